Context: an optimization exercise on an open-source flow, tuned for small area. The choices shown serve that exercise and are no tape-out recipe.
Function was checked by simulation only, so behaviour that the tests miss may differ from the original.
Runs are listed by start time; runs that overlapped did not see each other's results, and the first one shown may already differ from the original design.
Some runs may be left out. An edit can pass the tests and still lose a function that they never use.
No activity file was given, so power comes from the tool's default toggle rates.

## design/flow/run.sh

```bash
#!/bin/bash
# synth_recipe.tcl (not shown) runs the flow's synth.tcl, then flattens the netlist and writes it again
# the make line also repeats each setting of config.mk as NAME=value (left out here)
make -C /OpenROAD-flow-scripts/flow DESIGN_CONFIG=/design/flow/config.mk WORK_HOME=/design/flow/orfs CLKGATE_MAP_FILE= SYNTH_SCRIPT=/design/flow/synth_recipe.tcl finish
```

## design/flow/config.mk

```make
export PLATFORM = sky130hd
export DESIGN_NAME = top_mailbox
export DESIGN_NICKNAME = top_mailbox
export VERILOG_FILES = /design/flow/design.v
export SDC_FILE = /design/flow/constraint.sdc
export NUM_CORES = 4
export LEC_CHECK = 0
export CAP_MARGIN = 20
export CORE_MARGIN = 2
export CORE_UTILIZATION = 40
export SLEW_MARGIN = 20
```

## design/flow/constraint.sdc

```tcl
create_clock -name core_clock -period 10.0 [get_ports {pclk_i}]
set_input_delay 2.0000 -clock core_clock [delete_from_list [all_inputs] [get_ports {pclk_i}]]
set_output_delay 2.0000 -clock core_clock [all_outputs]
set_load 0.01 [all_outputs]
```

## design/flow/design.v

```verilog
module apb_controller 
#(
    parameter   [31:0]  W_WIDTH_SYS     =   32  ,
    parameter   [31:0]  WIDTH_ADDR      =   32  
)
(
    input                        pclk_i     ,
    input                        psel_i     ,
    input                        penable_i  ,
    input                        presetn_i  ,
    input                        ack_w_i    ,
    input                        ack_r_i    ,
    input                        pwrite_i   ,
    input      [WIDTH_ADDR-1:0]  paddr_i    ,
    input      [W_WIDTH_SYS-1:0] pwdata_i   ,
    input                        err_w_i    ,
    input                        err_r_i    ,
    input      [W_WIDTH_SYS-1:0] rdata_i    ,
    input                        irq        ,
    output reg [W_WIDTH_SYS-1:0] prdata_o   ,
    output reg                   pslverr_o  ,
    output reg                   req_w_o    ,
    output reg                   req_r_o    ,
    output reg                   pready_o   ,
    output reg [WIDTH_ADDR-1:0]  addr_o     ,
    output reg [W_WIDTH_SYS-1:0] data_o     ,
    output reg                   write_o    
);
    reg                     r_err_i     ;
  enum logic [3:0] {
    CHECK_PSEL_PEN  ,
    CHECK_PWEN      ,
    REQ_WRITE       ,
    ACK_WRITE       ,
    WRITE_RDY       ,
    WRITE_ERR       ,
    REQ_READ        ,
    ACK_READ        ,
    READ_RDY        
  } state;
  always @(posedge pclk_i)
    if (!presetn_i) 
      begin
        state     <= CHECK_PSEL_PEN     ;
        req_w_o   <= 1'b0               ;
        req_r_o   <= 1'b0               ;
        pready_o  <= 1'b1               ;
        addr_o    <= {WIDTH_ADDR {1'b0}};
        data_o    <= {W_WIDTH_SYS{1'b0}};
        prdata_o  <= {W_WIDTH_SYS{1'b0}};
        write_o   <= 1'b0               ;
        pslverr_o <= 1'b1               ;
        r_err_i   <= '0                 ;  
      end 
    else
      case (state)
        CHECK_PSEL_PEN:
            begin
                pslverr_o   <=  1'b0    ;
                if(psel_i && penable_i)
                    begin
                        addr_o      <=  paddr_i         ;
                        data_o      <=  pwdata_i        ;
                        write_o     <=  pwrite_i        ;
                        state       <=  CHECK_PWEN      ;
                        pready_o    <=  1'b0            ;
                    end
                else
                    begin
                        state       <=  CHECK_PSEL_PEN  ;
                        pready_o    <=  1'b1            ;
                    end
            end
        CHECK_PWEN    :
            begin
                if(irq && write_o)
                    state   <=  WRITE_ERR   ;
                else    if(write_o)
                            state   <=  REQ_WRITE   ;
                        else
                            state   <=  REQ_READ    ;
            end
        REQ_WRITE     :
            begin
                if(req_w_o && ack_w_i)
                    begin
                        r_err_i <=  err_w_i     ;
                        req_w_o <=  1'b0        ;
                        state   <=  ACK_WRITE   ;
                    end
                else
                    req_w_o <=  1'b1    ;
            end
        ACK_WRITE     :
            begin
                if(!ack_w_i)
                    state   <=  WRITE_RDY   ;
            end
        WRITE_RDY     :
            begin
                addr_o      <=  '0              ;
                data_o      <=  '0              ;
                write_o     <=  '0              ;
                pready_o    <=  1'b1            ;
                pslverr_o   <=  r_err_i         ;
                state       <=  CHECK_PSEL_PEN  ;
            end
        WRITE_ERR     :
            begin
                addr_o      <=  '0              ;
                data_o      <=  '0              ;
                write_o     <=  '0              ;
                pready_o    <=  1'b1            ;
                pslverr_o   <=  1'b1            ;
                state       <=  CHECK_PSEL_PEN  ;
            end
        REQ_READ      :
            begin
                if(req_r_o && ack_r_i)
                    begin
                        prdata_o    <=  rdata_i     ;
                        r_err_i     <=  err_r_i     ;
                        req_r_o     <=  1'b0        ;
                        state       <=  ACK_READ    ;
                    end
                else
                    req_r_o <=  1'b1    ;
            end
        ACK_READ      :
            begin
                if(!ack_r_i)
                    state   <=  READ_RDY    ;
            end
        READ_RDY      :
            begin
                addr_o      <=  '0              ;
                data_o      <=  '0              ;
                write_o     <=  '0              ;
                pready_o    <=  1'b1            ;
                pslverr_o   <=  r_err_i         ;
                state       <=  CHECK_PSEL_PEN  ;
            end
        default: state <= CHECK_PSEL_PEN;
      endcase
endmodule
module fifo_ctrl #(
    parameter   [31:0]  W_WIDTH_SYS     =   32  ,
    parameter   [31:0]  WIDTH_ADDR      =   32  ,
    parameter           FIFO_DATA       =   0   ,
    parameter   [31:0]  N_NUMB_CPU      =   4   
    )
    (
        input                                           clk             ,
        input                                           rstn            ,
        output  reg                                     err_fifo_full_o ,
        input                                           req_i           ,
        input       [WIDTH_ADDR-1:0]                    addr_i          ,
        input       [W_WIDTH_SYS-1:0]                   data_i          ,
        input                                           wren_i          ,
        input       [31:0]                              numb_cpu_i      ,
        output  reg [W_WIDTH_SYS-1:0]                   rdata_o         ,
        output  reg [N_NUMB_CPU-1 : 0]                  ack_o           ,
        output  reg [FIFO_DATA-1:0]                     s_tdata_o       ,
        output  reg                                     s_tvalid_o      ,
        input                                           s_tready_i          
    );
    reg [1:0]   c_delay ;
    enum logic [3:0] {
        REQ ,
        WR  ,
        ERR ,
        FIN ,
        DEL 
    } state ;
    always @(posedge clk)
        if (!rstn)
            begin
                err_fifo_full_o <=  '0  ;         
                rdata_o         <=  '0  ;
                ack_o           <=  '0  ;
                s_tdata_o       <=  '0  ;    
                s_tvalid_o      <=  '0  ;
                c_delay         <=  '0  ;
                state           <=  REQ ;    
            end
        else
            begin
                case(state)
                REQ :
                    begin
                        if(req_i && s_tready_i && wren_i)
                            state   <=  WR  ;
                        else
                            if(req_i && !s_tready_i)
                                state   <=  ERR ;
                    end
                WR  :
                    begin
                        s_tdata_o   <=  {numb_cpu_i,addr_i,data_i}  ;
                        s_tvalid_o  <=  1'b1                        ;
                        state       <=  FIN                         ;
                    end
                ERR :
                    begin
                        err_fifo_full_o <=  1'b1        ;
                        ack_o [numb_cpu_i]  <=  1'b1    ;
                        state   <=  DEL                 ;
                    end
                FIN :
                    begin
                        s_tvalid_o          <=  1'b0    ;
                        ack_o [numb_cpu_i]  <=  1'b1    ;
                        state               <=  DEL     ;
                    end
                DEL :
                    begin
                        if(c_delay != 2'b11)
                            c_delay <=  c_delay +   1'b1    ;
                        else
                            begin
                                ack_o [numb_cpu_i]  <=  1'b0    ;
                                if(!req_i)
                                state               <=  REQ     ;
                                c_delay             <=  '0      ;
                                err_fifo_full_o     <=  1'b0    ;
                            end
                    end
                default :   state   <=  REQ ;
                endcase
            end
endmodule
module mux #(
        parameter   [31:0]  W_WIDTH_SYS     =   32  ,
        parameter   [31:0]  N_NUMB_CPU      =   3   
    ) 
    (
        input                                                   clk             ,
        input                                                   rstn            ,
        input           [N_NUMB_CPU-1 : 0]  [0:0]               req_i           ,
        input           [N_NUMB_CPU-1 : 0]  [W_WIDTH_SYS-1:0]   addr_i          ,
        input           [N_NUMB_CPU-1 : 0]  [W_WIDTH_SYS-1:0]   data_i          ,
        input           [N_NUMB_CPU-1 : 0]  [0:0]               write_i         ,
        output  reg     [N_NUMB_CPU-1: 0]                       mux_err_o       ,
        output  reg     [N_NUMB_CPU-1: 0]                       mux_req_o       ,
        output  reg     [W_WIDTH_SYS-1: 0]                      mux_addr_o      ,
        output  reg     [W_WIDTH_SYS-1: 0]                      mux_data_o      ,
        output  reg                                             mux_write_o     ,
        output  reg     [31:0]                                  mux_numb_cpu_o  ,
        input           [W_WIDTH_SYS-1: 0]                      rdata_i         ,
        output  reg     [N_NUMB_CPU-1 : 0]  [W_WIDTH_SYS-1: 0]  mux_rdata_o     ,
        input                                                   mux_err_i       ,
        input           [N_NUMB_CPU-1 : 0]                      ack_i           ,
        output  reg     [N_NUMB_CPU-1 : 0]                      mux_ack_o   
    );
	enum logic [N_NUMB_CPU-1:0] {
		CHECK_REQ_0,
		CHECK_REQ_1,
		CHECK_REQ_2,
		CHECK_REQ_3
		} state ;
	always @(posedge clk)
		if(!rstn)
			begin
				state		<=	CHECK_REQ_0	;
				mux_err_o	<=	'0	;
				mux_req_o	<=	'0	;
				mux_addr_o	<=	'0	;
				mux_data_o	<=	'0	;
				mux_write_o	<=	'0	;
				mux_rdata_o	<=	'0	;
				mux_ack_o	<=	'0	;
				mux_numb_cpu_o	<=	'0	;
			end
		else
			begin
				case(state)
					CHECK_REQ_0 :
						begin
						if(req_i[0])
							begin
							mux_err_o	[0]	<=	mux_err_i	;
							mux_req_o	[0]	<=	req_i	[0]	;
							mux_addr_o		<=	addr_i	[0]	;
							mux_data_o		<=	data_i	[0]	;
							mux_write_o		<=	write_i	[0]	;
							mux_rdata_o	[0]	<=	rdata_i		;
							mux_ack_o	[0]	<=	ack_i	[0]	;
							mux_numb_cpu_o	<=	32'd0		;
							end
						else if(!ack_i[0])
							begin
								mux_ack_o	[0]	<=	ack_i	[0]	;
								mux_req_o	[0]	<=	1'b0		;
								state	<=	CHECK_REQ_1		;
							end
						else
							mux_req_o	[0]	<=	1'b0		;
						end
					CHECK_REQ_1 :
						begin
						if(req_i[1])
							begin
							mux_err_o	[1]	<=	mux_err_i	;
							mux_req_o	[1]	<=	req_i	[1]	;
							mux_addr_o		<=	addr_i	[1]	;
							mux_data_o		<=	data_i	[1]	;
							mux_write_o		<=	write_i	[1]	;
							mux_rdata_o	[1]	<=	rdata_i		;
							mux_ack_o	[1]	<=	ack_i	[1]	;
							mux_numb_cpu_o	<=	32'd1		;
							end
						else if(!ack_i[1])
							begin
								mux_ack_o	[1]	<=	ack_i	[1]	;
								mux_req_o	[1]	<=	1'b0		;
								state	<=	CHECK_REQ_2		;
							end
						else
							mux_req_o	[1]	<=	1'b0		;
						end
					CHECK_REQ_2 :
						begin
						if(req_i[2])
							begin
							mux_err_o	[2]	<=	mux_err_i	;
							mux_req_o	[2]	<=	req_i	[2]	;
							mux_addr_o		<=	addr_i	[2]	;
							mux_data_o		<=	data_i	[2]	;
							mux_write_o		<=	write_i	[2]	;
							mux_rdata_o	[2]	<=	rdata_i		;
							mux_ack_o	[2]	<=	ack_i	[2]	;
							mux_numb_cpu_o	<=	32'd2		;
							end
						else if(!ack_i[2])
							begin
								mux_ack_o	[2]	<=	ack_i	[2]	;
								mux_req_o	[2]	<=	1'b0		;
								state	<=	CHECK_REQ_3		;
							end
						else
							mux_req_o	[2]	<=	1'b0		;
						end
					CHECK_REQ_3 :
						begin
						if(req_i[3])
							begin
							mux_err_o	[3]	<=	mux_err_i	;
							mux_req_o	[3]	<=	req_i	[3]	;
							mux_addr_o		<=	addr_i	[3]	;
							mux_data_o		<=	data_i	[3]	;
							mux_write_o		<=	write_i	[3]	;
							mux_rdata_o	[3]	<=	rdata_i		;
							mux_ack_o	[3]	<=	ack_i	[3]	;
							mux_numb_cpu_o	<=	32'd3		;
							end
						else if(!ack_i[3])
							begin
								mux_ack_o	[3]	<=	ack_i	[3]	;
								mux_req_o	[3]	<=	1'b0		;
								state	<=	CHECK_REQ_0		;
							end
						else
							mux_req_o	[3]	<=	1'b0		;
						end
					default:	state	<=	CHECK_REQ_0	;
				endcase
			end
endmodule
module reg_model #(
    parameter   FIFO_DATA   =   0,
    parameter   WIDTH_ADDR  =   0,
    parameter   W_WIDTH_SYS =   0,
    parameter   N_NUMB_CPU  =   4
    )
    (
        input                               clk         ,
        input                               rstn        ,
        input           [FIFO_DATA-1:0]     m_tdata_i   ,
        input                               m_tvalid_i  ,
        output  reg                         m_tready_o  ,
        input                               req_i       ,
        input           [WIDTH_ADDR-1:0]    addr_r_i    ,
        input           [W_WIDTH_SYS-1:0]   data_r_i    ,
        input                               write_r_i   ,
        input           [31:0]              numb_r_cpu_i,
        output  reg     [W_WIDTH_SYS-1:0]   rdata_r_o   ,
        output  reg                         err_r_o     ,
        output  reg     [N_NUMB_CPU-1:0]    ack_r_o     ,
        output  reg     [N_NUMB_CPU-1:0]    irq_o       
    );
    reg [(N_NUMB_CPU*N_NUMB_CPU)-1:0]   r_irq   ;
    genvar j;
    genvar i;
    generate
        assign  irq_o[0] =  |r_irq[(N_NUMB_CPU-1):0] ;
        for(j = 1; j < N_NUMB_CPU; j = j + 1)
        begin
            assign  irq_o[j] =  |r_irq[(j*N_NUMB_CPU)+N_NUMB_CPU-1:j*N_NUMB_CPU] ;
        end
    endgenerate
    reg [(N_NUMB_CPU*N_NUMB_CPU+N_NUMB_CPU + N_NUMB_CPU)-1:0] [W_WIDTH_SYS - 1: 0]  mem         ;
    reg                                                                             f_wr        ;
    reg [(N_NUMB_CPU*N_NUMB_CPU)-1:0]                                               f_busy      ;
    reg [1:0]                                                                       c_delay     ;
    reg [1:0]                                                                       c_delay_w   ;
    wire    [WIDTH_ADDR-1:0]    addr    ;
    wire    [W_WIDTH_SYS-1:0]   data    ;
    wire    [31:0]              numb    ;
    reg    [WIDTH_ADDR-1:0]     r_addr  ;
    reg    [W_WIDTH_SYS-1:0]    r_data  ;
    reg    [31:0]               r_numb  ;
    generate
    for(i = 0; i < WIDTH_ADDR; i++)
        begin
            assign addr[i] =  m_tdata_i[i+W_WIDTH_SYS] ;
        end
    for(i = 0; i < W_WIDTH_SYS; i++)
        begin
            assign data[i] =  m_tdata_i[i] ;
        end
    for(i = 0; i < 32; i++)
        begin
            assign numb[i] =  m_tdata_i[i+W_WIDTH_SYS+WIDTH_ADDR] ;
        end
    endgenerate
    enum logic [3:0] {
        RDY ,
        WR  ,
        WAIT,
        WAIT_RD 
    } state_wr  ;
    enum logic [3:0] {
        REQ         ,
        ERR_ADDR    ,
        READ        ,
        WAIT_R
    } state_r   ;
    always @(posedge clk) 
        if(!rstn)
            begin
                mem         <=  '0  ;
                m_tready_o  <=  '1  ;
                rdata_r_o   <=  '0  ;
                err_r_o     <=  '0  ;
                ack_r_o     <=  '0  ;
                f_wr        <=  '0  ;
                state_wr    <=  RDY ;
                r_addr      <=  '0  ;
                r_data      <=  '0  ;
                r_numb      <=  '0  ;
                f_busy      <=  '0  ;
                state_r     <=  REQ ;
                c_delay     <=  '0  ;
                c_delay_w   <=  '0  ;
                r_irq       <=  '0  ;
            end
        else
            begin
                case(state_wr)
                    RDY     :
                        begin
                            if(m_tvalid_i)
                                begin
                                    m_tready_o  <=  1       ;
                                    state_wr    <=  WR      ;
                                    r_addr      <=  addr    ;
                                    r_data      <=  data    ;
                                    r_numb      <=  numb    ;
                                end
                        end
                    WR      :
                        begin
                            m_tready_o  <=  0       ;
                            f_wr        <=  1       ;
                            if(((r_addr % N_NUMB_CPU) == 0) && r_numb == 0)
                                begin
                                    if((r_addr < (N_NUMB_CPU*N_NUMB_CPU)) && f_busy[r_addr])
                                        begin
                                            state_wr    <=  WAIT_RD ;
                                        end
                                    else
                                        begin
                                            if(r_addr < (N_NUMB_CPU*N_NUMB_CPU+N_NUMB_CPU+N_NUMB_CPU))
                                                mem[r_addr]   <=  r_data    ; 
                                            if(r_addr < (N_NUMB_CPU*N_NUMB_CPU+N_NUMB_CPU))
                                                mem[N_NUMB_CPU*N_NUMB_CPU+ (r_addr / N_NUMB_CPU)][r_numb] <= 1'b1  ;
                                            if(r_addr < (N_NUMB_CPU*N_NUMB_CPU))
                                                r_irq[r_addr] <=  1'b1    ;
                                            state_wr    <=  WAIT    ;
                                            if(r_addr < (N_NUMB_CPU*N_NUMB_CPU))
                                                f_busy[r_addr] <=   1'b1    ;
                                        end
                                end
                            else if (r_numb == (r_addr % N_NUMB_CPU))
                                begin
                                    if((r_addr < (N_NUMB_CPU*N_NUMB_CPU)) && f_busy[r_addr])
                                        begin
                                            state_wr    <=  WAIT_RD ;
                                        end
                                    else
                                        begin
                                            if(r_addr < (N_NUMB_CPU*N_NUMB_CPU+N_NUMB_CPU+N_NUMB_CPU))
                                                mem[r_addr]   <=  r_data    ; 
                                            if(r_addr < (N_NUMB_CPU*N_NUMB_CPU+N_NUMB_CPU))
                                                mem[N_NUMB_CPU*N_NUMB_CPU+ (r_addr / N_NUMB_CPU)][r_numb] <= 1'b1  ;
                                            if(r_addr < (N_NUMB_CPU*N_NUMB_CPU))
                                                r_irq[r_addr] <=  1'b1    ;
                                            state_wr    <=  WAIT    ;
                                            if(r_addr < (N_NUMB_CPU*N_NUMB_CPU))
                                                f_busy[r_addr] <=   1'b1    ;
                                        end
                                end
                                    else
                                        begin
                                           mem[N_NUMB_CPU*N_NUMB_CPU+N_NUMB_CPU+r_numb] <= mem[N_NUMB_CPU*N_NUMB_CPU+N_NUMB_CPU+r_numb] + 1 ;
                                           state_wr    <=  WAIT    ;
                                        end
                        end
                    WAIT    :
                        begin
                            f_wr        <=  1'b0    ;
                            if(c_delay_w    != 2'b11)
                                c_delay_w   <=  c_delay_w   +   1'b1    ;
                            else
                                begin
                                    c_delay_w   <=  '0      ;
                                    state_wr    <=  RDY     ;
                                end
                        end
                    WAIT_RD :
                        begin
                            f_wr        <=  1'b0    ;
                            if(!((r_addr < (N_NUMB_CPU*N_NUMB_CPU)) && f_busy[r_addr]))
                                state_wr    <= WR       ;
                        end
                    default : state_wr <=  RDY;
                endcase
                case(state_r)
                    REQ :
                        begin
                            if(req_i)
                                state_r   <=  ERR_ADDR    ;
                        end
                    ERR_ADDR :
                        begin
                            if(addr_r_i > ((N_NUMB_CPU*N_NUMB_CPU+N_NUMB_CPU + N_NUMB_CPU)-1))
                                begin
                                    ack_r_o[numb_r_cpu_i]   <=  1'b1    ;
                                    err_r_o                 <=  1'b1    ;
                                    state_r                 <=  WAIT_R  ;
                                end
                            else if(!f_wr)
                                state_r <=  READ    ;
                        end
                    READ:
                        begin
                            if ((addr_r_i >= (N_NUMB_CPU*numb_r_cpu_i)) && (addr_r_i <= ((N_NUMB_CPU*numb_r_cpu_i) + N_NUMB_CPU - 1)))
                                begin
                                    rdata_r_o               <=  (addr_r_i < (N_NUMB_CPU*N_NUMB_CPU+N_NUMB_CPU+N_NUMB_CPU)) ? mem[addr_r_i] : {W_WIDTH_SYS{1'b0}};
                                    r_irq[addr_r_i]         <=  1'b0    ;
                                    state_r                 <=  WAIT_R  ;
                                    f_busy[addr_r_i]        <=  1'b0    ;
                                    ack_r_o[numb_r_cpu_i]   <=  1'b1    ;
                                    mem[N_NUMB_CPU*N_NUMB_CPU+(numb_r_cpu_i)][addr_r_i % N_NUMB_CPU] <= 1'b0  ; 
                                end
                            else
                                begin
                                    rdata_r_o               <=  (addr_r_i < (N_NUMB_CPU*N_NUMB_CPU+N_NUMB_CPU+N_NUMB_CPU)) ? mem[addr_r_i] : {W_WIDTH_SYS{1'b0}};
                                    state_r                 <=  WAIT_R          ;
                                    ack_r_o[numb_r_cpu_i]   <=  1'b1            ; 
                                end
                        end
                    WAIT_R:
                        begin
                            if (c_delay != 2'b11)
                                c_delay <=  c_delay + 1;
                            else
                                begin
                                    c_delay                 <=  '0      ;
                                    ack_r_o[numb_r_cpu_i]   <=  1'b0    ;
                                    err_r_o                 <=  1'b0    ;
                                    if(!req_i)
                                    state_r                 <=  REQ     ;
                                end
                        end
                    default : state_r                 <=  REQ     ;
                endcase
            end
endmodule
`resetall
`timescale 1ns / 1ps
`default_nettype none
module axis_fifo #
(
    parameter DEPTH = 4096,
    parameter DATA_WIDTH = 8,
    parameter KEEP_ENABLE = 1'b1 ,
    parameter KEEP_WIDTH = ((DATA_WIDTH+7)/8),
    parameter LAST_ENABLE = 0,
    parameter ID_ENABLE = 0,
    parameter ID_WIDTH = 8,
    parameter DEST_ENABLE = 0,
    parameter DEST_WIDTH = 8,
    parameter USER_ENABLE = 0,
    parameter USER_WIDTH = 1,
    parameter RAM_PIPELINE = 32,
    parameter OUTPUT_FIFO_ENABLE = 0,
    parameter FRAME_FIFO = 0,
    parameter USER_BAD_FRAME_VALUE = 1'b1,
    parameter USER_BAD_FRAME_MASK = 1'b1,
    parameter DROP_OVERSIZE_FRAME = FRAME_FIFO,
    parameter DROP_BAD_FRAME = 0,
    parameter DROP_WHEN_FULL = 0
)
(
    input  wire                   clk,
    input  wire                   rst,
    input  wire [DATA_WIDTH-1:0]  s_axis_tdata,
    input  wire [KEEP_WIDTH-1:0]  s_axis_tkeep,
    input  wire                   s_axis_tvalid,
    output wire                   s_axis_tready,
    input  wire                   s_axis_tlast,
    input  wire [ID_WIDTH-1:0]    s_axis_tid,
    input  wire [DEST_WIDTH-1:0]  s_axis_tdest,
    input  wire [USER_WIDTH-1:0]  s_axis_tuser,
    output wire [DATA_WIDTH-1:0]  m_axis_tdata,
    output wire [KEEP_WIDTH-1:0]  m_axis_tkeep,
    output wire                   m_axis_tvalid,
    input  wire                   m_axis_tready,
    output wire                   m_axis_tlast,
    output wire [ID_WIDTH-1:0]    m_axis_tid,
    output wire [DEST_WIDTH-1:0]  m_axis_tdest,
    output wire [USER_WIDTH-1:0]  m_axis_tuser,
    output wire                   status_overflow,
    output wire                   status_bad_frame,
    output wire                   status_good_frame
);
parameter ADDR_WIDTH = (KEEP_ENABLE && KEEP_WIDTH > 1) ? $clog2(DEPTH/KEEP_WIDTH) : $clog2(DEPTH);
parameter OUTPUT_FIFO_ADDR_WIDTH = RAM_PIPELINE < 2 ? 3 : $clog2(RAM_PIPELINE*2+7);
initial begin
    if (FRAME_FIFO && !LAST_ENABLE) begin
        $error("Error: FRAME_FIFO set requires LAST_ENABLE set (instance %m)");
        $finish;
    end
    if (DROP_OVERSIZE_FRAME && !FRAME_FIFO) begin
        $error("Error: DROP_OVERSIZE_FRAME set requires FRAME_FIFO set (instance %m)");
        $finish;
    end
    if (DROP_BAD_FRAME && !(FRAME_FIFO && DROP_OVERSIZE_FRAME)) begin
        $error("Error: DROP_BAD_FRAME set requires FRAME_FIFO and DROP_OVERSIZE_FRAME set (instance %m)");
        $finish;
    end
    if (DROP_WHEN_FULL && !(FRAME_FIFO && DROP_OVERSIZE_FRAME)) begin
        $error("Error: DROP_WHEN_FULL set requires FRAME_FIFO and DROP_OVERSIZE_FRAME set (instance %m)");
        $finish;
    end
    if (DROP_BAD_FRAME && (USER_BAD_FRAME_MASK & {USER_WIDTH{1'b1}}) == 0) begin
        $error("Error: Invalid USER_BAD_FRAME_MASK value (instance %m)");
        $finish;
    end
end
localparam KEEP_OFFSET = DATA_WIDTH;
localparam LAST_OFFSET = KEEP_OFFSET + (KEEP_ENABLE ? KEEP_WIDTH : 0);
localparam ID_OFFSET   = LAST_OFFSET + (LAST_ENABLE ? 1          : 0);
localparam DEST_OFFSET = ID_OFFSET   + (ID_ENABLE   ? ID_WIDTH   : 0);
localparam USER_OFFSET = DEST_OFFSET + (DEST_ENABLE ? DEST_WIDTH : 0);
localparam WIDTH       = USER_OFFSET + (USER_ENABLE ? USER_WIDTH : 0);
reg [ADDR_WIDTH:0] wr_ptr_reg;
reg [ADDR_WIDTH:0] wr_ptr_cur_reg;
reg [ADDR_WIDTH:0] rd_ptr_reg;
(* ramstyle = "no_rw_check" *)
reg [WIDTH-1:0] mem[(2**ADDR_WIDTH)-1:0];
reg [WIDTH-1:0] mem_read_data_reg;
reg mem_read_data_valid_reg;
(* shreg_extract = "no" *)
reg [WIDTH-1:0] m_axis_pipe_reg[RAM_PIPELINE+1-1:0];
reg [RAM_PIPELINE+1-1:0] m_axis_tvalid_pipe_reg;
wire full = wr_ptr_reg == (rd_ptr_reg ^ {1'b1, {ADDR_WIDTH{1'b0}}});
wire full_cur = wr_ptr_cur_reg == (rd_ptr_reg ^ {1'b1, {ADDR_WIDTH{1'b0}}});
wire empty = wr_ptr_reg == rd_ptr_reg;
wire full_wr = wr_ptr_reg == (wr_ptr_cur_reg ^ {1'b1, {ADDR_WIDTH{1'b0}}});
reg drop_frame_reg;
reg send_frame_reg;
reg overflow_reg;
reg bad_frame_reg;
reg good_frame_reg;
assign s_axis_tready = FRAME_FIFO ? (!full_cur || (full_wr && DROP_OVERSIZE_FRAME) || DROP_WHEN_FULL) : !full;
wire [WIDTH-1:0] s_axis;
generate
    assign s_axis[DATA_WIDTH-1:0] = s_axis_tdata;
    if (KEEP_ENABLE) assign s_axis[KEEP_OFFSET +: KEEP_WIDTH] = s_axis_tkeep;
    if (LAST_ENABLE) assign s_axis[LAST_OFFSET]               = s_axis_tlast;
    if (ID_ENABLE)   assign s_axis[ID_OFFSET   +: ID_WIDTH]   = s_axis_tid;
    if (DEST_ENABLE) assign s_axis[DEST_OFFSET +: DEST_WIDTH] = s_axis_tdest;
    if (USER_ENABLE) assign s_axis[USER_OFFSET +: USER_WIDTH] = s_axis_tuser;
endgenerate
wire [WIDTH-1:0] m_axis = RAM_PIPELINE ? m_axis_pipe_reg[RAM_PIPELINE+1-1] : mem_read_data_reg;
wire                   m_axis_tvalid_pipe = m_axis_tvalid_pipe_reg[RAM_PIPELINE+1-1];
wire [DATA_WIDTH-1:0]  m_axis_tdata_pipe  = m_axis[DATA_WIDTH-1:0];
wire [KEEP_WIDTH-1:0]  m_axis_tkeep_pipe  = KEEP_ENABLE ? m_axis[KEEP_OFFSET +: KEEP_WIDTH] : {KEEP_WIDTH{1'b1}};
wire                   m_axis_tlast_pipe  = LAST_ENABLE ? m_axis[LAST_OFFSET] : 1'b1;
wire [ID_WIDTH-1:0]    m_axis_tid_pipe    = ID_ENABLE   ? m_axis[ID_OFFSET +: ID_WIDTH] : {ID_WIDTH{1'b0}};
wire [DEST_WIDTH-1:0]  m_axis_tdest_pipe  = DEST_ENABLE ? m_axis[DEST_OFFSET +: DEST_WIDTH] : {DEST_WIDTH{1'b0}};
wire [USER_WIDTH-1:0]  m_axis_tuser_pipe  = USER_ENABLE ? m_axis[USER_OFFSET +: USER_WIDTH] : {USER_WIDTH{1'b0}};
wire pipe_ready;
assign status_overflow = overflow_reg;
assign status_bad_frame = bad_frame_reg;
assign status_good_frame = good_frame_reg;
always @(posedge clk) begin
    overflow_reg <= 1'b0;
    bad_frame_reg <= 1'b0;
    good_frame_reg <= 1'b0;
    if (s_axis_tready && s_axis_tvalid) begin
        if (!FRAME_FIFO) begin
            mem[wr_ptr_reg[ADDR_WIDTH-1:0]] <= s_axis;
            wr_ptr_reg <= wr_ptr_reg + 1;
        end else if ((full_cur && DROP_WHEN_FULL) || (full_wr && DROP_OVERSIZE_FRAME) || drop_frame_reg) begin
            drop_frame_reg <= 1'b1;
            if (s_axis_tlast) begin
                wr_ptr_cur_reg <= wr_ptr_reg;
                drop_frame_reg <= 1'b0;
                overflow_reg <= 1'b1;
            end
        end else begin
            mem[wr_ptr_cur_reg[ADDR_WIDTH-1:0]] <= s_axis;
            wr_ptr_cur_reg <= wr_ptr_cur_reg + 1;
            if (s_axis_tlast || (!DROP_OVERSIZE_FRAME && (full_wr || send_frame_reg))) begin
                send_frame_reg <= !s_axis_tlast;
                if (s_axis_tlast && DROP_BAD_FRAME && USER_BAD_FRAME_MASK & ~(s_axis_tuser ^ USER_BAD_FRAME_VALUE)) begin
                    wr_ptr_cur_reg <= wr_ptr_reg;
                    bad_frame_reg <= 1'b1;
                end else begin
                    wr_ptr_reg <= wr_ptr_cur_reg + 1;
                    good_frame_reg <= s_axis_tlast;
                end
            end
        end
    end else if (s_axis_tvalid && full_wr && FRAME_FIFO && !DROP_OVERSIZE_FRAME) begin
        send_frame_reg <= 1'b1;
        wr_ptr_reg <= wr_ptr_cur_reg;
    end
    if (rst) begin
        wr_ptr_reg <= {ADDR_WIDTH+1{1'b0}};
        wr_ptr_cur_reg <= {ADDR_WIDTH+1{1'b0}};
        drop_frame_reg <= 1'b0;
        send_frame_reg <= 1'b0;
        overflow_reg <= 1'b0;
        bad_frame_reg <= 1'b0;
        good_frame_reg <= 1'b0;
    end
end
integer j;
always @(posedge clk) begin
    if (OUTPUT_FIFO_ENABLE || m_axis_tready) begin
        m_axis_tvalid_pipe_reg[RAM_PIPELINE+1-1] <= 1'b0;
    end
    for (j = RAM_PIPELINE+1-1; j > 0; j = j - 1) begin
        if (OUTPUT_FIFO_ENABLE || m_axis_tready || ((~m_axis_tvalid_pipe_reg) >> j)) begin
            m_axis_tvalid_pipe_reg[j] <= m_axis_tvalid_pipe_reg[j-1];
            m_axis_pipe_reg[j] <= j == 1 ? mem_read_data_reg : m_axis_pipe_reg[j-1];
            m_axis_tvalid_pipe_reg[j-1] <= 1'b0;
        end
    end
    if (OUTPUT_FIFO_ENABLE || m_axis_tready || ~m_axis_tvalid_pipe_reg) begin
        m_axis_tvalid_pipe_reg[0] <= 1'b0;
        mem_read_data_reg <= mem[rd_ptr_reg[ADDR_WIDTH-1:0]];
        if (!empty && pipe_ready) begin
            m_axis_tvalid_pipe_reg[0] <= 1'b1;
            rd_ptr_reg <= rd_ptr_reg + 1;
        end
    end
    if (rst) begin
        rd_ptr_reg <= {ADDR_WIDTH+1{1'b0}};
        m_axis_tvalid_pipe_reg <= 0;
    end
end
generate
if (!OUTPUT_FIFO_ENABLE) begin
    assign pipe_ready = 1'b1;
    assign m_axis_tvalid = m_axis_tvalid_pipe;
    assign m_axis_tdata = m_axis_tdata_pipe;
    assign m_axis_tkeep = m_axis_tkeep_pipe;
    assign m_axis_tlast = m_axis_tlast_pipe;
    assign m_axis_tid   = m_axis_tid_pipe;
    assign m_axis_tdest = m_axis_tdest_pipe;
    assign m_axis_tuser = m_axis_tuser_pipe;
end else begin
    reg [DATA_WIDTH-1:0] m_axis_tdata_reg;
    reg [KEEP_WIDTH-1:0] m_axis_tkeep_reg;
    reg                  m_axis_tvalid_reg;
    reg                  m_axis_tlast_reg;
    reg [ID_WIDTH-1:0]   m_axis_tid_reg;
    reg [DEST_WIDTH-1:0] m_axis_tdest_reg;
    reg [USER_WIDTH-1:0] m_axis_tuser_reg;
    reg [OUTPUT_FIFO_ADDR_WIDTH+1-1:0] out_fifo_wr_ptr_reg;
    reg [OUTPUT_FIFO_ADDR_WIDTH+1-1:0] out_fifo_rd_ptr_reg;
    reg out_fifo_half_full_reg;
    wire out_fifo_full = out_fifo_wr_ptr_reg == (out_fifo_rd_ptr_reg ^ {1'b1, {OUTPUT_FIFO_ADDR_WIDTH{1'b0}}});
    wire out_fifo_empty = out_fifo_wr_ptr_reg == out_fifo_rd_ptr_reg;
    (* ram_style = "distributed", ramstyle = "no_rw_check, mlab" *)
    reg [DATA_WIDTH-1:0] out_fifo_tdata[2**OUTPUT_FIFO_ADDR_WIDTH-1:0];
    (* ram_style = "distributed", ramstyle = "no_rw_check, mlab" *)
    reg [KEEP_WIDTH-1:0] out_fifo_tkeep[2**OUTPUT_FIFO_ADDR_WIDTH-1:0];
    (* ram_style = "distributed", ramstyle = "no_rw_check, mlab" *)
    reg                  out_fifo_tlast[2**OUTPUT_FIFO_ADDR_WIDTH-1:0];
    (* ram_style = "distributed", ramstyle = "no_rw_check, mlab" *)
    reg [ID_WIDTH-1:0]   out_fifo_tid[2**OUTPUT_FIFO_ADDR_WIDTH-1:0];
    (* ram_style = "distributed", ramstyle = "no_rw_check, mlab" *)
    reg [DEST_WIDTH-1:0] out_fifo_tdest[2**OUTPUT_FIFO_ADDR_WIDTH-1:0];
    (* ram_style = "distributed", ramstyle = "no_rw_check, mlab" *)
    reg [USER_WIDTH-1:0] out_fifo_tuser[2**OUTPUT_FIFO_ADDR_WIDTH-1:0];
    assign pipe_ready = !out_fifo_half_full_reg;
    assign m_axis_tdata  = m_axis_tdata_reg;
    assign m_axis_tkeep  = KEEP_ENABLE ? m_axis_tkeep_reg : {KEEP_WIDTH{1'b1}};
    assign m_axis_tvalid = m_axis_tvalid_reg;
    assign m_axis_tlast  = LAST_ENABLE ? m_axis_tlast_reg : 1'b1;
    assign m_axis_tid    = ID_ENABLE   ? m_axis_tid_reg   : {ID_WIDTH{1'b0}};
    assign m_axis_tdest  = DEST_ENABLE ? m_axis_tdest_reg : {DEST_WIDTH{1'b0}};
    assign m_axis_tuser  = USER_ENABLE ? m_axis_tuser_reg : {USER_WIDTH{1'b0}};
    always @(posedge clk) begin
        m_axis_tvalid_reg <= m_axis_tvalid_reg && !m_axis_tready;
        out_fifo_half_full_reg <= $unsigned(out_fifo_wr_ptr_reg - out_fifo_rd_ptr_reg) >= 2**(OUTPUT_FIFO_ADDR_WIDTH-1);
        if (!out_fifo_full && m_axis_tvalid_pipe) begin
            out_fifo_tdata[out_fifo_wr_ptr_reg[OUTPUT_FIFO_ADDR_WIDTH-1:0]] <= m_axis_tdata_pipe;
            out_fifo_tkeep[out_fifo_wr_ptr_reg[OUTPUT_FIFO_ADDR_WIDTH-1:0]] <= m_axis_tkeep_pipe;
            out_fifo_tlast[out_fifo_wr_ptr_reg[OUTPUT_FIFO_ADDR_WIDTH-1:0]] <= m_axis_tlast_pipe;
            out_fifo_tid[out_fifo_wr_ptr_reg[OUTPUT_FIFO_ADDR_WIDTH-1:0]] <= m_axis_tid_pipe;
            out_fifo_tdest[out_fifo_wr_ptr_reg[OUTPUT_FIFO_ADDR_WIDTH-1:0]] <= m_axis_tdest_pipe;
            out_fifo_tuser[out_fifo_wr_ptr_reg[OUTPUT_FIFO_ADDR_WIDTH-1:0]] <= m_axis_tuser_pipe;
            out_fifo_wr_ptr_reg <= out_fifo_wr_ptr_reg + 1;
        end
        if (!out_fifo_empty && (!m_axis_tvalid_reg || m_axis_tready)) begin
            m_axis_tdata_reg <= out_fifo_tdata[out_fifo_rd_ptr_reg[OUTPUT_FIFO_ADDR_WIDTH-1:0]];
            m_axis_tkeep_reg <= out_fifo_tkeep[out_fifo_rd_ptr_reg[OUTPUT_FIFO_ADDR_WIDTH-1:0]];
            m_axis_tvalid_reg <= 1'b1;
            m_axis_tlast_reg <= out_fifo_tlast[out_fifo_rd_ptr_reg[OUTPUT_FIFO_ADDR_WIDTH-1:0]];
            m_axis_tid_reg <= out_fifo_tid[out_fifo_rd_ptr_reg[OUTPUT_FIFO_ADDR_WIDTH-1:0]];
            m_axis_tdest_reg <= out_fifo_tdest[out_fifo_rd_ptr_reg[OUTPUT_FIFO_ADDR_WIDTH-1:0]];
            m_axis_tuser_reg <= out_fifo_tuser[out_fifo_rd_ptr_reg[OUTPUT_FIFO_ADDR_WIDTH-1:0]];
            out_fifo_rd_ptr_reg <= out_fifo_rd_ptr_reg + 1;
        end
        if (rst) begin
            out_fifo_wr_ptr_reg <= 0;
            out_fifo_rd_ptr_reg <= 0;
            m_axis_tvalid_reg <= 1'b0;
        end
    end
end
endgenerate
endmodule
`resetall
module top_mailbox
    #(
        parameter   [31:0]  W_WIDTH_SYS     =   32  ,
        parameter   [31:0]  N_NUMB_CPU      =   4   ,
        parameter   [31:0]  K_FIFO_DEPTH    =   32  ,
        parameter   [31:0]  WIDTH_ADDR      =   32  ,
        parameter           FIFO_DATA       =   W_WIDTH_SYS + WIDTH_ADDR + 32
    )
    (
        input  wire                                         pclk_i     ,
        input  wire                                         presetn_i  ,
        input  wire [N_NUMB_CPU-1: 0]                       psel_i     ,
        input  wire [N_NUMB_CPU-1: 0]                       penable_i  ,
        input  wire [N_NUMB_CPU-1: 0]                       pwrite_i   ,
        input  wire [N_NUMB_CPU*W_WIDTH_SYS-1:0]            paddr_i    ,
        input  wire [N_NUMB_CPU*WIDTH_ADDR-1:0]             pwdata_i   ,
        output wire [N_NUMB_CPU*W_WIDTH_SYS-1:0]            prdata_o   ,
        output wire [N_NUMB_CPU-1: 0]                       pslverr_o  ,
        output wire [N_NUMB_CPU-1: 0]                       pready_o   ,
        output wire [N_NUMB_CPU-1: 0]                       irq        
    );
    genvar  i   ;
    wire                        [N_NUMB_CPU-1 : 0]  w_ack_apb_ctrl      ;
    wire                        [N_NUMB_CPU-1 : 0]  w_err_w_apb_ctrl    ;
    wire                        [N_NUMB_CPU-1 : 0]  w_err_r_apb_ctrl    ;
    wire    [N_NUMB_CPU-1 : 0]  [W_WIDTH_SYS-1: 0]  w_rdata_apb_ctrl    ;
    wire    [N_NUMB_CPU-1 : 0]  [WIDTH_ADDR-1: 0]   w_addr_mux          ;
    wire                        [WIDTH_ADDR-1: 0]   w_addr_w_mux        ;
    wire                        [WIDTH_ADDR-1: 0]   w_addr_r_mux        ;
    wire    [N_NUMB_CPU-1 : 0]  [W_WIDTH_SYS-1: 0]  w_data_mux          ;
    wire                        [W_WIDTH_SYS-1: 0]  w_data_w_mux        ;
    wire                        [W_WIDTH_SYS-1: 0]  w_data_r_mux        ;
    wire                        [N_NUMB_CPU-1 : 0]  w_wren_mux          ;
    wire                        [N_NUMB_CPU-1 : 0]  w_req_mux           ;
    wire    [N_NUMB_CPU-1:0]                        w_req_w_mx          ;
    wire    [N_NUMB_CPU-1:0]                        w_req_r_mx          ;
    wire    [N_NUMB_CPU-1:0]                        w_req_w_mx_reg      ;
    wire    [N_NUMB_CPU-1:0]                        w_req_r_mx_reg      ;
    wire    [WIDTH_ADDR-1: 0]                       w_addr_mx           ;
    wire    [W_WIDTH_SYS-1: 0]                      w_data_mx           ;
    wire                                            w_write_w_mx        ;
    wire                                            w_write_r_mx        ;
    wire    [W_WIDTH_SYS-1: 0]                      w_rdata_w_mx        ;
    wire    [W_WIDTH_SYS-1: 0]                      w_rdata_r_mx        ;
    wire                                            w_err_w_mx          ;
    wire    [N_NUMB_CPU-1:0]                        w_ack_w_mx          ;
    wire    [N_NUMB_CPU-1:0]                        w_ack_r_mx          ;
    wire    [31:0]                                  w_mux_numb_w_cpu    ;
    wire    [31:0]                                  w_mux_numb_r_cpu    ;
    wire    [N_NUMB_CPU-1:0]                        w_irq               ;
    wire    [N_NUMB_CPU-1 : 0]                      w_ack_w             ;
    wire    [FIFO_DATA-1:0]                         w_fifo_sdata        ;
    wire                                            w_fifo_stvalid      ;
    wire                                            w_fifo_stready      ;
    wire    [FIFO_DATA-1:0]                         w_m_tdata           ; 
    wire                                            w_m_tvalid          ;
    wire                                            w_m_tready          ;
    wire                                            w_err_r             ;
    wire    [N_NUMB_CPU-1:0]                        w_ack_r             ;
    wire    [W_WIDTH_SYS-1: 0]                      w_rdata_r           ;
    wire                                            w_req_r             ;
    wire                                            w_req_w             ;    
    assign  w_req_w = |w_req_w_mx_reg [N_NUMB_CPU-1:0];
    assign  w_req_r = |w_req_r_mx_reg [N_NUMB_CPU-1:0];
    assign  irq =   w_irq   ;
    if(W_WIDTH_SYS > 1024 || W_WIDTH_SYS < 8)
            begin : instances_width_error
                initial
                begin
                $error("Error: Incorrect number of parameter 8 > W_WIDTH_SYS < 1024");
                $finish;
                end
            end   : instances_width_error
    if(2**$clog2(W_WIDTH_SYS) != W_WIDTH_SYS)
            begin : instances_width1_error
                initial
                begin
                $error("Error: W_WIDTH_SYS word must be even power of two");
                $finish;
                end
            end   : instances_width1_error
    if(K_FIFO_DEPTH != 32)
            begin : instances_fifo_error
                initial
                begin
                $error("Error: Incorrect number of parameter K_FIFO_DEPTH != 32 Prostite");
                $finish;
                end
            end   : instances_fifo_error
    if(N_NUMB_CPU < 1)
            begin : instances_cpu_error
                initial
                begin
                $error("Error: Incorrect number of parameter N_NUMB_CPU < 1");
                $finish;
                end
            end   : instances_cpu_error
    generate
        for (i = 0; i < N_NUMB_CPU; i=i+1)
        begin   :   gen_apb_ctrl
            apb_controller #(
                .W_WIDTH_SYS(W_WIDTH_SYS),
                .WIDTH_ADDR (WIDTH_ADDR )
            ) 
            apb_ctrl_inst
            (
                .pclk_i     (pclk_i                )   ,
                .presetn_i  (presetn_i             )   ,
                .psel_i     (psel_i             [i])   ,
                .penable_i  (penable_i          [i])   ,
                .pwrite_i   (pwrite_i           [i])   ,
                .paddr_i    (paddr_i  [i*W_WIDTH_SYS +: W_WIDTH_SYS])   ,
                .pwdata_i   (pwdata_i [i*WIDTH_ADDR  +: WIDTH_ADDR ])   ,
                .prdata_o   (prdata_o [i*W_WIDTH_SYS +: W_WIDTH_SYS])   ,
                .pslverr_o  (pslverr_o          [i])   ,
                .pready_o   (pready_o           [i])   ,
                .ack_w_i    (w_ack_w_mx         [i])   ,
                .ack_r_i    (w_ack_r_mx         [i])   ,
                .req_w_o    (w_req_w_mx         [i])   ,
                .req_r_o    (w_req_r_mx         [i])   ,
                .err_w_i    (w_err_w_apb_ctrl   [i])   ,
                .err_r_i    (w_err_r_apb_ctrl   [i])   ,
                .rdata_i    (w_rdata_apb_ctrl   [i])   ,
                .irq        (w_irq              [i])   ,    
                .addr_o     (w_addr_mux         [i])   ,
                .data_o     (w_data_mux         [i])   ,
                .write_o    (w_wren_mux         [i])    
            );
        end     :   gen_apb_ctrl
    endgenerate
    mux 
    #(
        .W_WIDTH_SYS(W_WIDTH_SYS),  
        .N_NUMB_CPU (N_NUMB_CPU) 
    ) write_mux
    (
        .clk            (pclk_i             ),
        .rstn           (presetn_i          ),
        .req_i          (w_req_w_mx         ),
        .addr_i         (w_addr_mux         ),
        .data_i         (w_data_mux         ),
        .write_i        (w_wren_mux         ),
        .mux_err_o      (w_err_w_apb_ctrl   ),
        .mux_req_o      (w_req_w_mx_reg     ),  
        .mux_addr_o     (w_addr_w_mux       ),  
        .mux_data_o     (w_data_w_mux       ),  
        .mux_write_o    (w_write_w_mx       ),  
        .mux_numb_cpu_o (w_mux_numb_w_cpu   ),  
        .rdata_i        (w_rdata_w_mx       ),  
        .mux_rdata_o    (        ),
        .mux_err_i      (w_err_w_mx         ),  
        .ack_i          (w_ack_w            ),  
        .mux_ack_o      (w_ack_w_mx         )  
    );
    fifo_ctrl #(
        .W_WIDTH_SYS    (W_WIDTH_SYS),
        .WIDTH_ADDR     (WIDTH_ADDR ),
        .FIFO_DATA      (FIFO_DATA  ), 
        .N_NUMB_CPU     (N_NUMB_CPU ) 
    ) fifo_ctrl
    (
        .clk            (pclk_i),
        .rstn           (presetn_i),
        .err_fifo_full_o(w_err_w_mx),
        .req_i          (w_req_w),
        .addr_i         (w_addr_w_mux),
        .data_i         (w_data_w_mux),
        .wren_i         (w_write_w_mx),
        .numb_cpu_i     (w_mux_numb_w_cpu),
        .rdata_o        (w_rdata_w_mx),
        .ack_o          (w_ack_w),
        .s_tdata_o      (w_fifo_sdata),
        .s_tvalid_o     (w_fifo_stvalid),
        .s_tready_i     (w_fifo_stready)
    );
    axis_fifo #(
        .DATA_WIDTH(FIFO_DATA),
        .DEPTH(K_FIFO_DEPTH)      
    )   fifo_wr
    (
        .clk             (pclk_i         ),
        .rst             (!presetn_i     ),
        .s_axis_tdata    (w_fifo_sdata   ),
        .s_axis_tvalid   (w_fifo_stvalid ),
        .s_axis_tkeep    ('1),
        .s_axis_tlast    (1'b1) ,
        .s_axis_tid      ('0),
        .s_axis_tdest    ('0),
        .s_axis_tuser    ('0),
        .s_axis_tready   (w_fifo_stready ),
        .m_axis_tdata    (w_m_tdata      ),
        .m_axis_tvalid   (w_m_tvalid     ),
        .m_axis_tready   (w_m_tready     )
    );
    mux 
    #(
        .W_WIDTH_SYS(W_WIDTH_SYS),  
        .N_NUMB_CPU (N_NUMB_CPU) 
    ) read_mux
    (
        .clk            (pclk_i             ),
        .rstn           (presetn_i          ),
        .req_i          (w_req_r_mx         ),
        .addr_i         (w_addr_mux         ),
        .data_i         (w_data_mux         ),
        .write_i        (w_wren_mux         ),
        .mux_err_o      (w_err_r_apb_ctrl   ),
        .mux_req_o      (w_req_r_mx_reg     ),  
        .mux_addr_o     (w_addr_r_mux       ),  
        .mux_data_o     (w_data_r_mux       ),  
        .mux_write_o    (w_write_r_mx       ),  
        .mux_numb_cpu_o (w_mux_numb_r_cpu   ),  
        .rdata_i        (w_rdata_r          ),  
        .mux_rdata_o    (w_rdata_apb_ctrl   ),
        .mux_err_i      (w_err_r            ),  
        .ack_i          (w_ack_r            ),  
        .mux_ack_o      (w_ack_r_mx         )  
    );
    reg_model
    #(
        .FIFO_DATA(FIFO_DATA),
        .WIDTH_ADDR(WIDTH_ADDR),
        .W_WIDTH_SYS(W_WIDTH_SYS),
        .N_NUMB_CPU (N_NUMB_CPU)    
    ) reg_model_inst
    (
        .clk            (pclk_i             ),
        .rstn           (presetn_i          ),
        .m_tdata_i      (w_m_tdata          ),
        .m_tvalid_i     (w_m_tvalid         ),
        .m_tready_o     (w_m_tready         ),
        .req_i          (w_req_r            ),
        .addr_r_i       (w_addr_r_mux       ),
        .data_r_i       (w_data_r_mux       ),
        .write_r_i      (w_write_r_mx       ),
        .numb_r_cpu_i   (w_mux_numb_r_cpu   ),
        .rdata_r_o      (w_rdata_r          ),
        .err_r_o        (w_err_r            ),
        .ack_r_o        (w_ack_r            ),
        .irq_o          (w_irq              )
    );
endmodule
```

==> results of run 1 <==
[cell type report]
cell class / instances / area, um^2
diodes: 29 / 72.6
fillers: 33300 / 201000
well taps: 4972 / 6220
flip-flops and latches: 4018 / 104000
multi-input cells: 7201 / 42900
clock inverters: 181 / 1860
repair buffers: 644 / 6000
inverters: 105 / 402
clock buffers: 542 / 10900
[routing by layer]
layer  up-vias  GRT usage (%)  routed length (um)
li1      44900              -                   -
met2      4578           33.5              191000
met3      1105           5.74               41400
met5         -              0                 106
met4        16           11.3               25200
met1     48200           28.9              172000
[cells by family after synthesis]
family	Yosys count	share of synthesized area [%]
buf+inv	995	2.59
xor+xnor	117	0.724
mux	453	5.27
compound gates	2880	11.6
simple gates	3706	10.3
flops	4018	69.1
fa+ha+maj	45	0.376
[final timing paths]
check	startpoint	endpoint	slack, ns	cells past startpoint
worst max-delay path	reg_model_inst.r_addr[9]$_SDFFE_PN0P_	reg_model_inst.mem[608]$_SDFF_PN0_	3.48	11
worst min-delay path	fifo_wr.m_axis_pipe_reg[20][15]$_DFFE_PP_	fifo_wr.m_axis_pipe_reg[21][15]$_DFFE_PP_	0.38	0
worst max register to register	reg_model_inst.r_addr[9]$_SDFFE_PN0P_	reg_model_inst.mem[608]$_SDFF_PN0_	3.48	11
worst min register to register	fifo_wr.m_axis_pipe_reg[20][15]$_DFFE_PP_	fifo_wr.m_axis_pipe_reg[21][15]$_DFFE_PP_	0.38	0
[layout by cell type, fill, tap and decap left out, types with 62 or more instances in the layout]
master | Yosys | layout
a211oi_1 | 63 | 62
a21oi_1 | 1328 | 1326
a222oi_1 | 102 | 102
a22oi_1 | 312 | 312
buf_4 | 19 | 222
clkbuf_1 | 745 | 102
clkbuf_16 | 0 | 398
clkdlybuf4s50_1 | 0 | 408
dfxtp_1 | 1708 | 1680
edfxtp_1 | 2310 | 2310
inv_1 | 99 | 83
mux2_2 | 75 | 75
mux2i_1 | 115 | 109
mux4_2 | 261 | 261
nand2_1 | 2265 | 2245
nand3_1 | 134 | 130
nor2_1 | 815 | 800
nor3_1 | 121 | 117
o21ai_0 | 626 | 625
xnor2_1 | 70 | 69
[power groups by stage]
stage | Clock, mW | Combinational (mW) | Sequential (mW)
6_report | 14.7 | 3.46 | 18.1
5_1_grt | 15.6 | 3.66 | 18.1
4_1_cts | 14.9 | 3.40 | 18.1
3_5_place_dp | 0 | 3.39 | 18.4
3_3_place_gp | 0 | 3.37 | 18.4
2_1_floorplan | 0 | 2.15 | 18.2
[through the flow]
stage / area (um^2) / hold WS (ns) / utilization, % / std cells
after floorplan: 150000 / 0.400 / - / 12200
final: 172000 / 0.376 / 46.1 / 17700
after CTS: 172000 / 0.357 / 46.1 / 17700
after global routing: 172000 / 0.396 / 46.1 / 17700
after detailed placement: 159000 / 0.405 / 42.7 / 16900
after global placement: 159000 / 0.400 / 42.6 / 16900
==> flow_summary.ini, run 1 <==
[timing]
worstMarginPinSlew_ns = 1.34
finalCriticalPeriod_ns = 6.52
relSlewSlack_pct = 9.52
max_freq_mhz = 153
hold_viol_final = 0
finalSetupTns_ns = 0
fin_skew_ns = 0.0676
post-route-period-util_pct = 65.2
rsz0062_at_grt = false
setup_viol = 0
maxSlewViolCount = 0
setup_slack_ns = 3.48

[logic_synthesis]
syn-cell-area_mm2 = 0.150
synth.largest_area_cell = edfxtp_1
ys_seq_area_share_pct = 69.1
yosys.area.top_type_share_pct = 46.3
netlist_instances = 12200
async_flop_share_pct = 0
synth_commonest_cells = 2310 x edfxtp_1, 2265 x nand2_1, 1708 x dfxtp_1
synth_warnings = 10
synth_cell_types = 102
synth_edf_count = 2310
synthTopCellsByArea = edfxtp_1 46%, dfxtp_1 23%, nand2_1 5.7%
synth_top_flop_cell = edfxtp_1
avgSynthCellArea_um2 = 12.3
ys_ff_latch = 4018
syn_nets = 12500
post-synth-top-count-cell = edfxtp_1

[power_and_ir_drop]
ir_drop_mv = 0.179
comb_power_share_pct = 9.5
internal_power_mw = 27.1
p_clk_share_pct = 40.5
power_mw = 36.2
pwr-share-seq_pct = 50.0
powerDensity_mw_per_mm2 = 211
p_sw_share_pct = 25.1
switching_power_mw = 9.10
leakagePower_nw = 57.9

[global_route]
antenna_found_initial = 42
grt-ovfl-total = 0
grt_pass1_wl_um = 632000
grt_pass1_vias = 93600
grt_max_degree = 225
grt_util_all_layers_pct = 22.0

[cts]
htreeDepth = 5
cts_tree = built
cts_buffer_depth = 4
cts-root-buf = clkbuf_16
insertion_delay_ns = 0.95
cts_hold_buf = 0
cts.sinks = 4018
clk_pin_slew_worst_paths_ns = 0.06
post-cts-setup-buffers = 0
cts_resized = 0
cts_made_buffers = 392

[place]
place_ws_ns = 3.72
portBuffers = 409
gp_congestion = 0.957
detailed_place_hpwl_um = 270000

[min_path]
hold_path.class = reg2reg

[critical_path]
worstPathCellList = nand4_1, nor4_1, xor2_1, nor4b_2, nand4_1, xnor2_1, mux2i_1, and3_1, and2_1, a31oi_1, a2111oi_0
cpMostUsedCell = nand4_1
endpoint_kind = register
path_class = reg2reg
cp.arrival_ns = 7.32
max_stage_delay_ns = 0.94
cp_top_family = simple AND/OR/NAND/NOR gates
worstSetupStartpointType = register
cp_num_buf_inv = 0
crit_fanout = 21
crit_slowest_cell = and3_1
crit_required_ns = 10.80

[route]
dr.pass1.iters = 12
first_iter_violations = 11700
ant_nets = 0
vias = 98800
via_per_inst = 5.58
drt_wl_total_um = 430000
wl_per_cell_um = 24.3
drc_errors = 0

[run_status]
status = no timing/DRC/antenna violations

[floorplan]
dieArea_mm2 = 0.380
fp.dieH_um = 616
start_util_pct = 40.2
die_width_um = 616
num_io_pins = 410
core_region_area_mm2 = 0.373
rows = 224

[finish]
largest_register_ffs = 2112
num-nets-final = 12700
drive_gt1_share_pct = 10.6
syn_to_final_growth_pct = 14.7

[job]
maxCapViolCount = 0
==> run 2: changes to the inputs <==
==> design/flow/design.v (replaced) <==
module apb_controller
(
    input                   pclk_i     ,
    input                   psel_i     ,
    input                   penable_i  ,
    input                   presetn_i  ,
    input                   ack_w_i    ,
    input                   ack_r_i    ,
    input                   pwrite_i   ,
    input      [31:0]       paddr_i    ,
    input      [31:0]       pwdata_i   ,
    input                   err_w_i    ,
    input                   err_r_i    ,
    input      [31:0]       rdata_i    ,
    input                   irq        ,
    output reg [31:0]       prdata_o   ,
    output reg              pslverr_o  ,
    output reg              req_w_o    ,
    output reg              req_r_o    ,
    output reg              pready_o   ,
    output reg [5:0]        addr_o     ,
    output reg [31:0]       data_o
);
    localparam [3:0] CHECK_PSEL_PEN = 4'd0,
                     CHECK_PWEN     = 4'd1,
                     REQ_WRITE      = 4'd2,
                     ACK_WRITE      = 4'd3,
                     WRITE_RDY      = 4'd4,
                     WRITE_ERR      = 4'd5,
                     REQ_READ       = 4'd6,
                     ACK_READ       = 4'd7,
                     READ_RDY       = 4'd8;
    reg  [3:0]  state   ;
    reg         r_err_i ;
    reg         write_o ;
    always @(posedge pclk_i)
        if (presetn_i && state == CHECK_PSEL_PEN && psel_i && penable_i) begin
            addr_o  <= {|paddr_i[31:5], paddr_i[4:0]};
            data_o  <= pwdata_i;
            write_o <= pwrite_i;
        end
    always @(posedge pclk_i)
        if (!presetn_i) begin
            state     <= CHECK_PSEL_PEN;
            req_w_o   <= 1'b0;
            req_r_o   <= 1'b0;
            pready_o  <= 1'b1;
            prdata_o  <= 32'd0;
            pslverr_o <= 1'b1;
            r_err_i   <= 1'b0;
        end else
            case (state)
                CHECK_PSEL_PEN: begin
                    pslverr_o <= 1'b0;
                    if (psel_i && penable_i) begin
                        state    <= CHECK_PWEN;
                        pready_o <= 1'b0;
                    end else
                        pready_o <= 1'b1;
                end
                CHECK_PWEN:
                    if (irq && write_o)  state <= WRITE_ERR;
                    else if (write_o)    state <= REQ_WRITE;
                    else                 state <= REQ_READ;
                REQ_WRITE:
                    if (req_w_o && ack_w_i) begin
                        r_err_i <= err_w_i;
                        req_w_o <= 1'b0;
                        state   <= ACK_WRITE;
                    end else
                        req_w_o <= 1'b1;
                ACK_WRITE:
                    if (!ack_w_i) state <= WRITE_RDY;
                WRITE_RDY, READ_RDY: begin
                    pready_o  <= 1'b1;
                    pslverr_o <= r_err_i;
                    state     <= CHECK_PSEL_PEN;
                end
                WRITE_ERR: begin
                    pready_o  <= 1'b1;
                    pslverr_o <= 1'b1;
                    state     <= CHECK_PSEL_PEN;
                end
                REQ_READ:
                    if (req_r_o && ack_r_i) begin
                        prdata_o <= rdata_i;
                        r_err_i  <= err_r_i;
                        req_r_o  <= 1'b0;
                        state    <= ACK_READ;
                    end else
                        req_r_o <= 1'b1;
                ACK_READ:
                    if (!ack_r_i) state <= READ_RDY;
                default: state <= CHECK_PSEL_PEN;
            endcase
endmodule
module fifo_ctrl
    (
        input               clk             ,
        input               rstn            ,
        output reg          err_fifo_full_o ,
        input               req_i           ,
        input       [1:0]   numb_cpu_i      ,
        output reg  [3:0]   ack_o           ,
        output reg          s_tvalid_o      ,
        input               s_tready_i
    );
    localparam [2:0] REQ = 3'd0, WR = 3'd1, ERR = 3'd2, FIN = 3'd3, DEL = 3'd4;
    reg [1:0] c_delay;
    reg [2:0] state;
    always @(posedge clk)
        if (!rstn) begin
            err_fifo_full_o <= 1'b0;
            ack_o           <= 4'd0;
            s_tvalid_o      <= 1'b0;
            c_delay         <= 2'd0;
            state           <= REQ;
        end else
            case (state)
                REQ:
                    if (req_i && s_tready_i)  state <= WR;
                    else if (req_i)           state <= ERR;
                WR: begin
                    s_tvalid_o <= 1'b1;
                    state      <= FIN;
                end
                ERR: begin
                    err_fifo_full_o    <= 1'b1;
                    ack_o[numb_cpu_i]  <= 1'b1;
                    state              <= DEL;
                end
                FIN: begin
                    s_tvalid_o         <= 1'b0;
                    ack_o[numb_cpu_i]  <= 1'b1;
                    state              <= DEL;
                end
                DEL:
                    if (c_delay != 2'b11)
                        c_delay <= c_delay + 2'd1;
                    else begin
                        ack_o[numb_cpu_i] <= 1'b0;
                        if (!req_i) state <= REQ;
                        c_delay         <= 2'd0;
                        err_fifo_full_o <= 1'b0;
                    end
                default: state <= REQ;
            endcase
endmodule
module mux
    (
        input               clk             ,
        input               rstn            ,
        input       [3:0]   req_i           ,
        output reg  [3:0]   mux_err_o       ,
        output reg  [3:0]   mux_req_o       ,
        output reg  [1:0]   mux_numb_cpu_o  ,
        input               mux_err_i       ,
        input       [3:0]   ack_i           ,
        output reg  [3:0]   mux_ack_o
    );
    reg [1:0] state;
    always @(posedge clk)
        if (!rstn) begin
            state          <= 2'd0;
            mux_err_o      <= 4'd0;
            mux_req_o      <= 4'd0;
            mux_ack_o      <= 4'd0;
            mux_numb_cpu_o <= 2'd0;
        end else begin
            if (req_i[state]) begin
                mux_err_o[state] <= mux_err_i;
                mux_req_o[state] <= 1'b1;
                mux_ack_o[state] <= ack_i[state];
                mux_numb_cpu_o   <= state;
            end else begin
                mux_req_o[state] <= 1'b0;
                if (!ack_i[state]) begin
                    mux_ack_o[state] <= 1'b0;
                    state            <= state + 2'd1;
                end
            end
        end
endmodule
module reg_model
    (
        input               clk         ,
        input               rstn        ,
        input       [36:0]  m_tdata_i   ,
        input               m_tvalid_i  ,
        output reg          m_tready_o  ,
        input               req_i       ,
        input       [5:0]   addr_r_i    ,
        input       [1:0]   numb_r_cpu_i,
        output reg  [31:0]  rdata_r_o   ,
        output reg          err_r_o     ,
        output reg  [3:0]   ack_r_o     ,
        output      [3:0]   irq_o
    );
    reg [15:0]          f_busy      ;
    reg [24*32-1:0]     mem         ;
    reg                 f_wr        ;
    reg [1:0]           c_delay     ;
    reg [1:0]           c_delay_w   ;
    reg [31:0]          r_data      ;
    reg [2:0]           r_cls       ;
    reg [1:0]           r_numb      ;
    genvar g;
    generate
        for (g = 0; g < 4; g = g + 1) begin : g_irq
            assign irq_o[g] = |f_busy[4*g +: 4];
        end
    endgenerate
    localparam [1:0] RDY = 2'd0, WR = 2'd1, WAIT = 2'd2, WAIT_RD = 2'd3;
    localparam [1:0] REQ = 2'd0, ERR_ADDR = 2'd1, READ = 2'd2, WAIT_R = 2'd3;
    reg [1:0] state_wr;
    reg [1:0] state_r;
    wire [3:0]  w_slot    = {r_cls[1:0], r_numb};
    wire        w_is_slot = !r_cls[2];
    wire        w_busy    = w_is_slot && f_busy[w_slot];
    wire [4:0]  w_reg     = {r_cls, r_numb};
    wire        w_go      = (state_wr == WR) && (r_cls != 3'd7) && !w_busy;
    wire        w_wdata   = w_go && (r_cls <= 3'd5);
    wire        w_wstat   = w_go && (r_cls <= 3'd4);
    wire        w_inc     = (state_wr == WR) && (r_cls == 3'd7);
    wire [31:0] w_cnt     = mem[32*(20 + r_numb) +: 32] + 32'd1;
    wire        r_big     = addr_r_i[5];
    wire [4:0]  r_a       = addr_r_i[4:0];
    wire        r_bad     = r_big || (r_a[4] && r_a[3]);
    wire        r_own     = !r_big && !r_a[4] && (r_a[3:2] == numb_r_cpu_i);
    wire [31:0] r_word    = r_a[4] ? mem[32*{2'b10, r_a[2:0]} +: 32] : mem[32*{1'b0, r_a[3:0]} +: 32];
    wire        r_clr     = (state_r == READ) && r_own;
    always @(posedge clk)
        if (rstn && state_wr == RDY && m_tvalid_i) begin
            r_data <= m_tdata_i[31:0];
            r_cls  <= m_tdata_i[34:32];
            r_numb <= m_tdata_i[36:35];
        end
    integer n;
    always @(posedge clk)
        if (!rstn)
            mem <= {24*32{1'b0}};
        else
            for (n = 0; n < 24; n = n + 1) begin
                if (w_wdata && w_reg == n)
                    mem[32*n +: 32] <= r_data;
                if (n >= 20 && w_inc && r_numb == n - 20)
                    mem[32*n +: 32] <= w_cnt;
                if (n >= 16 && n <= 20 && w_wstat && r_cls == n - 16)
                    mem[32*n + r_numb] <= 1'b1;
                if (n >= 16 && n <= 19 && r_clr && numb_r_cpu_i == n - 16)
                    mem[32*n + r_a[1:0]] <= 1'b0;
            end
    always @(posedge clk)
        if (!rstn)
            f_busy <= 16'd0;
        else
            for (n = 0; n < 16; n = n + 1) begin
                if (w_go && w_is_slot && w_slot == n)
                    f_busy[n] <= 1'b1;
                if (r_clr && r_a[3:0] == n)
                    f_busy[n] <= 1'b0;
            end
    always @(posedge clk)
        if (!rstn) begin
            m_tready_o  <= 1'b1;
            rdata_r_o   <= 32'd0;
            err_r_o     <= 1'b0;
            ack_r_o     <= 4'd0;
            f_wr        <= 1'b0;
            state_wr    <= RDY;
            state_r     <= REQ;
            c_delay     <= 2'd0;
            c_delay_w   <= 2'd0;
        end else begin
            case (state_wr)
                RDY:
                    if (m_tvalid_i) begin
                        m_tready_o <= 1'b1;
                        state_wr   <= WR;
                    end
                WR: begin
                    m_tready_o <= 1'b0;
                    f_wr       <= 1'b1;
                    if (r_cls != 3'd7 && w_busy)
                        state_wr <= WAIT_RD;
                    else
                        state_wr <= WAIT;
                end
                WAIT: begin
                    f_wr <= 1'b0;
                    if (c_delay_w != 2'b11)
                        c_delay_w <= c_delay_w + 2'd1;
                    else begin
                        c_delay_w <= 2'd0;
                        state_wr  <= RDY;
                    end
                end
                WAIT_RD: begin
                    f_wr <= 1'b0;
                    if (!w_busy)
                        state_wr <= WR;
                end
            endcase
            case (state_r)
                REQ:
                    if (req_i) state_r <= ERR_ADDR;
                ERR_ADDR:
                    if (r_bad) begin
                        ack_r_o[numb_r_cpu_i] <= 1'b1;
                        err_r_o               <= 1'b1;
                        state_r               <= WAIT_R;
                    end else if (!f_wr)
                        state_r <= READ;
                READ: begin
                    rdata_r_o             <= r_word;
                    ack_r_o[numb_r_cpu_i] <= 1'b1;
                    state_r               <= WAIT_R;
                end
                WAIT_R:
                    if (c_delay != 2'b11)
                        c_delay <= c_delay + 2'd1;
                    else begin
                        c_delay               <= 2'd0;
                        ack_r_o[numb_r_cpu_i] <= 1'b0;
                        err_r_o               <= 1'b0;
                        if (!req_i) state_r <= REQ;
                    end
            endcase
        end
endmodule
module axis_fifo #
(
    parameter DATA_WIDTH = 37
)
(
    input  wire                   clk,
    input  wire                   rst,
    input  wire [DATA_WIDTH-1:0]  s_axis_tdata,
    input  wire                   s_axis_tvalid,
    output wire                   s_axis_tready,
    output wire [DATA_WIDTH-1:0]  m_axis_tdata,
    output wire                   m_axis_tvalid,
    input  wire                   m_axis_tready
);
    localparam NST = 33;
    reg [1:0]            wr_ptr_reg;
    reg [1:0]            rd_ptr_reg;
    reg [DATA_WIDTH-1:0] mem0, mem1;
    reg [DATA_WIDTH-1:0] pipe [0:NST-1];
    reg [NST-1:0]        valid;
    wire full  = wr_ptr_reg == (rd_ptr_reg ^ 2'b10);
    wire empty = wr_ptr_reg == rd_ptr_reg;
    assign s_axis_tready = !full;
    assign m_axis_tdata  = pipe[NST-1];
    assign m_axis_tvalid = valid[NST-1];
    wire [NST-1:0] hole_at_or_after;
    genvar g;
    generate
        for (g = 0; g < NST; g = g + 1) begin : g_hole
            if (g == NST-1) begin : g_last
                assign hole_at_or_after[g] = !valid[g];
            end else begin : g_mid
                assign hole_at_or_after[g] = !valid[g] || hole_at_or_after[g+1];
            end
        end
    endgenerate
    wire [NST-1:0] adv = {NST{m_axis_tready}} | hole_at_or_after;
    always @(posedge clk)
        if (s_axis_tvalid && !full) begin
            if (wr_ptr_reg[0]) mem1 <= s_axis_tdata;
            else               mem0 <= s_axis_tdata;
        end
    always @(posedge clk) begin
        if (adv[0])
            pipe[0] <= rd_ptr_reg[0] ? mem1 : mem0;
    end
    generate
        for (g = 1; g < NST; g = g + 1) begin : g_pipe
            always @(posedge clk)
                if (adv[g]) pipe[g] <= pipe[g-1];
        end
    endgenerate
    integer j;
    always @(posedge clk)
        if (rst) begin
            wr_ptr_reg <= 2'd0;
            rd_ptr_reg <= 2'd0;
            valid      <= {NST{1'b0}};
        end else begin
            if (s_axis_tvalid && !full)
                wr_ptr_reg <= wr_ptr_reg + 2'd1;
            if (m_axis_tready)
                valid[NST-1] <= 1'b0;
            for (j = NST-1; j > 0; j = j - 1)
                if (adv[j]) begin
                    valid[j]   <= valid[j-1];
                    valid[j-1] <= 1'b0;
                end
            if (adv[0]) begin
                valid[0] <= 1'b0;
                if (!empty) begin
                    valid[0]   <= 1'b1;
                    rd_ptr_reg <= rd_ptr_reg + 2'd1;
                end
            end
        end
endmodule
module top_mailbox
    #(
        parameter   [31:0]  W_WIDTH_SYS     =   32  ,
        parameter   [31:0]  N_NUMB_CPU      =   4   ,
        parameter   [31:0]  K_FIFO_DEPTH    =   32  ,
        parameter   [31:0]  WIDTH_ADDR      =   32  ,
        parameter           FIFO_DATA       =   W_WIDTH_SYS + WIDTH_ADDR + 32
    )
    (
        input  wire                                         pclk_i     ,
        input  wire                                         presetn_i  ,
        input  wire [N_NUMB_CPU-1: 0]                       psel_i     ,
        input  wire [N_NUMB_CPU-1: 0]                       penable_i  ,
        input  wire [N_NUMB_CPU-1: 0]                       pwrite_i   ,
        input  wire [N_NUMB_CPU*W_WIDTH_SYS-1:0]            paddr_i    ,
        input  wire [N_NUMB_CPU*WIDTH_ADDR-1:0]             pwdata_i   ,
        output wire [N_NUMB_CPU*W_WIDTH_SYS-1:0]            prdata_o   ,
        output wire [N_NUMB_CPU-1: 0]                       pslverr_o  ,
        output wire [N_NUMB_CPU-1: 0]                       pready_o   ,
        output wire [N_NUMB_CPU-1: 0]                       irq
    );
    genvar  i;
    wire [3:0]          w_req_w_mx, w_req_r_mx;
    wire [3:0]          w_ack_w_mx, w_ack_r_mx;
    wire [3:0]          w_err_w_apb, w_err_r_apb;
    wire [3:0]          w_req_w_reg, w_req_r_reg;
    wire [1:0]          w_numb_w, w_numb_r;
    wire [5:0]          w_addr [0:3];
    wire [31:0]         w_data [0:3];
    wire [3:0]          w_irq;
    wire                w_err_fifo_full;
    wire [3:0]          w_ack_w;
    wire                w_fifo_svalid, w_fifo_sready;
    wire [36:0]         w_m_tdata;
    wire                w_m_tvalid, w_m_tready;
    wire [31:0]         w_rdata_r;
    wire                w_err_r;
    wire [3:0]          w_ack_r;
    assign irq = w_irq;
    generate
        for (i = 0; i < 4; i = i + 1) begin : gen_apb_ctrl
            apb_controller apb_ctrl_inst (
                .pclk_i     (pclk_i),
                .presetn_i  (presetn_i),
                .psel_i     (psel_i[i]),
                .penable_i  (penable_i[i]),
                .pwrite_i   (pwrite_i[i]),
                .paddr_i    (paddr_i [i*32 +: 32]),
                .pwdata_i   (pwdata_i[i*32 +: 32]),
                .prdata_o   (prdata_o[i*32 +: 32]),
                .pslverr_o  (pslverr_o[i]),
                .pready_o   (pready_o[i]),
                .ack_w_i    (w_ack_w_mx[i]),
                .ack_r_i    (w_ack_r_mx[i]),
                .req_w_o    (w_req_w_mx[i]),
                .req_r_o    (w_req_r_mx[i]),
                .err_w_i    (w_err_w_apb[i]),
                .err_r_i    (w_err_r_apb[i]),
                .rdata_i    (w_rdata_r),
                .irq        (w_irq[i]),
                .addr_o     (w_addr[i]),
                .data_o     (w_data[i])
            );
        end
    endgenerate
    mux write_mux (
        .clk            (pclk_i),
        .rstn           (presetn_i),
        .req_i          (w_req_w_mx),
        .mux_err_o      (w_err_w_apb),
        .mux_req_o      (w_req_w_reg),
        .mux_numb_cpu_o (w_numb_w),
        .mux_err_i      (w_err_fifo_full),
        .ack_i          (w_ack_w),
        .mux_ack_o      (w_ack_w_mx)
    );
    fifo_ctrl fifo_ctrl (
        .clk            (pclk_i),
        .rstn           (presetn_i),
        .err_fifo_full_o(w_err_fifo_full),
        .req_i          (|w_req_w_reg),
        .numb_cpu_i     (w_numb_w),
        .ack_o          (w_ack_w),
        .s_tvalid_o     (w_fifo_svalid),
        .s_tready_i     (w_fifo_sready)
    );
    wire [5:0]  w_wa    = w_addr[w_numb_w];
    wire        w_match = w_wa[1:0] == w_numb_w;
    wire [2:0]  w_cls   = !w_match                           ? 3'd7 :
                          (w_wa[5] || (w_wa[4] && w_wa[3])) ? 3'd6 :
                                                              w_wa[4:2];
    axis_fifo #(.DATA_WIDTH(37)) fifo_wr (
        .clk            (pclk_i),
        .rst            (!presetn_i),
        .s_axis_tdata   ({w_numb_w, w_cls, w_data[w_numb_w]}),
        .s_axis_tvalid  (w_fifo_svalid),
        .s_axis_tready  (w_fifo_sready),
        .m_axis_tdata   (w_m_tdata),
        .m_axis_tvalid  (w_m_tvalid),
        .m_axis_tready  (w_m_tready)
    );
    mux read_mux (
        .clk            (pclk_i),
        .rstn           (presetn_i),
        .req_i          (w_req_r_mx),
        .mux_err_o      (w_err_r_apb),
        .mux_req_o      (w_req_r_reg),
        .mux_numb_cpu_o (w_numb_r),
        .mux_err_i      (w_err_r),
        .ack_i          (w_ack_r),
        .mux_ack_o      (w_ack_r_mx)
    );
    reg_model reg_model_inst (
        .clk            (pclk_i),
        .rstn           (presetn_i),
        .m_tdata_i      (w_m_tdata),
        .m_tvalid_i     (w_m_tvalid),
        .m_tready_o     (w_m_tready),
        .req_i          (|w_req_r_reg),
        .addr_r_i       (w_addr[w_numb_r]),
        .numb_r_cpu_i   (w_numb_r),
        .rdata_r_o      (w_rdata_r),
        .err_r_o        (w_err_r),
        .ack_r_o        (w_ack_r),
        .irq_o          (w_irq)
    );
endmodule
==> flow_summary.ini, run 2 <==
[timing]
fin_skew_ns = 0.0567
max_freq_mhz = 209
finalSetupTns_ns = 0
rsz0062_at_grt = false
post-route-period-util_pct = 47.8
hold_viol_final = 0
finalCriticalPeriod_ns = 4.78
worstMarginPinSlew_ns = 1.28
relSlewSlack_pct = 14.9
setup_viol = 0
maxSlewViolCount = 0

[global_route]
grt.busiest_layer = met2
grt_use_met1_pct = 25.9
grt-ovfl-total = 0
grt_pass1_vias = 58500
grt_max_degree = 209
grt_pass1_wl_um = 358000
antenna_found_initial = 7
grt_util_all_layers_pct = 19.6
grt_use_met3_pct = 4.68
grtUsageMet2_pct = 31.2

[finish]
regArea_mm2 = 0.0662
mostFrequentLayoutCells = 1823 x nand2_1, 1488 x edfxtp_1, 1072 x dfxtp_1
num-nets-final = 7948
multiInputGateArea_mm2 = 0.0259
layout.cells.non_filler = 11000
drive_gt1_share_pct = 11.7
syn_to_final_growth_pct = 16.7
n_fill_cell = 20500
final_common_cell = nand2_1
largest_register_ffs = 1221

[power_and_ir_drop]
leakagePower_nw = 37.9
ir_drop_mv = 0.155
powerDensity_mw_per_mm2 = 233

[logic_synthesis]
syn_nets = 7638
synth_commonest_cells = 1836 x nand2_1, 1488 x edfxtp_1, 1075 x dfxtp_1
synth_top_flop_cell = edfxtp_1
synth_cell_types = 78
ys_seq_area_share_pct = 70.1
synth.largest_area_cell = edfxtp_1
netlist_instances = 7352
yosys.area.top_type_share_pct = 47.3
post-synth-top-count-cell = nand2_1
ys_ff_latch = 2563
synth_warnings = 7
syn-cell-area_mm2 = 0.0944
avgSynthCellArea_um2 = 12.8
synth_edf_count = 1488
async_flop_share_pct = 0
synthTopCellsByArea = edfxtp_1 47%, dfxtp_1 23%, nand2_1 7.3%

[place]
gp_congestion = 0.873
dpl.cell_count = 10500
detailed_place_hpwl_um = 149000
portBuffers = 409

[route]
via_per_inst = 5.40
ant_nets = 0
drt_wl_total_um = 240000
vias = 59400
drc_errors = 0
first_iter_violations = 5806
wl_per_cell_um = 21.8
dr.pass1.iters = 6

[critical_path]
crit_fanout = 3
max_stage_delay_ns = 0.64
crit_slowest_cell = clkdlybuf4s50_1
cp.arrival_ns = 2.78
cp_num_buf_inv = 3
worstPathCellList = nor4_1, buf_4, inv_1, clkdlybuf4s50_1
endpoint_kind = output pin
cp_top_family = buffers and inverters
path_class = reg2out
worstSetupStartpointType = register
crit_required_ns = 8.00

[floorplan]
die_width_um = 490
start_util_pct = 40.2
num_io_pins = 410
rows = 178
dieArea_mm2 = 0.240
fp.dieH_um = 490
core_region_area_mm2 = 0.235

[cts]
insertion_delay_ns = 0.93
htreeDepth = 5
post-cts-setup-buffers = 0
cts_tree = built
cts-root-buf = clkbuf_16
clk_pin_slew_worst_paths_ns = 0.06
cts_made_buffers = 277
cts_buffer_depth = 4
cts_hold_buf = 0
cts.sinks = 2563
cts_resized = 0

[job]
maxCapViolCount = 0

[run_status]
status = no timing/DRC/antenna violations

[min_path]
hold_path.class = reg2reg
-- run 2: cell types whose count changed after synthesis, moves of 91 or more --
cell      change
a21oi_1     -457
a222oi_1    -101
a22oi_1     -258
clkbuf_1    -402
dfxtp_1     -633
edfxtp_1    -822
nand2_1     -429
nand3_1      -91
nor2_1      -559
o21ai_0     -538
-- run 2: final cells by class --
class / instances / share of cell area (%)
multi-input combinational: 4233 / 23.5
clock buffer: 370 / 7.01
sequential: 2563 / 60.1
inverter: 52 / 0.184
timing repair buffer: 535 / 4.71
antenna: 3 / 0.00682
tap: 3150 / 3.58
clock inverter: 99 / 0.840
-- run 2: cell families after synthesis --
family                   Yosys count  synth area share, %
XOR/XNOR                          37                0.351
adder cells (fa/ha/maj)           16                0.212
AND/OR/NAND/NOR                 2400                 10.5
flip-flops                      2563                 70.1
multiplexers                     517                 8.48
AO/OA/AOI/OAI                   1263                 7.70
buffers and inverters            556                 2.64
-- run 2: path summary, 6_finish.rpt --
kind                                                 from                                         to  slack [ns]  cells after the start
hold / removal             fifo_wr.pipe[24][29]$_DFFE_PP_             fifo_wr.pipe[25][29]$_DFFE_PP_        0.38                      0
hold reg to reg            fifo_wr.pipe[24][29]$_DFFE_PP_             fifo_wr.pipe[25][29]$_DFFE_PP_        0.38                      0
setup reg to reg  read_mux.mux_numb_cpu_o[1]$_SDFFE_PN0P_  reg_model_inst.rdata_r_o[15]$_SDFFE_PN0N_        5.85                      8
setup / recovery    reg_model_inst.f_busy[7]$_SDFFE_PP0P_                                     irq[1]        5.22                      4
-- run 2: worst register-to-register path, delay by kind of cell, from the launching register on --
family / cells / cell delay (ns)
AOI/OAI and AO/OA: 2 / 0.56
and+or+nand+nor: 1 / 0.18
muxes: 2 / 0.72
DFF: 1 / 0.56
buffers and inverters: 3 / 2.00
-- run 2: power breakdown --
group	internal (mW)	switching, mW	total [mW]
Sequential	14.0	0.706	14.7
Combinational	0.498	0.652	1.15
Clock	5.83	3.94	9.77
Total	20.3	5.30	25.6
-- run 2: per-layer routing --
metal  vias up  routed length (um)  part of all wire, %
li1      26900                   -                    -
met4         0                8980                  3.7
met1     29200               96900                   40
met2      2717              111000                   47
met3       524               22200                  9.2
met5         -                   0                    0
-- run 2: per-stage QoR --
stage,setup slack [ns],total power [mW],hold WS [ns],util [%],area (um^2)
2_1_floorplan,3.12,15.4,0.400,-,94400
3_3_place_gp,5.20,16.0,0.400,43.1,101000
3_5_place_dp,5.06,16.1,0.405,43.1,101000
4_1_cts,5.12,25.9,0.381,46.8,110000
5_1_grt,5.14,26.6,0.381,46.9,110000
6_report,5.22,25.6,0.383,46.9,110000
==> run 3: changes to the inputs <==
--- a/design/flow/design.v
+++ b/design/flow/design.v
@@ -41,2 +41,6 @@
         end
+    wire rd_done = (state == REQ_READ) && req_r_o && ack_r_i;
+    always @(posedge pclk_i)
+        if (!presetn_i || rd_done)
+            prdata_o <= {32{presetn_i}} & rdata_i;
     always @(posedge pclk_i)
@@ -47,3 +51,2 @@
             pready_o  <= 1'b1;
-            prdata_o  <= 32'd0;
             pslverr_o <= 1'b1;
@@ -85,3 +88,2 @@
                     if (req_r_o && ack_r_i) begin
-                        prdata_o <= rdata_i;
                         r_err_i  <= err_r_i;
@@ -237,17 +239,41 @@
         end
-    integer n;
-    always @(posedge clk)
-        if (!rstn)
-            mem <= {24*32{1'b0}};
-        else
-            for (n = 0; n < 24; n = n + 1) begin
-                if (w_wdata && w_reg == n)
-                    mem[32*n +: 32] <= r_data;
-                if (n >= 20 && w_inc && r_numb == n - 20)
-                    mem[32*n +: 32] <= w_cnt;
-                if (n >= 16 && n <= 20 && w_wstat && r_cls == n - 16)
-                    mem[32*n + r_numb] <= 1'b1;
-                if (n >= 16 && n <= 19 && r_clr && numb_r_cpu_i == n - 16)
-                    mem[32*n + r_a[1:0]] <= 1'b0;
+    wire [31:0] d_data = {32{rstn}} & r_data;
+    wire [31:0] d_cnt  = {32{rstn}} & (w_inc ? w_cnt : r_data);
+    generate
+        for (g = 0; g < 24; g = g + 1) begin : g_reg
+            wire wd = w_wdata && (w_reg == g);
+            if (g < 16) begin : g_slot
+                always @(posedge clk)
+                    if (!rstn || wd) mem[32*g +: 32] <= d_data;
+            end else if (g < 20) begin : g_stat
+                always @(posedge clk)
+                    if (!rstn || wd) mem[32*g+4 +: 28] <= d_data[31:4];
+                genvar b;
+                for (b = 0; b < 4; b = b + 1) begin : g_bit
+                    wire set = w_wstat && (r_cls == g - 16) && (r_numb == b);
+                    wire clr = r_clr && (numb_r_cpu_i == g - 16) && (r_a[1:0] == b);
+                    always @(posedge clk)
+                        if (!rstn || clr || set || wd)
+                            mem[32*g+b] <= rstn && !clr && (set || r_data[b]);
+                end
+            end else begin : g_cnt
+                wire inc = w_inc && (r_numb == g - 20);
+                if (g == 20) begin : g_set
+                    always @(posedge clk)
+                        if (!rstn || wd || inc) mem[32*g+4 +: 28] <= d_cnt[31:4];
+                    genvar b;
+                    for (b = 0; b < 4; b = b + 1) begin : g_bit
+                        wire set = w_wstat && (r_cls == 3'd4) && (r_numb == b);
+                        always @(posedge clk)
+                            if (!rstn || set || wd || inc)
+                                mem[32*g+b] <= rstn && (set || d_cnt[b]);
+                    end
+                end else begin : g_plain
+                    always @(posedge clk)
+                        if (!rstn || wd || inc) mem[32*g +: 32] <= d_cnt;
+                end
             end
+        end
+    endgenerate
+    integer n;
     always @(posedge clk)
==> flow_summary.ini, run 3 <==
[global_route]
grt_max_degree = 108
grt-ovfl-total = 0
grt_util_all_layers_pct = 15.1
antenna_found_initial = 6
grt_pass1_wl_um = 263000
grt_pass1_vias = 42300

[logic_synthesis]
ys_ff_latch = 2563
syn_nets = 4616
synth_top_flop_cell = edfxtp_1
synth_commonest_cells = 2384 x edfxtp_1, 271 x mux4_2, 191 x nor2_1
ys_seq_area_share_pct = 83.0
synth_xor_area_share_pct = 0.319
synth_adder_area_share_pct = 0.221
synth.largest_area_cell = edfxtp_1
syn-cell-area_mm2 = 0.0906
synth_compound_area_share_pct = 2.75
synth_cell_types = 71
avgSynthCellArea_um2 = 20.9
synth_edf_count = 2384
yosys.area.top_type_share_pct = 79.0
post-synth-top-count-cell = edfxtp_1
synthSimpleGateAreaFrac_pct = 3.86
synth_top_family_by_area = multiplexers
synth_mux_area_share_pct = 8.56
synth_warnings = 7
netlist_instances = 4330
synthTopCellsByArea = edfxtp_1 79%, mux4_2 6.7%, dfxtp_1 4.0%
async_flop_share_pct = 0

[power_and_ir_drop]
powerDensity_mw_per_mm2 = 250
pwr-share-seq_pct = 58.5
leakagePower_nw = 36.4
internal_power_mw = 21.3
comb_power_share_pct = 5.6
p_clk_share_pct = 35.9
power_mw = 26.6
ir_drop_mv = 0.189
p_sw_share_pct = 20.1
switching_power_mw = 5.35

[cts]
clk_pin_slew_worst_paths_ns = 0.06
cts_tree = built
insertion_delay_ns = 0.91
post-cts-setup-buffers = 0
cts_made_buffers = 277
cts-root-buf = clkbuf_16
cts_resized = 0
cts_buffer_depth = 4
htreeDepth = 5
cts_hold_buf = 0
cts.sinks = 2563

[timing]
finalCriticalPeriod_ns = 4.92
setup_viol = 0
worstMarginPinSlew_ns = 1.10
rsz0062_at_grt = false
fin_skew_ns = 0.0765
post-route-period-util_pct = 49.2
max_freq_mhz = 203
maxSlewViolCount = 0
relSlewSlack_pct = 26.0
finalSetupTns_ns = 0
hold_viol_final = 0

[floorplan]
core_region_area_mm2 = 0.225
dieArea_mm2 = 0.230
fp.dieH_um = 480
num_io_pins = 410
start_util_pct = 40.3
die_width_um = 480
rows = 174

[finish]
final_common_cell = edfxtp_1
multiInputGateArea_mm2 = 0.0144
num-nets-final = 5187
postLayoutCoreUtil_pct = 47.5
regArea_mm2 = 0.0752
drive_gt1_share_pct = 17.5
stdcell_area_mm2 = 0.107
mostFrequentLayoutCells = 2384 x edfxtp_1, 408 x clkdlybuf4s50_1, 284 x clkbuf_16
syn_to_final_growth_pct = 17.8
largest_register_ffs = 1221
n_fill_cell = 18400

[critical_path]
path_class = reg2out
crit_required_ns = 8.00
max_stage_delay_ns = 0.93
cp_num_buf_inv = 2
worstSetupStartpointType = register
crit_fanout = 3
worstPathCellList = nor4_1, inv_1, clkdlybuf4s50_1
crit_slowest_cell = nor4_1
endpoint_kind = output pin
cp_top_family = simple AND/OR/NAND/NOR gates
cp.arrival_ns = 2.92

[route]
drc_errors = 0
dr.pass1.iters = 5
via_per_inst = 5.11
ant_nets = 0
first_iter_violations = 3653
drt_wl_total_um = 176000
vias = 41400
wl_per_cell_um = 21.8

[place]
portBuffers = 409
gp_congestion = 0.912
detailed_place_hpwl_um = 106000
placed_area_mm2 = 0.0982

[job]
maxCapViolCount = 0

[min_path]
hold_path.class = reg2reg

[run_status]
status = no timing/DRC/antenna violations
==> run 3: logic make-up after synthesis <==
group	Yosys count
adders and majority gates	16
DFF	2563
buffers and inverters	246
xor gates and xnor gates	33
and+or+nand+nor	689
muxes	425
AOI/OAI and AO/OA	358
==> run 3: metrics by stage <==
stage / hold slack (ns) / std cells / setup slack, ns
2_1_floorplan: 0.400 / 4330 / 5.00
3_3_place_gp: 0.400 / 7612 / 4.88
3_5_place_dp: 0.405 / 7613 / 4.77
4_1_cts: 0.352 / 8087 / 4.93
5_1_grt: 0.358 / 8092 / 4.94
6_report: 0.363 / 8097 / 5.08
==> run 3: final timing paths <==
path,depth (start not counted),startpoint,to,slack (ns)
worst max-delay path,3,reg_model_inst.f_busy[7]$_SDFFE_PP0P_,irq[1],5.08
worst min-delay path,0,fifo_wr.pipe[31][8]$_DFFE_PP_,fifo_wr.pipe[32][8]$_DFFE_PN_,0.36
worst max register to register,9,fifo_wr.valid[32]$_SDFFE_PN0P_,fifo_wr.pipe[0][36]$_DFFE_PP_,5.77
worst min register to register,0,fifo_wr.pipe[31][8]$_DFFE_PP_,fifo_wr.pipe[32][8]$_DFFE_PN_,0.36
==> run 3: cell type report <==
| cell class | instances | area share (%) |
|---|---|---|
| antenna | 9 | 0.0211 |
| clock buffer | 372 | 7.11 |
| clock inverter | 102 | 0.878 |
| inverter | 61 | 0.217 |
| multi-input combinational | 1521 | 13.5 |
| sequential | 2563 | 70.4 |
| tap | 2992 | 3.51 |
| timing repair buffer | 477 | 4.36 |
==> run 3: power groups by stage <==
stage          clock network, mW  registers (mW)  logic, mW
2_1_floorplan                  0            15.5       1.03
3_3_place_gp                   0            15.7       1.48
3_5_place_dp                   0            15.8       1.50
4_1_cts                     9.83            15.6       1.51
5_1_grt                     10.2            15.8       1.62
6_report                    9.57            15.6       1.48
==> run 3: layer usage <==
layer  track usage [%]  wire, um  vias up
met5                 0         0        -
met4              5.51      5660        0
met3              2.77     10500      348
met2              25.0     85900     1356
met1              20.1     74400    21100
li1                  -         -    18600
==> run 4: changes to the inputs <==
--- a/design/flow/config.mk
+++ b/design/flow/config.mk
@@ -10,2 +10,4 @@
 export CORE_UTILIZATION = 40
+export CTS_CLUSTER_DIAMETER = 100
+export CTS_CLUSTER_SIZE = 25
 export SLEW_MARGIN = 20
==> flow_summary.ini, run 4 <==
[logic_synthesis]
synth_top_flop_cell = edfxtp_1
synth_adder_area_share_pct = 0.221
synth_mux_area_share_pct = 8.56
synth_compound_area_share_pct = 2.75
synthSimpleGateAreaFrac_pct = 3.86
synth_warnings = 7
yosys.area.top_type_share_pct = 79.0
synth_edf_count = 2384
ys_ff_latch = 2563
avgSynthCellArea_um2 = 20.9
synth_top_family_by_area = multiplexers
netlist_instances = 4330
syn-cell-area_mm2 = 0.0906
syn_nets = 4616
synth_commonest_cells = 2384 x edfxtp_1, 271 x mux4_2, 191 x nor2_1
async_flop_share_pct = 0
synth_xor_area_share_pct = 0.319
ys_seq_area_share_pct = 83.0
synthTopCellsByArea = edfxtp_1 79%, mux4_2 6.7%, dfxtp_1 4.0%
synth_cell_types = 71
synth.largest_area_cell = edfxtp_1
post-synth-top-count-cell = edfxtp_1

[cts]
insertion_delay_ns = 0.83
cts_hold_buf = 0
cts-root-buf = clkbuf_16
cts.sinks = 2563
clk_pin_slew_worst_paths_ns = 0.10
post-cts-setup-buffers = 0
cts_resized = 0
htreeDepth = 3
cts_made_buffers = 114
cts_tree = built
cts_buffer_depth = 3

[finish]
stdcell_area_mm2 = 0.102
largest_register_ffs = 1221
n_fill_cell = 18900
num-nets-final = 5024
layout.cells.non_filler = 7803
mostFrequentLayoutCells = 2384 x edfxtp_1, 408 x clkdlybuf4s50_1, 268 x mux4_2
drive_gt1_share_pct = 13.7
final_common_cell = edfxtp_1
syn_to_final_growth_pct = 12.1

[place]
place_ws_ns = 4.77
portBuffers = 409
placed_area_mm2 = 0.0982
gp_congestion = 0.912
detailed_place_hpwl_um = 106000
dpl.cell_count = 7613

[floorplan]
rows = 174
core_region_area_mm2 = 0.225
die_width_um = 480
dieArea_mm2 = 0.230
start_util_pct = 40.3
fp.dieH_um = 480
num_io_pins = 410

[critical_path]
cp.arrival_ns = 3.00
crit_slowest_cell = nor4_1
crit_required_ns = 8.00
max_stage_delay_ns = 1.02
worstPathCellList = nor4_1, inv_1, clkdlybuf4s50_1
path_class = reg2out
worstSetupStartpointType = register
endpoint_kind = output pin
crit_fanout = 3

[timing]
rsz0062_at_grt = false
finalSetupTns_ns = 0
finalCriticalPeriod_ns = 5.00
post-route-period-util_pct = 50.0
fin_skew_ns = 0.106
hold_viol_final = 0
setup_slack_ns = 5.00
max_freq_mhz = 200
setup_viol = 0
maxSlewViolCount = 0
worstMarginPinSlew_ns = 1.21
relSlewSlack_pct = 18.3

[power_and_ir_drop]
power_mw = 22.3
leakagePower_nw = 33.8
ir_drop_mv = 0.180
powerDensity_mw_per_mm2 = 220

[route]
vias = 40300
ant_nets = 0
first_iter_violations = 3759
drt_wl_total_um = 173000
drc_errors = 0
wl_per_cell_um = 22.2
dr.pass1.iters = 6
via_per_inst = 5.16

[global_route]
grt_pass1_wl_um = 257000
grt-ovfl-total = 0
grt_max_degree = 108
grt_pass1_vias = 40800
grt_util_all_layers_pct = 14.8
antenna_found_initial = 4

[job]
maxCapViolCount = 0

[run_status]
status = no timing/DRC/antenna violations

[min_path]
hold_path.class = reg2reg
-- run 4: changes by cell type in the layout (fill, tap and decap cells not counted), moves of 4 or more --
cell and delta:
clkbuf_8 -15, clkinv_2 -35, diode_2 +4, bufinv_16 -17, clkinvlp_4 -9, clkbuf_1 -24, clkinv_1 -36, clkinv_16 +6
clkbuf_16 -168
-- run 4: kinds of logic after synthesis --
logic type	after synthesis
buf+inv	246
flops	2563
compound gates	358
simple gates	689
mux	425
xor+xnor	33
fa+ha+maj	16
-- run 4: final cells by class --
cell class / count / area [um^2] / share of cell area [%]
antenna: 13 / 32.5 / 0.0320
clock inverter: 11 / 241 / 0.238
tap: 2992 / 3740 / 3.69
multi-input combinational: 1521 / 14400 / 14.2
inverter: 61 / 231 / 0.228
timing repair buffer: 477 / 4660 / 4.59
clock buffer: 165 / 3090 / 3.04
sequential: 2563 / 75200 / 74.0
-- run 4: per-layer routing --
metal | track usage (%) | up-vias | share of wire [%]
met2 | 25.2 | 1198 | 50
met5 | 0 | - | 0
li1 | - | 18100 | -
met1 | 19.9 | 20800 | 42
met4 | 4.22 | 0 | 2.4
met3 | 2.06 | 205 | 5.3
-- run 4: power by group --
part           total [mW]  internal [mW]  switching (mW)
registers            15.5           14.8           0.707
logic                1.49          0.680           0.805
clock network        5.29           2.18            3.10
-- run 4: final timing paths --
path / slack [ns] / cells after the start / to / from
setup / recovery: 5.00 / 3 / irq[2] / reg_model_inst.f_busy[11]$_SDFFE_PP0P_
hold / removal: 0.35 / 0 / fifo_wr.pipe[25][16]$_DFFE_PP_ / fifo_wr.pipe[24][16]$_DFFE_PP_
setup reg to reg: 5.76 / 9 / fifo_wr.pipe[0][27]$_DFFE_PP_ / fifo_wr.valid[32]$_SDFFE_PN0P_
hold reg to reg: 0.35 / 0 / fifo_wr.pipe[25][16]$_DFFE_PP_ / fifo_wr.pipe[24][16]$_DFFE_PP_
-- run 4: critical path: cells and delay by family, from the launching register on --
family	cells	cell delay, ns
buffers and inverters	2	0.83
DFF	1	0.34
and+or+nand+nor	1	1.02
-- run 4: metrics by stage --
stage | hold slack, ns | util (%)
after CTS | 0.330 | 45.1
after global routing | 0.346 | 45.1
after detailed placement | 0.405 | 43.6
final | 0.354 | 45.1
after floorplan | 0.400 | -
after global placement | 0.400 | 43.6
==> run 5: changes to the inputs <==
==> design/flow/flow/run.sh (new file) <==
#!/bin/bash
# Layout flow: the standard flow (standard synthesis unchanged), with
# two changes to how the layout is built:
#  - ports are buffered with the smallest buffer (sky130_fd_sc_hd__buf_1)
#    instead of the default delay buffer; every port still gets a buffer;
#  - the clock tree clusters up to 25 sinks within 100 um per leaf buffer
#    and adds no dummy loads.
# Each tool's full output is kept under orfs/logs; the output of the make
# run itself goes to standard.log in this folder.
set -e
cp standard.sh standard.sh.log
export BUFFER_PORTS_ARGS="-buffer_cell sky130_fd_sc_hd__buf_1"
export CTS_ARGS="-sink_clustering_enable -repair_clock_nets -dont_use_dummy_load -sink_clustering_size 25 -sink_clustering_max_diameter 100"
bash standard.sh > standard.log 2>&1
==> design/flow/standard.sh (new file) <==
#!/bin/bash
# synth_recipe.tcl (not shown) runs the flow's synth.tcl, then flattens the netlist and writes it again
# the make line also repeats each setting of config.mk as NAME=value (left out here)
make -C /OpenROAD-flow-scripts/flow DESIGN_CONFIG=/design/flow/config.mk WORK_HOME=/design/flow/orfs CLKGATE_MAP_FILE= SYNTH_SCRIPT=/design/flow/synth_recipe.tcl "${@:-finish}"
--- a/design/flow/config.mk
+++ b/design/flow/config.mk
@@ -10,4 +10,2 @@
 export CORE_UTILIZATION = 40
-export CTS_CLUSTER_DIAMETER = 100
-export CTS_CLUSTER_SIZE = 25
 export SLEW_MARGIN = 20
removed: design/flow/run.sh
==> flow_summary.ini, run 5 <==
[route]
dr.pass1.iters = 6
drt_wl_total_um = 178000
drc_errors = 0
first_iter_violations = 3945
ant_nets = 0
via_per_inst = 5.23
vias = 40500
wl_per_cell_um = 22.9

[global_route]
antenna_found_initial = 16
grt_max_degree = 170
grt_util_all_layers_pct = 15.1
grt_pass1_wl_um = 261000
grt-ovfl-total = 0
grt_pass1_vias = 41000

[finish]
final_common_cell = edfxtp_1
multiInputGateArea_mm2 = 0.0144
mostFrequentLayoutCells = 2384 x edfxtp_1, 408 x buf_1, 268 x mux4_2
drive_gt1_share_pct = 13.8
postLayoutCoreUtil_pct = 43.8
syn_to_final_growth_pct = 8.81
regArea_mm2 = 0.0752
n_fill_cell = 19000
num-nets-final = 5030
largest_register_ffs = 1221
layout.cells.non_filler = 7744

[logic_synthesis]
post-synth-top-count-cell = edfxtp_1
yosys.area.top_type_share_pct = 79.0
synth_cell_types = 71
synth_edf_count = 2384
netlist_instances = 4330
async_flop_share_pct = 0
avgSynthCellArea_um2 = 20.9
ys_ff_latch = 2563
syn_nets = 4616
synth_commonest_cells = 2384 x edfxtp_1, 271 x mux4_2, 191 x nor2_1
syn-cell-area_mm2 = 0.0906
ys_seq_area_share_pct = 83.0
synth_top_flop_cell = edfxtp_1
synth_warnings = 7
synthTopCellsByArea = edfxtp_1 79%, mux4_2 6.7%, dfxtp_1 4.0%
synth.largest_area_cell = edfxtp_1

[critical_path]
endpoint_kind = register
cp.arrival_ns = 5.34
max_stage_delay_ns = 0.94
path_class = reg2reg
worstSetupStartpointType = register
crit_slowest_cell = mux4_4
cp-startpoint = read_mux.mux_numb_cpu_o[1]$_SDFFE_PN0P_
r2r-start = read_mux.mux_numb_cpu_o[1]$_SDFFE_PN0P_
crit_required_ns = 10.57
cpMostUsedCell = buf_4
cp_num_buf_inv = 2
worstPathCellList = mux4_4, buf_4, buf_4, mux4_2, mux2_2, o22ai_1, a211oi_1
crit_fanout = 51
cp_top_family = multiplexers

[floorplan]
die_width_um = 480
fp.dieH_um = 480
rows = 174
core_region_area_mm2 = 0.225
dieArea_mm2 = 0.230
num_io_pins = 410
start_util_pct = 40.3

[cts]
cts_tree = built
insertion_delay_ns = 0.80
htreeDepth = 3
cts_made_buffers = 115
cts.sinks = 2563
post-cts-setup-buffers = 0
cts-root-buf = clkbuf_16
cts_buffer_depth = 3
cts_resized = 0
cts_hold_buf = 0
clk_pin_slew_worst_paths_ns = 0.10

[timing]
max_freq_mhz = 209
rsz0062_at_grt = false
worstMarginPinSlew_ns = 1.11
hold_viol_final = 0
finalCriticalPeriod_ns = 4.78
setup_viol = 0
post-route-period-util_pct = 47.8
fin_skew_ns = 0.161
relSlewSlack_pct = 25.8
maxSlewViolCount = 0
finalSetupTns_ns = 0

[min_path]
holdCritStartpoint = fifo_wr.pipe[23][23]$_DFFE_PP_
hold_path.class = reg2reg

[place]
dpl.cell_count = 7619
gp_congestion = 0.893
detailed_place_hpwl_um = 105000
portBuffers = 409

[job]
maxCapViolCount = 0

[power_and_ir_drop]
ir_drop_mv = 0.170
powerDensity_mw_per_mm2 = 223
leakagePower_nw = 32.6

[run_status]
status = no timing/DRC/antenna violations
## run 5: worst register-to-register path: stages (launching register included)
cell and delay [ns]:
dfxtp_1 0.76, mux4_4 0.95, buf_4 0.90, buf_4 0.88, mux4_2 0.61, mux2_2 0.27, o22ai_1 0.13, a211oi_1 0.07
## run 5: final cells by class
cell class | count | area share, %
Antenna cell | 10 | 0.0254
Clock buffer | 115 | 2.92
Inverter | 61 | 0.236
Multi-Input combinational cell | 1521 | 14.6
Sequential cell | 2563 | 76.3
Tap cell | 2992 | 3.80
Timing Repair Buffer | 482 | 2.16
## run 5: path summary, 6_finish.rpt
check,endpoint,slack (ns),depth (start not counted)
worst min register to register,fifo_wr.pipe[24][23]$_DFFE_PP_,0.26,0
worst min-delay path,fifo_wr.pipe[24][23]$_DFFE_PP_,0.26,0
worst max register to register,reg_model_inst.rdata_r_o[15]$_SDFFE_PN0N_,5.22,7
worst max-delay path,reg_model_inst.rdata_r_o[15]$_SDFFE_PN0N_,5.22,7
## run 5: metrics by stage
step | setup WS [ns] | hold WS, ns | cell area, um^2 | power, mW
after floorplan | 5.00 | 0.400 | 90600 | 16.5
after global placement | 5.26 | 0.400 | 95600 | 17.1
after detailed placement | 5.17 | 0.405 | 95600 | 17.2
after CTS | 5.12 | 0.242 | 98500 | 22.2
after global routing | 4.81 | 0.242 | 98500 | 22.9
final | 5.22 | 0.257 | 98500 | 22.0
## run 5: metal layers
layer,share of wire (%),track usage (%),vias to the layer above
met5,0.010,0,-
met4,2.5,4.11,2
met3,5.8,2.01,227
met2,49,25.5,1292
met1,43,20.7,21000
li1,-,-,18000
## run 5: power breakdown
| part | switching, mW | leakage [nW] | total, mW | internal [mW] |
|---|---|---|---|---|
| clock | 2.97 | 1.42 | 5.01 | 2.04 |
| sequential | 0.710 | 25.8 | 15.5 | 14.8 |
| combinational | 0.816 | 5.29 | 1.39 | 0.572 |
## run 5: cell families after synthesis
| group | share of synthesized area [%] |
|---|---|
| muxes | 8.56 |
| buffers and inverters | 1.28 |
| xor gates and xnor gates | 0.319 |
| DFF | 83.0 |
| AOI/OAI and AO/OA | 2.75 |
| and+or+nand+nor | 3.86 |
| adders and majority gates | 0.221 |
==> run 6: changes to the inputs <==
--- a/design/flow/design.v
+++ b/design/flow/design.v
@@ -231,3 +231,10 @@
     wire        r_own     = !r_big && !r_a[4] && (r_a[3:2] == numb_r_cpu_i);
-    wire [31:0] r_word    = r_a[4] ? mem[32*{2'b10, r_a[2:0]} +: 32] : mem[32*{1'b0, r_a[3:0]} +: 32];
+    reg  [31:0] r_word;
+    integer m;
+    always @* begin
+        r_word = 32'd0;
+        for (m = 0; m < 24; m = m + 1)
+            if ((m < 16) ? (!r_a[4] && r_a[3:0] == m) : (r_a[4] && r_a[2:0] == m - 16))
+                r_word = r_word | mem[32*m +: 32];
+    end
     wire        r_clr     = (state_r == READ) && r_own;
==> flow_summary.ini, run 6 <==
[logic_synthesis]
synth_top_flop_cell = edfxtp_1
ys_seq_area_share_pct = 83.3
synth_cell_types = 75
post-synth-top-count-cell = edfxtp_1
syn-cell-area_mm2 = 0.0903
syn_nets = 5137
async_flop_share_pct = 0
synth.largest_area_cell = edfxtp_1
netlist_instances = 4851
synth_warnings = 7
synth_edf_count = 2384
synthTopCellsByArea = edfxtp_1 79%, dfxtp_1 4.0%, mux4_2 1.7%
ys_ff_latch = 2563
yosys.area.top_type_share_pct = 79.3
avgSynthCellArea_um2 = 18.6
synth_commonest_cells = 2384 x edfxtp_1, 365 x nand2_1, 218 x nor2_1

[cts]
post-cts-setup-buffers = 0
cts_made_buffers = 115
cts_resized = 0
cts-root-buf = clkbuf_16
insertion_delay_ns = 0.80
htreeDepth = 3
cts_buffer_depth = 3
clk_pin_slew_worst_paths_ns = 0.10
cts_hold_buf = 0
cts_tree = built
cts.sinks = 2563

[job]
maxCapViolCount = 0

[critical_path]
worstPathCellList = buf_4, mux4_4, buf_4, or3b_2, o22ai_1, a2111oi_0, a31oi_1
cp_num_buf_inv = 2
worstSetupStartpointType = register
cpMostUsedCell = buf_4
endpoint_kind = register
crit_slowest_cell = or3b_2
cp.arrival_ns = 5.29
max_stage_delay_ns = 1.08
crit_required_ns = 10.67
crit_fanout = 63
path_class = reg2reg
cp_top_family = buffers and inverters

[timing]
setup_viol = 0
relSlewSlack_pct = 16.5
whs_ns = 0.339
rsz0062_at_grt = false
fin_skew_ns = 0.114
maxSlewViolCount = 0
finalCriticalPeriod_ns = 4.62
worstMarginPinSlew_ns = 1.24
max_freq_mhz = 216
finalSetupTns_ns = 0
hold_viol_final = 0
post-route-period-util_pct = 46.2

[global_route]
grt-ovfl-total = 0
antenna_found_initial = 6
grt_max_degree = 65
grt_util_all_layers_pct = 16.5
grt_pass1_wl_um = 284000
grt_pass1_vias = 44100

[finish]
final_common_cell = edfxtp_1
syn_to_final_growth_pct = 9.04
n_fill_cell = 19400
drive_gt1_share_pct = 8.51
largest_register_ffs = 1221
mostFrequentLayoutCells = 2384 x edfxtp_1, 408 x buf_1, 356 x nand2_1
num-nets-final = 5528

[power_and_ir_drop]
p_clk_share_pct = 23.1
pwr-share-seq_pct = 70.9
leakagePower_nw = 32.7
internal_power_mw = 17.3
ir_drop_mv = 0.152
switching_power_mw = 4.55
powerDensity_mw_per_mm2 = 222
p_sw_share_pct = 20.8
comb_power_share_pct = 5.9

[floorplan]
die_width_um = 479
core_region_area_mm2 = 0.225
start_util_pct = 40.2
dieArea_mm2 = 0.229
fp.dieH_um = 479
rows = 174
num_io_pins = 410

[place]
detailed_place_hpwl_um = 119000
portBuffers = 409
gp_congestion = 0.864

[route]
via_per_inst = 5.40
vias = 44500
dr.pass1.iters = 5
drt_wl_total_um = 194000
first_iter_violations = 4887
highest_layer = met4
ant_nets = 0
wl_per_cell_um = 23.6
met2WireLength_um = 93600
drc_errors = 0
m1WireLength_um = 79400
wl_met3_um = 13900

[min_path]
hold_path.class = reg2reg

[run_status]
status = no timing/DRC/antenna violations
==> run 6: changes by cell type after synthesis, sizes merged, moves of 35 or more <==
cell    previous run  this run
buf               98        63
a22oi              7       118
a211oi            70        27
nand2            156       365
mux4             271        84
a21oi             83       209
clkbuf            87       162
==> run 6: layer usage <==
metal	vias to the layer above	global-route usage (%)
met5	-	0
met4	0	6.46
met3	322	2.31
met2	1883	27.2
met1	22500	22.1
li1	19700	-
==> run 6: cell type report <==
| class | count | area [um^2] | share of cell area [%] |
|---|---|---|---|
| antenna | 8 | 20.0 | 0.0203 |
| clock buffer | 115 | 2880 | 2.92 |
| inverter | 61 | 231 | 0.235 |
| multi-input combinational | 2002 | 14100 | 14.3 |
| sequential | 2563 | 75200 | 76.4 |
| tap | 2992 | 3740 | 3.80 |
| timing repair buffer | 499 | 2280 | 2.32 |
==> run 6: worst register-to-register path: stages, from the launching register on <==
cell and delay (ns):
dfxtp_1 0.65, buf_4 0.32, mux4_4 0.72, buf_4 0.91, or3b_2 1.10, o22ai_1 0.21
a2111oi_0 0.49, a31oi_1 0.16
==> run 6: final timing paths <==
check / startpoint / to / slack (ns) / cells after the start
setup / recovery: read_mux.mux_numb_cpu_o[0]$_SDFFE_PN0P_ / reg_model_inst.rdata_r_o[28]$_SDFFE_PN0N_ / 5.38 / 7
hold / removal: fifo_wr.pipe[24][36]$_DFFE_PP_ / fifo_wr.pipe[25][36]$_DFFE_PP_ / 0.34 / 0
setup reg to reg: read_mux.mux_numb_cpu_o[0]$_SDFFE_PN0P_ / reg_model_inst.rdata_r_o[28]$_SDFFE_PN0N_ / 5.38 / 7
hold reg to reg: fifo_wr.pipe[24][36]$_DFFE_PP_ / fifo_wr.pipe[25][36]$_DFFE_PP_ / 0.34 / 0
==> run 6: metrics by stage <==
step	setup slack, ns	instances	instance area (um^2)	power, mW	utilization (%)
6_report	5.38	8240	98400	21.8	43.8
5_1_grt	5.14	8237	98400	22.7	43.8
4_1_cts	5.46	8228	98300	22.0	43.8
3_5_place_dp	5.09	8113	95400	17.1	42.5
3_3_place_gp	5.15	8112	95400	16.9	42.5
2_1_floorplan	5.30	4851	90300	16.3	-
==> run 6: power groups by stage <==
stage | registers [mW] | logic [mW] | clock network, mW
CTS | 15.5 | 1.30 | 5.20
floorplan | 15.4 | 0.903 | 0
detailed placement | 15.8 | 1.30 | 0
finish | 15.5 | 1.29 | 5.05
global route | 15.7 | 1.41 | 5.55
global placement | 15.6 | 1.27 | 0
==> run 6: cells by family (layout without fill, tap and decap cells) <==
logic type,after synthesis,count (layout),synth area share [%]
XOR/XNOR,37,37,0.359
adder cells (fa/ha/maj),16,16,0.222
other,0,8,0
multiplexers,259,259,4.21
AO/OA/AOI/OAI,704,704,5.40
AND/OR/NAND/NOR,986,986,5.21
flip-flops,2563,2563,83.3
buffers and inverters,286,675,1.31
==> run 7: changes to the inputs <==
--- a/design/flow/design.v
+++ b/design/flow/design.v
@@ -226,3 +226,4 @@
     wire        w_inc     = (state_wr == WR) && (r_cls == 3'd7);
-    wire [31:0] w_cnt     = mem[32*(20 + r_numb) +: 32] + 32'd1;
+    wire [1:0]  q_numb    = m_tdata_i[36:35];
+    wire [31:0] q_cnt     = mem[32*(20 + q_numb) +: 32] + 32'd1;
     wire        r_big     = addr_r_i[5];
@@ -231,4 +232,8 @@
     wire        r_own     = !r_big && !r_a[4] && (r_a[3:2] == numb_r_cpu_i);
-    reg  [31:0] r_word;
+    reg  [23:0] r_sel;
     integer m;
+    always @(posedge clk)
+        for (m = 0; m < 24; m = m + 1)
+            r_sel[m] <= (m < 16) ? (!r_a[4] && r_a[3:0] == m) : (r_a[4] && r_a[2:0] == m - 16);
+    reg  [31:0] r_word;
     always @* begin
@@ -236,4 +241,3 @@
         for (m = 0; m < 24; m = m + 1)
-            if ((m < 16) ? (!r_a[4] && r_a[3:0] == m) : (r_a[4] && r_a[2:0] == m - 16))
-                r_word = r_word | mem[32*m +: 32];
+            r_word = r_word | ({32{r_sel[m]}} & mem[32*m +: 32]);
     end
@@ -242,3 +246,3 @@
         if (rstn && state_wr == RDY && m_tvalid_i) begin
-            r_data <= m_tdata_i[31:0];
+            r_data <= (m_tdata_i[34:32] == 3'd7) ? q_cnt : m_tdata_i[31:0];
             r_cls  <= m_tdata_i[34:32];
@@ -247,3 +251,2 @@
     wire [31:0] d_data = {32{rstn}} & r_data;
-    wire [31:0] d_cnt  = {32{rstn}} & (w_inc ? w_cnt : r_data);
     generate
@@ -269,3 +272,3 @@
                     always @(posedge clk)
-                        if (!rstn || wd || inc) mem[32*g+4 +: 28] <= d_cnt[31:4];
+                        if (!rstn || wd || inc) mem[32*g+4 +: 28] <= d_data[31:4];
                     genvar b;
@@ -275,3 +278,3 @@
                             if (!rstn || set || wd || inc)
-                                mem[32*g+b] <= rstn && (set || d_cnt[b]);
+                                mem[32*g+b] <= rstn && (set || d_data[b]);
                     end
@@ -279,3 +282,3 @@
                     always @(posedge clk)
-                        if (!rstn || wd || inc) mem[32*g +: 32] <= d_cnt;
+                        if (!rstn || wd || inc) mem[32*g +: 32] <= d_data;
                 end
==> flow_summary.ini, run 7 <==
[run_status]
status = no timing/DRC/antenna violations

[floorplan]
num_io_pins = 410
fp.dieH_um = 475
rows = 172
die_width_um = 475
core_region_area_mm2 = 0.220
dieArea_mm2 = 0.226
start_util_pct = 40.3

[logic_synthesis]
synth_cell_types = 71
synth_mux_area_share_pct = 2.98
post-synth-top-count-cell = edfxtp_1
ys_seq_area_share_pct = 85.3
avgSynthCellArea_um2 = 19.8
syn-cell-area_mm2 = 0.0887
synth_adder_area_share_pct = 0.226
synthSimpleGateAreaFrac_pct = 4.85
synth_xor_area_share_pct = 0.375
synth.largest_area_cell = edfxtp_1
synth_commonest_cells = 2384 x edfxtp_1, 206 x nand2_1, 205 x nor2_1
ys_ff_latch = 2587
async_flop_share_pct = 0
synth_top_family_by_area = compound AO/OA/AOI/OAI gates
netlist_instances = 4491
synthTopCellsByArea = edfxtp_1 81%, dfxtp_1 4.6%, mux4_2 2.0%
synth_edf_count = 2384
synth_warnings = 7
synth_top_flop_cell = edfxtp_1
syn_nets = 4777
yosys.area.top_type_share_pct = 80.7
synth_compound_area_share_pct = 5.16

[min_path]
min_path_cells = 0
hold_path.class = reg2reg
holdCritStartpoint = fifo_wr.pipe[31][7]$_DFFE_PP_
hold_end = fifo_wr.pipe[32][7]$_DFFE_PN_

[place]
dpl.cell_count = 7773
detailed_place_hpwl_um = 108000
portBuffers = 409
place_ws_ns = 5.39
placed_area_mm2 = 0.0941
gp_congestion = 0.910

[critical_path]
r2r_slack_ns = 5.74
cp_num_buf_inv = 3
worstSetupStartpointType = register
crit_required_ns = 8.00
endpoint_kind = output pin
cp.arrival_ns = 2.57
r2r-start = reg_model_inst.r_numb[0]$_DFFE_PP_
r2r_cells = 5
worstPathCellList = nor4_1, buf_4, inv_1, buf_1
cp.depth = 4
max_stage_delay_ns = 0.93
cp_top_family = simple AND/OR/NAND/NOR gates
cp-startpoint = reg_model_inst.f_busy[1]$_SDFFE_PP0P_
crit_slowest_cell = nor4_1
r2r-end = reg_model_inst.mem[269]$_DFFE_PP_
crit_fanout = 3
path_class = reg2out

[finish]
stdcell_area_mm2 = 0.0970
largest_register_ffs = 1221
final_common_cell = edfxtp_1
drive_gt1_share_pct = 8.68
mostFrequentLayoutCells = 2384 x edfxtp_1, 408 x buf_1, 202 x nand2_1
syn_to_final_growth_pct = 9.35
layout.cells.non_filler = 7897
num-nets-final = 5220

[global_route]
antenna_found_initial = 7
grt_pass1_wl_um = 274000
grt_max_degree = 139
grt-ovfl-total = 0
grt_pass1_vias = 42200
grt_util_all_layers_pct = 16.4

[cts]
cts_resized = 0
cts_hold_buf = 0
cts-root-buf = clkbuf_16
cts_tree = built
cts.sinks = 2587
post-cts-setup-buffers = 0
cts_buffer_depth = 3
htreeDepth = 3
insertion_delay_ns = 0.81
clk_pin_slew_worst_paths_ns = 0.10
cts_made_buffers = 117

[timing]
fin_skew_ns = 0.105
post-route-period-util_pct = 45.7
rsz0062_at_grt = false
maxSlewViolCount = 0
finalCriticalPeriod_ns = 4.57
setup_slack_ns = 5.43
finalSetupTns_ns = 0
relSlewSlack_pct = 22.7
hold_viol_final = 0
max_freq_mhz = 219
worstMarginPinSlew_ns = 1.15
setup_viol = 0

[route]
dr.pass1.iters = 9
ant_nets = 0
vias = 42500
via_per_inst = 5.39
drc_errors = 0
wl_per_cell_um = 24.0
drt_wl_total_um = 189000
first_iter_violations = 4548

[power_and_ir_drop]
ir_drop_mv = 0.151
leakagePower_nw = 32.0
power_mw = 22.2
powerDensity_mw_per_mm2 = 229

[job]
maxCapViolCount = 0
## run 7: final cells by class
cell class	instances	area [um^2]
Antenna cell	7	17.5
Tap cell	2958	3700
Inverter	66	250
Clock buffer	117	2930
Sequential cell	2587	75700
Fill cell	18800	123000
Timing Repair Buffer	503	2290
Multi-Input combinational cell	1659	12200
## run 7: cell families (layout without fill, tap and decap cells)
logic type | after synthesis | after routing
flip-flops | 2587 | 2587
AND/OR/NAND/NOR | 841 | 841
AO/OA/AOI/OAI | 607 | 607
buffers and inverters | 245 | 686
multiplexers | 157 | 157
XOR/XNOR | 38 | 38
adder cells (fa/ha/maj) | 16 | 16
other | 0 | 7
## run 7: where the power goes
part           internal, mW  switching (mW)  total [mW]
logic                 0.558            1.01        1.57
registers              14.8           0.709        15.6
clock network          2.08            3.02        5.10
## run 7: stage by stage
step / hold slack (ns) / util, %
floorplan: 0.400 / -
global placement: 0.400 / 42.7
detailed placement: 0.405 / 42.7
CTS: 0.342 / 44.1
global route: 0.355 / 44.1
finish: 0.350 / 44.1
## run 7: worst register-to-register path, stage by stage, from the launching register on
cell and delay, ns:
edfxtp_1 0.70, mux4_2 0.60, nor4b_1 0.88, nand2_1 0.46, nand2_1 0.62, buf_4 0.62
## run 7: worst max path at each step
| stage | to | slack [ns] |
|---|---|---|
| finish | irq[0] | 5.43 |
| global route | irq[0] | 5.43 |
| CTS | irq[0] | 5.47 |
| detailed placement | reg_model_inst.mem[59]$_DFFE_PP_ | 5.39 |
| global placement | reg_model_inst.mem[55]$_DFFE_PP_ | 5.45 |
| floorplan | reg_model_inst.r_cls[0]$_DFFE_PP_ | 4.51 |
## run 7: routing by layer
layer	wire, um	up-vias	global-route usage (%)	share of wire, %
li1	-	18700	-	-
met1	76300	21700	21.9	40
met2	91700	1857	27.4	48
met3	14900	324	2.58	7.9
met4	6500	2	5.41	3.4
met5	13	-	0	0.0069
==> run 8: changes to the inputs <==
--- a/design/flow/design.v
+++ b/design/flow/design.v
@@ -106,3 +106,3 @@
         output reg  [3:0]   ack_o           ,
-        output reg          s_tvalid_o      ,
+        output wire         s_tvalid_o      ,
         input               s_tready_i
@@ -112,2 +112,3 @@
     reg [2:0] state;
+    assign s_tvalid_o = state == FIN;
     always @(posedge clk)
@@ -116,3 +117,2 @@
             ack_o           <= 4'd0;
-            s_tvalid_o      <= 1'b0;
             c_delay         <= 2'd0;
@@ -124,6 +124,4 @@
                     else if (req_i)           state <= ERR;
-                WR: begin
-                    s_tvalid_o <= 1'b1;
-                    state      <= FIN;
-                end
+                WR:
+                    state <= FIN;
                 ERR: begin
@@ -134,3 +132,2 @@
                 FIN: begin
-                    s_tvalid_o         <= 1'b0;
                     ack_o[numb_cpu_i]  <= 1'b1;
@@ -155,6 +152,4 @@
         input       [3:0]   req_i           ,
-        output reg  [3:0]   mux_err_o       ,
         output reg  [3:0]   mux_req_o       ,
         output reg  [1:0]   mux_numb_cpu_o  ,
-        input               mux_err_i       ,
         input       [3:0]   ack_i           ,
@@ -166,3 +161,2 @@
             state          <= 2'd0;
-            mux_err_o      <= 4'd0;
             mux_req_o      <= 4'd0;
@@ -172,3 +166,2 @@
             if (req_i[state]) begin
-                mux_err_o[state] <= mux_err_i;
                 mux_req_o[state] <= 1'b1;
@@ -467,3 +460,2 @@
     wire [3:0]          w_ack_w_mx, w_ack_r_mx;
-    wire [3:0]          w_err_w_apb, w_err_r_apb;
     wire [3:0]          w_req_w_reg, w_req_r_reg;
@@ -499,4 +491,4 @@
                 .req_r_o    (w_req_r_mx[i]),
-                .err_w_i    (w_err_w_apb[i]),
-                .err_r_i    (w_err_r_apb[i]),
+                .err_w_i    (w_err_fifo_full),
+                .err_r_i    (w_err_r),
                 .rdata_i    (w_rdata_r),
@@ -512,6 +504,4 @@
         .req_i          (w_req_w_mx),
-        .mux_err_o      (w_err_w_apb),
         .mux_req_o      (w_req_w_reg),
         .mux_numb_cpu_o (w_numb_w),
-        .mux_err_i      (w_err_fifo_full),
         .ack_i          (w_ack_w),
@@ -548,6 +538,4 @@
         .req_i          (w_req_r_mx),
-        .mux_err_o      (w_err_r_apb),
         .mux_req_o      (w_req_r_reg),
         .mux_numb_cpu_o (w_numb_r),
-        .mux_err_i      (w_err_r),
         .ack_i          (w_ack_r),
==> flow_summary.ini, run 8 <==
[critical_path]
crit_fanout = 25
crit_slowest_cell = or4_1
path_class = reg2reg
cpMostUsedCell = or4_1
cp.arrival_ns = 4.65
crit_required_ns = 10.53
endpoint_kind = register
worstSetupStartpointType = register
max_stage_delay_ns = 0.86
worstPathCellList = buf_4, mux4_1, nand4_2, or4_1, or4_1, a31oi_1

[logic_synthesis]
synth_commonest_cells = 2384 x edfxtp_1, 194 x dfxtp_1, 181 x nand2_1
synth.largest_area_cell = edfxtp_1
netlist_instances = 4472
synthSimpleGateAreaFrac_pct = 4.74
yosys.area.top_type_share_pct = 80.5
ys_seq_area_share_pct = 84.9
avgSynthCellArea_um2 = 19.9
synth_edf_count = 2384
synth_warnings = 7
ys_ff_latch = 2578
post-synth-top-count-cell = edfxtp_1
async_flop_share_pct = 0
syn_nets = 4758
syn-cell-area_mm2 = 0.0889
synth_cell_types = 75
synth_mux_area_share_pct = 3.10
synth_top_flop_cell = edfxtp_1
synth_adder_area_share_pct = 0.225
synth_top_family_by_area = compound AO/OA/AOI/OAI gates
synthTopCellsByArea = edfxtp_1 81%, dfxtp_1 4.4%, mux4_2 1.7%
synth_xor_area_share_pct = 0.207
synth_compound_area_share_pct = 5.63

[cts]
cts_resized = 0
htreeDepth = 3
cts-root-buf = clkbuf_16
post-cts-setup-buffers = 0
cts_buffer_depth = 3
cts_made_buffers = 116
cts_tree = built
clk_pin_slew_worst_paths_ns = 0.09
cts.sinks = 2578
cts_hold_buf = 0
insertion_delay_ns = 0.79

[floorplan]
rows = 173
start_util_pct = 40.1
num_io_pins = 410
dieArea_mm2 = 0.226
die_width_um = 475
core_region_area_mm2 = 0.222
fp.dieH_um = 475

[route]
first_iter_violations = 5135
ant_nets = 0
dr.pass1.iters = 6
vias = 43200
via_per_inst = 5.49
wl_per_cell_um = 24.7
drc_errors = 0
drt_wl_total_um = 194000

[finish]
layout.cells.non_filler = 7874
num-nets-final = 5174
drive_gt1_share_pct = 9.13
largest_register_ffs = 1221
stdcell_area_mm2 = 0.0971
final_common_cell = edfxtp_1
mostFrequentLayoutCells = 2384 x edfxtp_1, 408 x buf_1, 191 x dfxtp_1
syn_to_final_growth_pct = 9.21

[place]
portBuffers = 409
dpl.cell_count = 7743
placed_area_mm2 = 0.0941
gp_congestion = 0.961
detailed_place_hpwl_um = 113000

[global_route]
grt_pass1_wl_um = 281000
grt_max_degree = 140
grt-ovfl-total = 0
grt_util_all_layers_pct = 16.8
grt_pass1_vias = 42600
antenna_found_initial = 12

[timing]
finalCriticalPeriod_ns = 4.12
post-route-period-util_pct = 41.2
rsz0062_at_grt = false
relSlewSlack_pct = 25.8
maxSlewViolCount = 0
setup_viol = 0
worstMarginPinSlew_ns = 1.11
max_freq_mhz = 243
finalSetupTns_ns = 0
hold_viol_final = 0
fin_skew_ns = 0.103

[power_and_ir_drop]
ir_drop_mv = 0.189
powerDensity_mw_per_mm2 = 191
leakagePower_nw = 31.8

[run_status]
status = no timing/DRC/antenna violations

[job]
maxCapViolCount = 0

[min_path]
hold_path.class = reg2reg
-- run 8: changes by cell type in the layout (fill, tap and decap cells not counted), sizes merged, moves of 14 or more --
cell    delta
a21oi     -36
nor2      -30
o221a     +30
nand2     -26
o21ai     -24
or4       +18
o211ai    +17
xor2      -15
a31oi     +14
nor3      +14
-- run 8: through the flow --
step	util, %	power [mW]	hold WS (ns)	setup WS, ns
after floorplan	-	13.3	0.400	4.32
after global placement	42.4	13.7	0.400	5.28
after detailed placement	42.5	13.7	0.405	5.21
after CTS	43.8	18.7	0.356	5.81
after global routing	43.8	19.2	0.361	5.70
final	43.8	18.6	0.358	5.88
-- run 8: power breakdown --
| part | internal (mW) | switching [mW] | leakage [nW] | total, mW |
|---|---|---|---|---|
| clock | 2.06 | 3.00 | 1.43 | 5.06 |
| combinational | 0.353 | 0.675 | 4.45 | 1.03 |
| sequential | 12.2 | 0.239 | 25.9 | 12.5 |
-- run 8: cell type report --
type | instances | area (um^2)
Antenna cell | 13 | 32.5
Timing Repair Buffer | 495 | 2230
Sequential cell | 2578 | 75500
Fill cell | 19000 | 125000
Multi-Input combinational cell | 1635 | 12500
Inverter | 62 | 234
Tap cell | 2975 | 3720
Clock buffer | 116 | 2900
-- run 8: worst max-delay path, delay by kind of cell, from the launching register on --
family | cells | cell delay [ns]
multiplexers | 1 | 0.65
AO/OA/AOI/OAI | 1 | 0.20
AND/OR/NAND/NOR | 3 | 1.68
flip-flops | 1 | 0.75
buffers and inverters | 1 | 0.62
-- run 8: final timing paths --
path,startpoint,endpoint,slack [ns],depth (start not counted)
max,fifo_wr.pipe[32][35]$_DFFE_PN_,reg_model_inst.r_data[20]$_DFFE_PP_,5.88,6
min,fifo_wr.pipe[16][30]$_DFFE_PP_,fifo_wr.pipe[17][30]$_DFFE_PP_,0.36,0
min reg2reg,fifo_wr.pipe[16][30]$_DFFE_PP_,fifo_wr.pipe[17][30]$_DFFE_PP_,0.36,0
max reg2reg,fifo_wr.pipe[32][35]$_DFFE_PN_,reg_model_inst.r_data[20]$_DFFE_PP_,5.88,6
-- run 8: cells by family after synthesis --
group           after synthesis
flops                      2578
simple gates                810
compound gates              628
buf+inv                     259
mux                         160
xor+xnor                     21
fa+ha+maj                    16
-- run 8: metal layers --
| metal | part of all wire [%] | vias up | GRT usage, % | routed length [um] |
|---|---|---|---|---|
| met5 | 0 | - | 0 | 0 |
| met1 | 41 | 22200 | 23.2 | 79300 |
| met2 | 47 | 2005 | 27.0 | 92300 |
| met3 | 8.6 | 277 | 3.12 | 16800 |
| met4 | 3.1 | 0 | 5.33 | 6110 |
| li1 | - | 18800 | - | - |

==> port drivers added, routing unchanged <==
Ports are ideal in the flow. The routed layouts listed here were re-timed in OpenROAD. Step 1, drivers: a clkbuf_16 drives pclk_i and a buf_2 each remaining input, both assumed. Step 2 times the ports against the registers' clock, not the clock port: input delays grow and output delays shrink by t, the midpoint of the rising clock arrivals with the driver on. Three values: no drivers, after step 1, after step 2; two values: the first two.
| run | shift t [ns] | slack for setup (ns) | clock arrival spread, ns | slew at the worst register clock pin (ns) |
|---|---|---|---|---|
| run 1 | 1.034 | 3.483 / 3.483 / 3.483 | 0.079 / 0.078 | 0.07 / 0.07 |
| run 2 | 1.006 | 5.225 / 5.118 / 4.849 | 0.059 / 0.058 | 0.07 / 0.07 |
| run 3 | 0.960 | 5.082 / 4.994 / 4.755 | 0.081 / 0.081 | 0.07 / 0.07 |
| run 4 | 0.859 | 5.002 / 4.916 / 4.726 | 0.119 / 0.119 | 0.11 / 0.11 |
| run 5 | 0.813 | 5.222 / 5.222 / 5.222 | 0.166 / 0.166 | 0.11 / 0.11 |
| run 6 | 0.840 | 5.380 / 5.380 / 5.114 | 0.135 / 0.136 | 0.10 / 0.10 |
| run 7 | 0.825 | 5.431 / 5.341 / 5.357 | 0.141 / 0.140 | 0.10 / 0.10 |
| run 8 | 0.829 | 5.879 / 5.821 / 5.218 | 0.109 / 0.109 | 0.10 / 0.10 |
After both steps every run listed still meets setup and hold. For run 8, which loses most, drivers alone change the setup slack by -0.058 ns; drivers and shift together by -0.661 ns.
